This design comes from an exercise in tuning for small area on the open sky130 flow, not from production work.
In this exercise RTL edits were held to simulation tests only and were not proved equivalent to the original.
The runs stand in the order in which they began. Some may have run side by side, so a run need not build on the results above it, and the first need not be the original design.
The series may have gaps, and a smaller design here may also do less where the tests do not look.
No driver is modelled on the clock port, so clocking that relies on it looks cheaper here than on a real chip.
Power figures rest on the tool's default switching activity, not on a simulated workload.

--- flow/config.mk ---
export PLATFORM = sky130hd
export DESIGN_NAME = uart_syn
export DESIGN_NICKNAME = uart_syn
export VERILOG_FILES = /design/flow/design.v
export SDC_FILE = /design/flow/constraint.sdc
export NUM_CORES = 4
export LEC_CHECK = 0
export CAP_MARGIN = 20
export CORE_MARGIN = 2
export CORE_UTILIZATION = 40
export SLEW_MARGIN = 20
--- flow/constraint.sdc ---
create_clock -name core_clock -period 20.0 [get_ports {sys_clk}]
set_input_delay 4.0000 -clock core_clock [delete_from_list [all_inputs] [get_ports {sys_clk}]]
set_output_delay 4.0000 -clock core_clock [all_outputs]
set_load 0.01 [all_outputs]
--- flow/design.v ---
module uart_receive (
	input				sys_clk,
	input				sys_rst,
	input          uart_r,   
	output    reg         uart_finish,   
	output    reg  [7:0]  uart_data
);
parameter CLK_FRE = 50000000;   
parameter UART_BPS = 9600;  
localparam BPS_CNT =CLK_FRE/UART_BPS;   
reg     [7:0]     data_r;  
reg               flag_r;  
reg     [3:0]     count_data_r;  
reg     [15:0]    count_clk;  
reg               uart_r_0;
reg               uart_r_1;  
wire              start_flag;  
assign  start_flag = uart_r_1 & (~uart_r_0); 
always @(posedge sys_clk or negedge sys_rst) begin
	if (!sys_rst)	begin
		uart_r_1 <= 1'b0;
		uart_r_0 <= 1'b0;
	end
	else begin
		uart_r_0 <= uart_r;
		uart_r_1 <= uart_r_0;  
	end
end
always @(posedge sys_clk or negedge sys_rst) begin
	if (!sys_rst) begin
		flag_r <= 1'b0;  
	end
	else begin
		if (start_flag == 1'b1) begin  
			flag_r <= 1'b1;  
		end
		else if ((count_data_r == 4'd9)&&(count_clk==BPS_CNT/2))  
			flag_r <= 1'b0;
		else
			flag_r <= flag_r;
	end
end
always @(posedge sys_clk or negedge sys_rst) begin
	if (!sys_rst) begin
		count_clk <= 16'd0;
		count_data_r <= 4'd0;  
	end
	else if (flag_r == 1'b1) begin
		if(count_clk < BPS_CNT-1) begin  
			count_clk <= count_clk + 1'b1;
			count_data_r <= count_data_r;   
		end
		else begin
			count_clk <= 16'd0;
			count_data_r <= count_data_r + 1; 
		end
	end
	else begin  
		count_clk <= 16'd0;
		count_data_r <= 4'd0;  
	end
end
always @(posedge sys_clk or negedge sys_rst) begin
	if (!sys_rst)
		data_r <= 8'b0;   
	else if (flag_r)  
		if (count_clk == BPS_CNT/2) begin  
			case (count_data_r)  
				4'd1  :   data_r [0] <= uart_r_1;  
				4'd2  :   data_r [1] <= uart_r_1;
				4'd3  :   data_r [2] <= uart_r_1;
				4'd4  :   data_r [3] <= uart_r_1;
				4'd5  :   data_r [4] <= uart_r_1;
				4'd6  :   data_r [5] <= uart_r_1;
				4'd7  :   data_r [6] <= uart_r_1;
				4'd8  :   data_r [7] <= uart_r_1;
				default:;
			endcase
		end
		else data_r <= data_r;
	else
		data_r <= 8'b0;  
end
always @(posedge sys_clk or negedge sys_rst) begin
	if (!sys_rst) begin
		uart_data <= 8'd0;
		uart_finish <= 1'd0; 
	end
	else if (count_data_r == 4'd9) begin  
		uart_data <= data_r;  
		uart_finish <= 1'd1;  
	end
	else begin
		uart_data <= 8'd0;
		uart_finish <= 1'd0;  
	end
end
endmodule
module uart_sender (
	input              sys_clk,
	input              sys_rst,
	input              uart_en,   
	input     [7:0]    uart_data, 
	output      reg    uart_send
);
parameter CLK_FREQ = 50000000;  
parameter UART_BPS = 9600;   
localparam BPS_CNT = CLK_FREQ/UART_BPS;  
reg            uart_en_0;
reg            uart_en_1;  
reg    [15:0]  count_clk;  
reg    [3:0]   count_data_s;  
reg            flag_s;  
reg    [7:0]   data_s;  
wire           start_flag; 
assign  start_flag = (~uart_en_1) & uart_en_0; 
always @(posedge sys_clk or negedge sys_rst) begin
	if (!sys_rst)	begin
		uart_en_1 <= 1'b0;
		uart_en_0 <= 1'b0;
	end
	else begin
		uart_en_0 <= uart_en;
		uart_en_1 <= uart_en_0;  
	end
end
always @(posedge sys_clk or negedge sys_rst) begin
	if (!sys_rst) begin
		flag_s <= 1'b0;  
		data_s <= 8'd0;
	end
	else begin
		if (start_flag == 1'b1)  begin 
			flag_s <= 1'b1;  
			data_s <= uart_data;  
		end
		else if ((count_data_s == 4'd9)&&(count_clk==BPS_CNT/2)) begin 
			flag_s <= 1'b0;
			data_s <= 8'd0;  
		end
		else begin
			flag_s <= flag_s;
			data_s <= data_s;
		end
	end
end
always @(posedge sys_clk or negedge sys_rst) begin
	if (!sys_rst) begin
		count_data_s <= 4'd0;
		count_clk <= 16'd0;   
	end
	else if (flag_s ==1'b1) begin  
		if (count_clk < BPS_CNT-1) begin 
			count_clk <= count_clk + 1'b1;
			count_data_s <= count_data_s;    
		end
		else begin
			count_clk <= 16'd0;  
			count_data_s <= count_data_s + 1'b1;  
		end
	end
	else begin
		count_data_s <= 4'd0;
		count_clk <= 16'd0;   
	end
end
always @(posedge sys_clk or negedge sys_rst) begin
	if (!sys_rst)
		uart_send <= 1'b0;
	else if (flag_s ==1'b1)	begin
		case (count_data_s)
			4'd0  :  uart_send <= 1'b0;  
			4'd1  :  uart_send <= data_s [0];
			4'd2  :  uart_send <= data_s [1];
			4'd3  :  uart_send <= data_s [2];
			4'd4  :  uart_send <= data_s [3];
			4'd5  :  uart_send <= data_s [4];
			4'd6  :  uart_send <= data_s [5];
			4'd7  :  uart_send <= data_s [6];
			4'd8  :  uart_send <= data_s [7];
			4'd9  :  uart_send <= 1'b1;  
			default:;
			endcase
	end
	else
		uart_send <= 1'b1;  
end
endmodule
module uart_beep (
	input               sys_clk,
	input               sys_rst,
	input               uart_en,
	output     reg      beep_en
);
parameter       MAX_COUNT = 27'd5000000;
reg    [26:0]   count;
reg             uart_en_0;
reg             uart_en_1;  
reg             beep_flag;  
wire            uart_en_ris;  
assign uart_en_ris = (~uart_en_0) & uart_en_1; 
always @ (posedge sys_clk or negedge sys_rst) begin
	if (!sys_rst) begin
		uart_en_1 <= 1'b0;
		uart_en_0 <= 1'b0;
	end
	else begin
		uart_en_0 <= uart_en;
		uart_en_1 <= uart_en_0;    
	end
end
always @ (posedge sys_clk or negedge sys_rst) begin
	if (!sys_rst) begin      
		beep_flag <= 1'b0;
		beep_en <= 1'b0;
	end
	else if (uart_en_ris) begin  
		beep_flag <= 1'b1;  
		beep_en <= 1'b1;
	end
	else if (count == MAX_COUNT) begin  
		beep_flag <= 1'b0; 
		beep_en <= 1'b0;  
	end
end
always @ (posedge sys_clk or negedge sys_rst) begin
	if (!sys_rst)
		count <= 27'd0;  
	else if (beep_flag == 1'b1) begin   
		if (count < MAX_COUNT) 
			count <= count + 1;
		else
			count <= 27'd0;  
	end
	else 
		count <= 27'd0;  
end
endmodule
module uart_scan_seg (
	input                  sys_clk,
	input                  sys_rst,
	input                  uart_en,   
	output  reg   [5:0]    sel,       
	output  reg   [7:0]    seg_led   
);
parameter	SEG0 = 6'b111111;  
parameter	SEG1 = 6'b011111;  
parameter	SEG2 = 6'b101111;  
parameter	SEG3 = 6'b110111;  
parameter	SEG4 = 6'b111011;
parameter	SEG5 = 6'b111101;
parameter	SEG6 = 6'b111110;
parameter	WORD0 = 2'd0;
parameter	WORD1 = 2'd1;
parameter	WORD2 = 2'd2;
parameter   MAX_COUNT = 28'd100000000;  
parameter   CNT_MAX2 =  23'd50000;  
parameter   CNT_MAX3 =  50000000;  
reg  [1:0]  word_sel;   
reg         word_sel2;  
reg         uart_en_0;
reg         uart_en_1;  
reg         start_flag;  
reg  [27:0] count_clk;  
reg  [22:0] count_clk2;  
reg  [26:0] count_clk3;  
reg         next_seg;  
reg         next_word;  
wire        uart_en_ris;   
assign    uart_en_ris = (~uart_en_0) && uart_en_1;
always @ (posedge sys_clk or negedge sys_rst) begin
	if (!sys_rst) begin
		uart_en_0 <= 1'b0;
		uart_en_1 <= 1'b0;  
	end
	else begin
		uart_en_1 <= uart_en;
		uart_en_0 <= uart_en_1;  
	end
end
always @(posedge sys_clk or negedge sys_rst) begin
	if (!sys_rst) begin
		word_sel <= WORD0;
		start_flag <= 1'b0;
	end
	else if (uart_en_ris) begin  
		word_sel <= WORD1;
		start_flag <= 1'b1;
	end
	else if (count_clk == MAX_COUNT) begin  
		word_sel <= WORD2;  
		start_flag <= 1'b0;   
	end
	else begin
		word_sel <= word_sel;
		start_flag <= start_flag;  
	end
end
always @(posedge sys_clk or negedge sys_rst) begin
	if (!sys_rst)
		count_clk <= 27'd0;  
	else if (start_flag) begin  
		if (count_clk < MAX_COUNT) 
			count_clk <= count_clk + 1;  
		else
			count_clk <= 27'd0;  
	end
	else 
		count_clk <= 27'd0;
end
always @ (posedge sys_clk or negedge sys_rst) begin
	if (!sys_rst) begin
		count_clk2 <= 22'd0;
		next_seg <= 1'b0;
	end
	else if (count_clk2 < CNT_MAX2) begin
		count_clk2 <= count_clk2 + 1;
		next_seg <= 1'b0;
	end
	else begin
		count_clk2 <= 27'd0;
		next_seg <= 1'b1;
	end	
end
always @ (posedge sys_clk or negedge sys_rst) begin
	if (!sys_rst) begin
		count_clk3 <= 27'd0;
		next_word <= 1'b0;
	end
	else if (count_clk3 < CNT_MAX3) begin
		count_clk3 <= count_clk3 + 1;
		next_word <= 1'b0;
	end
	else begin
		count_clk3 <= 27'd0;
		next_word <= 1'b1;
	end	
end
always @ (posedge sys_clk or negedge sys_rst) begin
	if (!sys_rst)
		sel <= SEG0;
	else if (next_seg == 1)  
		case (sel)    
		SEG0 :   sel <= SEG1;
		SEG1 :   sel <= SEG2;
		SEG2 :   sel <= SEG3;
		SEG3 :   sel <= SEG4;
		SEG4 :   sel <= SEG5;
		SEG5 :   sel <= SEG6;
		SEG6 :   sel <= SEG1;
		endcase
	else
		sel <= sel;  
end
always @ (posedge sys_clk or negedge sys_rst) begin
	if (!sys_rst)
		word_sel2 <= 1'd0;
	else if (next_word == 1'b1)  
		case (word_sel2)    
		1'd0 :   word_sel2 <= 1'd1;
		1'd1 :   word_sel2 <= 1'd0;
		endcase
	else
		word_sel2 <= word_sel2;  
end
always @(posedge sys_clk or negedge sys_rst) begin
	if (!sys_rst)
		seg_led <= 8'b11111111;
	else  if (word_sel == WORD1)
		case (sel)     
			SEG0 :  seg_led <= 8'b1111_1111;
			SEG1 :  seg_led <= 8'b1100_0111;   
			SEG2 :  seg_led <= 8'b1100_0000;   
			SEG3 :  seg_led <= 8'b1000_1000;   
			SEG4 :  seg_led <= 8'b1010_0001;   
			SEG5 :  seg_led <= 8'b1000_0110;   
			SEG6 :  seg_led <= 8'b1010_0001;   
		endcase
	else if (word_sel == WORD2) begin
		if (word_sel2 == 1'b0)
			case (sel)
				SEG1 :  seg_led <= 8'b1000_0110;   
				SEG2 :  seg_led <= 8'b1100_0111;   
				SEG3 :  seg_led <= 8'b1000_0110;   
				SEG4 :  seg_led <= 8'b1100_0110;   
				SEG5 :  seg_led <= 8'b1111_1111;
				SEG6 :  seg_led <= 8'b1111_1111;
			endcase
		else
			case (sel)
				SEG1 :  seg_led <= 8'b1001_0010;   
				SEG2 :  seg_led <= 8'b1001_0010;   
				SEG3 :  seg_led <= 8'b1001_0010;   
				SEG4 :  seg_led <= 8'b1010_0100;   
				SEG5 :  seg_led <= 8'b1111_1111;
				SEG6 :  seg_led <= 8'b1111_1111;
			endcase
		end
	else
		seg_led <= 8'b11111111;
end
endmodule
module uart_syn (
	input            sys_clk,
	input            sys_rst,
	input            uart_r,    
	output    		  uart_s,     
	output           beep_en,    
	output  [5:0]    sel,       
	output  [7:0]    seg_led   
);
wire  [7:0]  uart_data;
wire         uart_en;
uart_receive
u_uart_receive (
	.sys_clk          (sys_clk),
	.sys_rst          (sys_rst),
	.uart_r           (uart_r),
	.uart_data        (uart_data),
	.uart_finish      (uart_en)
);
uart_sender
u_uart_sender(
	.sys_clk          (sys_clk),
	.sys_rst          (sys_rst),
	.uart_en          (uart_en),
	.uart_data        (uart_data),
	.uart_send        (uart_s)
);
uart_beep #(
	.MAX_COUNT        (27'd500000)
)
u_uart_beep(
	.sys_clk          (sys_clk),
	.sys_rst          (sys_rst),
	.uart_en          (uart_en),
	.beep_en          (beep_en)
);
uart_scan_seg #(
	.MAX_COUNT        (28'd10000000),
	.CNT_MAX2         (23'd5000),
	.CNT_MAX3         (5000000)
)
u_uart_scan_seg (
	.sys_clk          (sys_clk),
	.sys_rst          (sys_rst),
	.uart_en          (uart_en),
	.sel              (sel),
	.seg_led          (seg_led)
);
endmodule
--- flow/run.sh ---
#!/bin/bash
# synth_recipe.tcl (not shown) runs the flow's synth.tcl, then flattens the netlist and writes it again
# the make line also repeats each setting of config.mk as NAME=value (left out here)
make -C /OpenROAD-flow-scripts/flow DESIGN_CONFIG=/design/flow/config.mk WORK_HOME=/design/flow/orfs CLKGATE_MAP_FILE= SYNTH_SCRIPT=/design/flow/synth_recipe.tcl finish
==> results.cfg, run 1 <==
[die]
ios = 19
start_util_pct = 40.8
die_h_um = 153
design.die.area_um2 = 23500
die_x_um = 153
row_count = 54
core-area_um2 = 21800

[clock_tree]
htreeDepth = 4
cts_sinks = 196
hold_buffers = 0
clkSlewWorstSetupHoldPaths_ns = 0.07
cts_setup_buffers = 0
cts_tree = built
clk_latency_ns = 0.43
cts_root_buf = clkbuf_16
numCtsBuffers = 17
clockBufferDepth = 2
cts_resized = 0

[setup_path]
path_depth = 1
cp-endpoint = sel[2]
crit_family = flip-flops
ff2ff_setup_slack_ns = 17.71
slowest_stage = dfstp_2
worstRegToRegCells = 5
cp-startpoint = u_uart_scan_seg.sel[2]$_DFFE_PN1P_
startpoint_type = flop
critPathKind = reg -> out
critPathMaxFanout = 13
crit_path_cell_trace = clkdlybuf4s50_1
cp_data_required_time_ns = 16.00
crit_arrival_ns = 1.66
cp-end-kind = primary output
slowest_delay_ns = 0.66
path_buf_inv = 1
r2r-end = u_uart_scan_seg.count_clk[20]$_DFF_PN0_
reg2reg_from = u_uart_scan_seg.count_clk[25]$_DFF_PN0_

[route]
via_count = 5915
drc_errors = 0
wirelength_mm = 15.1
wl_per_cell_um = 12.5
drt_pass1_iterations = 4
ant_nets = 0
drt-initial-drc-count = 297
vias_per_cell = 4.90

[synthesis]
seq_area_frac_synth_pct = 55.2
synth_area_per_cell_um2 = 10.3
syn_inst = 867
yosysWarningCount = 4
synth-seq-cells = 196
synth_cell_types = 63
async_reset_ff_share_pct = 100
synth_top_flop_cell = dfrtp_1
syn-cell-area_um2 = 8910
synth-edff-count = 0

[power_and_ir_drop]
p_total_mw = 0.899
leakage_nw = 4.27
power.density_nw_per_um2 = 89.3
max-vdd-ir-drop_v = 0.0000466

[outcome]
status = no timing/DRC/antenna violations

[job]
cap_violations = 0

[timing]
min_period_over_period_pct = 28.3
max_slew.worst_pin.slew_ns = 0.919
fin_skew_ns = 0.0125
max_slew_margin_pct = 38.1
setup_viol = 0
fmaxAchievable_mhz = 177
fin_crit_ns = 5.66
tns_ns = 0
finalHoldViolations = 0
rsz0062_at_grt = no
maxSlewViolCount = 0

[grt]
global_route.usage.met2_pct = 21.7
grt_use_met3_pct = 3.06
grt_antenna_before_repair = 0
grt_use_total_pct = 14.2
top_usage_layer = met2
grt_max_degree = 120
grt_pass1_vias = 5932
grt_util_met1_pct = 20.1
grt_pass1_wl_mm = 27.9
gr-total-overflow = 0

[layout]
final_cell_mix = dfrtp_1 (183), nor2_1 (144), nand2_1 (68)
multi_input_area_um2 = 3890
areaGrowthSynthToFinish_pct = 12.9
diodes = 0
ff_latch_area_um2 = 4920
final_common_cell = dfrtp_1
drive_gt1_share_pct = 6.80
nFillCells = 2043
nNetsFinal = 934

[placed_design]
dp_hpwl_mm = 10.1
io_buffers = 17
place.gp.congestion = 0.802

[hold_path]
holdCritPathClass = reg -> reg
==> synth_stat cells (all sizes together) (14+ instances only) <==
master  number  area [um2]
and3        19         120
clkbuf      14        52.6
dfrtp      183        4580
ha          18         225
inv         30         113
nand2       68         255
nand3       57         285
nand4       23         144
nor2       144         541
nor3        26         130
o21ai       22         110
xnor2       38         333
xor2        54         473
==> worst min-delay path by stage <==
stage	to	cells past startpoint	slack, ns	from
2_1_floorplan	u_uart_beep.uart_en_0$_DFF_PN0_	0	0.33	u_uart_receive.uart_finish$_DFF_PN0_
3_3_place_gp	u_uart_beep.uart_en_0$_DFF_PN0_	0	0.34	u_uart_receive.uart_finish$_DFF_PN0_
3_5_place_dp	u_uart_beep.uart_en_0$_DFF_PN0_	0	0.34	u_uart_receive.uart_finish$_DFF_PN0_
4_1_cts	u_uart_beep.uart_en_0$_DFF_PN0_	0	0.35	u_uart_receive.uart_finish$_DFF_PN0_
5_1_grt	u_uart_beep.uart_en_0$_DFF_PN0_	0	0.36	u_uart_receive.uart_finish$_DFF_PN0_
6_report	u_uart_beep.uart_en_0$_DFF_PN0_	0	0.35	u_uart_receive.uart_finish$_DFF_PN0_
==> flip-flops by register name (all words and copies together) (netlist names), 2 cells and up <==
| register | flops |
|---|---|
| u_uart_scan_seg.seg_led | 7 |
| u_uart_scan_seg.sel | 6 |
| u_uart_beep.count | 27 |
| u_uart_sender.data_s | 8 |
| u_uart_receive.data_r | 8 |
| u_uart_scan_seg.count_clk | 28 |
| u_uart_sender.count_clk | 16 |
| u_uart_scan_seg.count_clk2 | 23 |
| u_uart_receive.uart_data | 8 |
| u_uart_receive.count_clk | 16 |
| u_uart_sender.count_data_s | 4 |
| u_uart_scan_seg.word_sel | 2 |
| u_uart_scan_seg.count_clk3 | 27 |
| u_uart_receive.count_data_r | 4 |
==> cells by family (layout without fill, tap and decap cells) <==
logic type,Yosys count,in the layout,share of synthesized area [%]
AO/OA/AOI/OAI,86,86,6.78
XOR/XNOR,92,92,9.04
adder cells (fa/ha/maj),18,18,2.53
buffers and inverters,54,82,2.48
flip-flops,196,196,55.2
multiplexers,16,16,1.84
other,2,33,0.0843
AND/OR/NAND/NOR,403,403,22.0
==> through the flow <==
step           instance area, um2  std cells  hold WS (ns)  setup WS [ns]  util [%]
2_1_floorplan                9030        898         0.331          15.45         -
3_3_place_gp                 9470       1174         0.337          14.21      43.4
3_5_place_dp                 9470       1174         0.336          14.19      43.4
4_1_cts                     10100       1206         0.346          14.32      46.1
5_1_grt                     10100       1206         0.364          14.28      46.1
6_report                    10100       1206         0.346          14.34      46.1
==> metal layers <==
metal / routed length (um) / part of all wire (%) / up-vias
met5: 0 / 0 / -
met3: 348 / 2.3 / 15
met1: 7840 / 52 / 2816
met2: 6750 / 45 / 52
met4: 201 / 1.3 / 0
li1: - / - / 3032
==> layout make-up <==
| class | count | area share (%) |
|---|---|---|
| sequential | 196 | 48.9 |
| timing repair buffer | 20 | 1.95 |
| clock buffer | 18 | 4.26 |
| multi-input combinational | 648 | 38.6 |
| clock inverter | 14 | 1.67 |
| tap | 280 | 3.48 |
| inverter | 30 | 1.12 |
==> power breakdown <==
| part | switching, mW | internal (mW) | total (mW) | leakage, nW |
|---|---|---|---|---|
| clock network | 0.155 | 0.188 | 0.343 | 0.283 |
| logic | 0.0614 | 0.0469 | 0.108 | 1.42 |
| registers | 0.0230 | 0.425 | 0.448 | 2.57 |
==> run 2: changes to the inputs <==
==> flow/design.v (replaced) <==
module uart_receive (
	input            sys_clk,
	input            sys_rst,
	input            uart_r,
	output reg       uart_finish,    
	output reg [7:0] uart_data       
);
localparam [12:0] CNT_TAPS = 13'h1214;
localparam [12:0] CNT_LAST = 13'h0c5f;
localparam [12:0] CNT_ZERO = 13'h18bf;
localparam [12:0] CNT_MID  = 13'h1e4f;
reg        uart_r_0;
reg        uart_r_1;
reg        flag_r;
reg  [3:0] count_data_r;
reg [12:0] count_clk;
wire start_flag = uart_r_1 & ~uart_r_0;
wire bit_end    = (count_clk == CNT_LAST);
wire bit_mid    = (count_clk == CNT_MID);
always @(posedge sys_clk or negedge sys_rst) begin
	if (!sys_rst) begin
		uart_r_0     <= 1'b0;
		uart_r_1     <= 1'b0;
		flag_r       <= 1'b0;
		count_data_r <= 4'd0;
		uart_finish  <= 1'b0;
	end
	else begin
		uart_r_0 <= uart_r;
		uart_r_1 <= uart_r_0;
		if (start_flag)
			flag_r <= 1'b1;
		else if ((count_data_r == 4'd9) && bit_mid)
			flag_r <= 1'b0;
		if (flag_r)
			count_data_r <= count_data_r + {3'd0, bit_end};
		else
			count_data_r <= 4'd0;
		uart_finish <= (count_data_r == 4'd9);
	end
end
always @(posedge sys_clk) begin
	if (flag_r)
		count_clk <= {count_clk[11:0], (^(count_clk & CNT_TAPS)) ^ bit_end};
	else
		count_clk <= CNT_ZERO;
	if (bit_mid)
		uart_data <= {uart_r_1, uart_data[7:1]};
end
endmodule
module uart_sender (
	input            sys_clk,
	input            sys_rst,
	input            start,       
	input      [7:0] uart_data,
	output reg       uart_send
);
localparam [12:0] CNT_TAPS = 13'h1214;
localparam [12:0] CNT_LAST = 13'h0c5f;
localparam [12:0] CNT_ZERO = 13'h18bf;
localparam [12:0] CNT_MID  = 13'h1e4f;
reg        flag_s;
reg  [3:0] count_data_s;
reg [12:0] count_clk;
reg  [7:0] data_s;          
wire bit_end = (count_clk == CNT_LAST);
wire bit_mid = (count_clk == CNT_MID);
wire tx_bit = count_data_s[3] ? (count_data_s[0] | data_s[0])
                              : ((|count_data_s[2:0]) & data_s[count_data_s[2:0]]);
always @(posedge sys_clk or negedge sys_rst) begin
	if (!sys_rst) begin
		flag_s    <= 1'b0;
		uart_send <= 1'b0;
	end
	else begin
		if (start)
			flag_s <= 1'b1;
		else if ((count_data_s == 4'd9) && bit_mid)
			flag_s <= 1'b0;
		uart_send <= ~flag_s | tx_bit;
	end
end
always @(posedge sys_clk) begin
	if (flag_s) begin
		count_clk    <= {count_clk[11:0], (^(count_clk & CNT_TAPS)) ^ bit_end};
		count_data_s <= count_data_s + {3'd0, bit_end};
	end
	else begin
		count_clk    <= CNT_ZERO;
		count_data_s <= 4'd0;
	end
	if (start)
		data_s <= {uart_data[6:0], uart_data[7]};
end
endmodule
module uart_beep (
	input      sys_clk,
	input      sys_rst,
	input      start,        
	output reg beep_en
);
localparam [18:0] CNT_TAPS = 19'h40023;
localparam [18:0] CNT_LAST = 19'h42921;
localparam [18:0] CNT_ZERO = 19'h05242;
reg [18:0] count;
wire done = (count == CNT_LAST);
always @(posedge sys_clk or negedge sys_rst) begin
	if (!sys_rst)
		beep_en <= 1'b0;
	else if (start)
		beep_en <= 1'b1;
	else if (done)
		beep_en <= 1'b0;
end
always @(posedge sys_clk) begin
	if (beep_en)
		count <= {count[17:0], (^(count & CNT_TAPS)) ^ done};
	else
		count <= CNT_ZERO;
end
endmodule
module uart_scan_seg (
	input            sys_clk,
	input            sys_rst,
	input            start_l,    
	output reg [5:0] sel,
	output reg [7:0] seg_led
);
localparam [12:0] SEG_TAPS  = 13'h1046;
localparam [12:0] SEG_LAST  = 13'h0044;
localparam [12:0] SEG_RESET = 13'h1822;
localparam [22:0] WORD_TAPS  = 23'h400010;
localparam [22:0] WORD_LAST  = 23'h465779;
localparam [22:0] WORD_RESET = 23'h032bbc;
localparam [23:0] LOAD_TAPS = 24'h800043;
localparam [23:0] LOAD_LAST = 24'h140353;
localparam [23:0] LOAD_ZERO = 24'h2806a6;
localparam [2:0] D0 = 3'd0;    
localparam [2:0] D1 = 3'd1;
localparam [2:0] D2 = 3'd3;
localparam [2:0] D3 = 3'd7;
localparam [2:0] D4 = 3'd6;
localparam [2:0] D5 = 3'd4;
localparam [2:0] D6 = 3'd5;
reg [12:0] seg_cnt;
reg [22:0] word_cnt;
reg [23:0] load_cnt;
reg  [2:0] sel_l;
reg        word2_l;
reg        load_l;
reg        seen_l;
wire next_seg  = (seg_cnt == SEG_LAST);
wire next_word = (word_cnt == WORD_LAST);
wire load_done = (load_cnt == LOAD_LAST);
reg [2:0] sel_now;
always @(*) begin
	if (!next_seg)
		sel_now = sel_l;
	else case (sel_l)
		D0: sel_now = D1;
		D1: sel_now = D2;
		D2: sel_now = D3;
		D3: sel_now = D4;
		D4: sel_now = D5;
		D5: sel_now = D6;
		D6: sel_now = D1;
		default: sel_now = 3'bxxx;
	endcase
end
always @(*) begin
	case (sel_now)
		D0: sel = 6'b111111;
		D1: sel = 6'b011111;
		D2: sel = 6'b101111;
		D3: sel = 6'b110111;
		D4: sel = 6'b111011;
		D5: sel = 6'b111101;
		D6: sel = 6'b111110;
		default: sel = 6'bxxxxxx;
	endcase
end
always @(*) begin
	if (load_l)
		case (sel_l)
			D0: seg_led = 8'b1111_1111;
			D1: seg_led = 8'b1100_0111;   
			D2: seg_led = 8'b1100_0000;   
			D3: seg_led = 8'b1000_1000;   
			D4: seg_led = 8'b1010_0001;   
			D5: seg_led = 8'b1000_0110;   
			D6: seg_led = 8'b1010_0001;   
			default: seg_led = 8'bxxxx_xxxx;
		endcase
	else if (seen_l) begin
		if (!word2_l)
			case (sel_l)
				D1: seg_led = 8'b1000_0110;   
				D2: seg_led = 8'b1100_0111;   
				D3: seg_led = 8'b1000_0110;   
				D4: seg_led = 8'b1100_0110;   
				D5: seg_led = 8'b1111_1111;
				D6: seg_led = 8'b1111_1111;
				default: seg_led = 8'bxxxx_xxxx;   
			endcase
		else
			case (sel_l)
				D1: seg_led = 8'b1001_0010;   
				D2: seg_led = 8'b1001_0010;   
				D3: seg_led = 8'b1001_0010;   
				D4: seg_led = 8'b1010_0100;   
				D5: seg_led = 8'b1111_1111;
				D6: seg_led = 8'b1111_1111;
				default: seg_led = 8'bxxxx_xxxx;
			endcase
	end
	else
		seg_led = 8'b1111_1111;
end
always @(posedge sys_clk or negedge sys_rst) begin
	if (!sys_rst) begin
		seg_cnt  <= SEG_RESET;
		word_cnt <= WORD_RESET;
		sel_l    <= D0;
		word2_l  <= 1'b0;
		load_l   <= 1'b0;
		seen_l   <= 1'b0;
	end
	else begin
		seg_cnt  <= {seg_cnt[11:0], (^(seg_cnt & SEG_TAPS)) ^ next_seg};
		word_cnt <= {word_cnt[21:0], (^(word_cnt & WORD_TAPS)) ^ next_word};
		sel_l    <= sel_now;
		word2_l  <= word2_l ^ next_word;
		if (start_l)
			load_l <= 1'b1;
		else if (load_done)
			load_l <= 1'b0;
		seen_l <= seen_l | start_l;
	end
end
always @(posedge sys_clk) begin
	if (load_l)
		load_cnt <= {load_cnt[22:0], (^(load_cnt & LOAD_TAPS)) ^ load_done};
	else
		load_cnt <= LOAD_ZERO;
end
endmodule
module uart_syn (
	input            sys_clk,
	input            sys_rst,
	input            uart_r,
	output           uart_s,
	output           beep_en,
	output  [5:0]    sel,
	output  [7:0]    seg_led
);
wire [7:0] uart_data;
wire       uart_en;
reg en_1, en_2, en_3;
always @(posedge sys_clk or negedge sys_rst) begin
	if (!sys_rst) begin
		en_1 <= 1'b0;
		en_2 <= 1'b0;
		en_3 <= 1'b0;
	end
	else begin
		en_1 <= uart_en;
		en_2 <= en_1;
		en_3 <= en_2;
	end
end
wire en_rise   = en_1 & ~en_2;
wire en_fall   = ~en_1 & en_2;
wire en_rise_l = en_2 & ~en_3;
uart_receive u_uart_receive (
	.sys_clk     (sys_clk),
	.sys_rst     (sys_rst),
	.uart_r      (uart_r),
	.uart_finish (uart_en),
	.uart_data   (uart_data)
);
uart_sender u_uart_sender (
	.sys_clk   (sys_clk),
	.sys_rst   (sys_rst),
	.start     (en_rise),
	.uart_data (uart_data),
	.uart_send (uart_s)
);
uart_beep u_uart_beep (
	.sys_clk (sys_clk),
	.sys_rst (sys_rst),
	.start   (en_fall),
	.beep_en (beep_en)
);
uart_scan_seg u_uart_scan_seg (
	.sys_clk (sys_clk),
	.sys_rst (sys_rst),
	.start_l (en_rise_l),
	.sel     (sel),
	.seg_led (seg_led)
);
endmodule
==> results.cfg, run 2 <==
[grt]
grt_pass1_vias = 2711
gr-total-overflow = 0
grt_pass1_wl_mm = 12.9
grt_antenna_before_repair = 0
grt_max_degree = 57
grt_use_total_pct = 12.4

[clock_tree]
cts_resized = 0
cts_setup_buffers = 0
htreeDepth = 4
clkSlewWorstSetupHoldPaths_ns = 0.06
numCtsBuffers = 17
clockBufferDepth = 2
clk_latency_ns = 0.41
cts_root_buf = clkbuf_16
cts_tree = built
cts_sinks = 145
hold_buffers = 0

[hold_path]
holdCritPathClass = reg -> reg
hold_depth = 0

[die]
design.die.area_um2 = 13600
die_h_um = 117
core-area_um2 = 12500
row_count = 41
die_x_um = 117
start_util_pct = 40.5
ios = 19

[setup_path]
cp-end-kind = primary output
worstRegToRegCells = 3
crit_path_cell_trace = nand2_1 -> o22a_1 -> o221a_2 -> clkdlybuf4s50_1
critPathMaxFanout = 38
cp_data_required_time_ns = 16.00
critPathKind = reg -> out
slowest_delay_ns = 0.95
crit_arrival_ns = 2.55
startpoint_type = flop
slowest_stage = dfrtp_1

[power_and_ir_drop]
power_switching_mw = 0.132
power.density_nw_per_um2 = 109
p_sw_share_pct = 20.2
seqPwrFrac_pct = 49.2
combPwrFrac_pct = 3.1
p_total_mw = 0.650
leakage_nw = 2.42
p_int_mw = 0.519
max-vdd-ir-drop_v = 0.0000713
clkPwrFrac_pct = 47.7

[synthesis]
synth_top_flop_cell = dfxtp_1
netlist_top_cells_count = dfxtp_1 (73), and2_1 (42), dfrtp_1 (41), nand2b_1 (31), nand2_1 (18)
yosys.cell_count.top_type = dfxtp_1
synth_cell_types = 53
yosysTopAreaCell = dfxtp_1
synth_area_leaders = dfxtp_1 (29%), dfrtp_1 (20%), edfxtp_1 (9.5%)
seq_area_frac_synth_pct = 66.3
synth-edff-count = 16
syn-cell-area_um2 = 5070
synth-seq-cells = 145
yosysWarningCount = 5
yosys.area.top_type_share_pct = 28.8
syn_inst = 402
async_reset_ff_share_pct = 38.6
synth_area_per_cell_um2 = 12.6

[outcome]
status = no timing/DRC/antenna violations

[timing]
fin_skew_ns = 0.00429
fmaxAchievable_mhz = 153
max_slew_margin_pct = 38.6
finalHoldViolations = 0
max_slew.worst_pin.slew_ns = 0.921
fin_crit_ns = 6.55
setup_viol = 0
tns_ns = 0
rsz0062_at_grt = no
min_period_over_period_pct = 32.8
maxSlewViolCount = 0

[job]
cap_violations = 0

[layout]
nNetsFinal = 433
largest-register = u_uart_scan_seg.load_cnt
final_cell_mix = dfxtp_1 (73), and2_1 (42), dfrtp_1 (41)
drive_gt1_share_pct = 11.9
diodes = 0
largestRegisters = u_uart_scan_seg.load_cnt (24), u_uart_scan_seg.word_cnt (23), u_uart_beep.count (19)
largest_register_ffs = 24
areaGrowthSynthToFinish_pct = 17.9
final_common_cell = dfxtp_1

[route]
vias_per_cell = 4.65
wirelength_mm = 7.49
drt-initial-drc-count = 205
wl_per_cell_um = 12.3
drc_errors = 0
drt_pass1_iterations = 5
ant_nets = 0
via_count = 2833

[placed_design]
place.gp.congestion = 0.768
dp_hpwl_mm = 4.72
io_buffers = 17
-- run 2: stage by stage --
| stage | std cells | cell area, um2 | hold WS (ns) | setup WS [ns] | util (%) |
|---|---|---|---|---|---|
| after global routing | 609 | 5970 | 0.356 | 13.24 | 47.7 |
| after floorplan | 402 | 5070 | 0.331 | 14.54 | - |
| after detailed placement | 577 | 5380 | 0.335 | 13.87 | 43.0 |
| after global placement | 577 | 5380 | 0.332 | 13.95 | 43.0 |
| after CTS | 609 | 5970 | 0.348 | 13.40 | 47.7 |
| final | 609 | 5970 | 0.347 | 13.45 | 47.7 |
-- run 2: area by class of cell --
type,instances,area (um2)
Inverter,8,30.0
Sequential cell,145,3360
Fill cell,1151,6550
Timing Repair Buffer,18,173
Tap cell,172,215
Clock buffer,20,447
Clock inverter,12,141
Multi-Input combinational cell,234,1600
-- run 2: cells by family (layout without fill, tap and decap cells) --
group | Yosys count | count (layout) | share of synthesized area, %
fa+ha+maj | 6 | 6 | 1.48
compound gates | 34 | 34 | 4.15
xor+xnor | 17 | 17 | 3.21
other cells | 1 | 1 | 0.0740
buf+inv | 23 | 58 | 2.00
flops | 145 | 145 | 66.3
mux | 7 | 7 | 1.65
simple gates | 169 | 169 | 21.1
-- run 2: power groups by stage --
stage / Clock, mW / Combinational, mW / Sequential, mW
2_1_floorplan: 0 / 0.0161 / 0.322
3_3_place_gp: 0 / 0.0199 / 0.325
3_5_place_dp: 0 / 0.0209 / 0.325
4_1_cts: 0.318 / 0.0211 / 0.320
5_1_grt: 0.332 / 0.0243 / 0.322
6_report: 0.310 / 0.0205 / 0.320
-- run 2: worst max-delay path, delay by kind of cell, from the launching register on --
kind | cells | cell delay, ns
compound gates | 2 | 0.51
simple gates | 1 | 0.21
buf+inv | 1 | 0.48
flops | 1 | 0.95
-- run 2: path summary, 6_finish.rpt --
| check | start | endpoint | slack [ns] |
|---|---|---|---|
| max in group asynchronous | sys_rst | u_uart_scan_seg.word_cnt[6]$_DFF_PN0_ | 15.83 |
| setup reg to reg | u_uart_receive.count_clk[2]$_SDFF_PN1_ | u_uart_receive.uart_data[1]$_DFFE_PP_ | 18.19 |
| hold reg to reg | u_uart_receive.uart_finish$_DFF_PN0_ | en_1$_DFF_PN0_ | 0.35 |
| hold / removal | u_uart_receive.uart_finish$_DFF_PN0_ | en_1$_DFF_PN0_ | 0.35 |
| min in group asynchronous | sys_rst | u_uart_scan_seg.load_l$_DFFE_PN0P_ | 3.71 |
| setup / recovery | u_uart_scan_seg.load_l$_DFFE_PN0P_ | seg_led[0] | 13.45 |
-- run 2: per-layer routing --
| layer | routed length, um | track usage (%) |
|---|---|---|
| met1 | 3840 | 17.5 |
| met2 | 3260 | 16.8 |
| met3 | 254 | 5.14 |
| met4 | 135 | 5.25 |
| met5 | 0 | 0 |
==> run 3: changes to the inputs <==
==> flow/flow/run.sh (new file) <==
#!/bin/bash
# Standard layout, with a smaller clock tree (small clock buffers, no dummy
# loads) and the smallest buffer on each input and output port.
set -euo pipefail
export CTS_ARGS="-sink_clustering_enable -repair_clock_nets -dont_use_dummy_load -buf_list {sky130_fd_sc_hd__clkbuf_4 sky130_fd_sc_hd__clkbuf_8} -root_buf sky130_fd_sc_hd__clkbuf_8 -sink_clustering_size 30"
export BUFFER_PORTS_ARGS="-buffer_cell sky130_fd_sc_hd__buf_1"
bash standard.sh > standard.log 2>&1
==> flow/standard.sh (new file) <==
#!/bin/bash
# synth_recipe.tcl (not shown) runs the flow's synth.tcl, then flattens the netlist and writes it again
# the make line also repeats each setting of config.mk as NAME=value (left out here)
make -C /OpenROAD-flow-scripts/flow DESIGN_CONFIG=/design/flow/config.mk WORK_HOME=/design/flow/orfs CLKGATE_MAP_FILE= SYNTH_SCRIPT=/design/flow/synth_recipe.tcl "${@:-finish}"
--- a/flow/config.mk
+++ b/flow/config.mk
@@ -9,3 +9,3 @@
 export CORE_MARGIN = 2
-export CORE_UTILIZATION = 40
+export CORE_UTILIZATION = 60
 export SLEW_MARGIN = 20
removed: flow/run.sh
==> results.cfg, run 3 <==
[outcome]
status = no timing/DRC/antenna violations

[setup_path]
worstRegToRegCells = 3
cp_data_required_time_ns = 16.00
cp-end-kind = primary output
crit_arrival_ns = 2.16
r2r-end = u_uart_receive.uart_data[0]$_DFFE_PP_
slowest_stage = dfrtp_1
reg2reg_from = u_uart_receive.count_clk[2]$_SDFF_PN1_
path_buf_inv = 1
critPathKind = reg -> out
crit_family = flip-flops
startpoint_type = flop
slowest_delay_ns = 0.92
crit_path_cell_trace = nand2_1 -> o22a_1 -> o221a_2 -> buf_1
critPathMaxFanout = 38
ff2ff_setup_slack_ns = 18.18

[hold_path]
worstHoldStart = u_uart_scan_seg.word_cnt[2]$_DFF_PN1_
hold_depth = 0
holdCritPathClass = reg -> reg
min_to = u_uart_scan_seg.word_cnt[3]$_DFF_PN1_

[die]
row_count = 33
ios = 19
core-area_um2 = 8220
start_util_pct = 61.7
die_x_um = 95.9
die_h_um = 95.9
design.die.area_um2 = 9200

[synthesis]
syn-cell-area_um2 = 5070
synth_cell_types = 53
async_reset_ff_share_pct = 38.6
syn_inst = 402
synth_top_flop_cell = dfxtp_1
yosysWarningCount = 5
synth-edff-count = 16
netlist_top_cells_count = dfxtp_1 (73), and2_1 (42), dfrtp_1 (41), nand2b_1 (31), nand2_1 (18)
yosys.area.top_type_share_pct = 28.8
synth_area_per_cell_um2 = 12.6
seq_area_frac_synth_pct = 66.3
synth-seq-cells = 145
yosys.cell_count.top_type = dfxtp_1
yosysTopAreaCell = dfxtp_1
synth_area_leaders = dfxtp_1 (29%), dfrtp_1 (20%), edfxtp_1 (9.5%)

[grt]
grt_max_degree = 57
grt_use_total_pct = 17.2
gr-total-overflow = 0
grt_antenna_before_repair = 0
grt_pass1_wl_mm = 12.0
grt_pass1_vias = 2600

[route]
drt_pass1_iterations = 5
via_count = 2797
wirelength_mm = 7.13
ant_nets = 0
vias_per_cell = 5.31
drc_errors = 0
drt-initial-drc-count = 104
wl_per_cell_um = 13.5

[clock_tree]
cts_setup_buffers = 0
cts_sinks = 145
numCtsBuffers = 17
cts_resized = 0
cts_tree = built
clk_latency_ns = 0.41
clockBufferDepth = 2
hold_buffers = 0
htreeDepth = 4
cts_root_buf = clkbuf_8
clkSlewWorstSetupHoldPaths_ns = 0.07

[layout]
final_area_um2 = 5430
nFillCells = 665
diodes = 0
largest-register = u_uart_scan_seg.load_cnt
areaGrowthSynthToFinish_pct = 7.23
drive_gt1_share_pct = 9.72
stdcell_count = 527
final_cell_mix = dfxtp_1 (73), and2_1 (42), dfrtp_1 (41)
final_common_cell = dfxtp_1
largest_register_ffs = 24
largestRegisters = u_uart_scan_seg.load_cnt (24), u_uart_scan_seg.word_cnt (23), u_uart_beep.count (19)
nNetsFinal = 433

[placed_design]
place.gp.congestion = 0.785
post-place-cells = 510
dp_hpwl_mm = 4.60
dpl_cell_area_um2 = 5200
dp_slack_ns = 14.23
io_buffers = 17

[job]
cap_violations = 0

[timing]
fin_ws_ns = 13.84
fin_crit_ns = 6.16
min_period_over_period_pct = 30.8
maxSlewViolCount = 0
rsz0062_at_grt = no
tns_ns = 0
hold_slack_ns = 0.355
fin_skew_ns = 0.0210
max_slew_margin_pct = 40.8
fmaxAchievable_mhz = 162
setup_viol = 0
finalHoldViolations = 0
max_slew.worst_pin.slew_ns = 0.887

[power_and_ir_drop]
clkPwrFrac_pct = 31.8
max-vdd-ir-drop_v = 0.0000685
power.density_nw_per_um2 = 91.7
leakage_nw = 2.20
combPwrFrac_pct = 4.0
power_switching_mw = 0.103
seqPwrFrac_pct = 64.1
p_sw_share_pct = 20.6
p_int_mw = 0.396
## run 3: worst max-delay path by stage
stage	startpoint	cells after the start	to	slack [ns]
6_report	u_uart_scan_seg.load_l$_DFFE_PN0P_	4	seg_led[0]	13.84
4_1_cts	u_uart_scan_seg.load_l$_DFFE_PN0P_	4	seg_led[0]	13.80
2_1_floorplan	u_uart_scan_seg.seg_cnt[1]$_DFF_PN1_	5	sel[2]	14.54
3_5_place_dp	u_uart_scan_seg.load_l$_DFFE_PN0P_	4	seg_led[0]	14.23
3_3_place_gp	u_uart_scan_seg.load_l$_DFFE_PN0P_	4	seg_led[0]	14.30
5_1_grt	u_uart_scan_seg.load_l$_DFFE_PN0P_	4	seg_led[0]	13.60
## run 3: cells by family (layout without fill, tap and decap cells)
logic type / after synthesis / after routing / share of synthesized area [%]
adder cells (fa/ha/maj): 6 / 6 / 1.48
AND/OR/NAND/NOR: 169 / 169 / 21.1
XOR/XNOR: 17 / 17 / 3.21
multiplexers: 7 / 7 / 1.65
AO/OA/AOI/OAI: 34 / 34 / 4.15
flip-flops: 145 / 145 / 66.3
buffers and inverters: 23 / 43 / 2.00
other: 1 / 1 / 0.0740
## run 3: metal layers
layer	GRT usage (%)	wire, um	up-vias
li1	-	-	1407
met1	24.3	3670	1360
met2	25.0	3200	25
met3	6.34	186	5
met4	5.00	66	0
met5	0	0	-
## run 3: final cells by class
type,count,area (um2),share of cell area (%)
sequential,145,3360,61.9
multi-input combinational,234,1600,29.5
clock buffer,17,234,4.31
tap,105,131,2.42
timing repair buffer,18,72.6,1.34
inverter,8,30.0,0.553
## run 3: stage by stage
step	total power, mW	utilization, %
floorplan	0.339	-
global placement	0.345	63.3
detailed placement	0.346	63.3
CTS	0.507	66.1
global route	0.522	66.1
finish	0.499	66.1
## run 3: power by group through the flow
stage / Sequential [mW] / Combinational, mW / Clock (mW)
after global placement: 0.325 / 0.0196 / 0
final: 0.320 / 0.0201 / 0.159
after floorplan: 0.322 / 0.0161 / 0
after detailed placement: 0.325 / 0.0206 / 0
after global routing: 0.322 / 0.0230 / 0.177
after CTS: 0.320 / 0.0207 / 0.166
==> run 4: changes to the inputs <==
==> flow/flow/run.sh (replaced) <==
#!/bin/bash
# Standard layout, except:
#  - the clock tree is built by flow/cts_pre.tcl (one root and a few leaf
#    clkbuf_8 buffers) instead of TritonCTS's H-tree with dummy loads;
#  - each input and output port gets the smallest buffer (buf_1).
# make's output goes to standard.log; ORFS's per-step logs are in orfs/logs.
set -euo pipefail
export PRE_CTS_TCL="$PWD/flow/cts_pre.tcl"
export CTS_ARGS="-dont_use_dummy_load"
export BUFFER_PORTS_ARGS="-buffer_cell sky130_fd_sc_hd__buf_1"
bash standard.sh > standard.log 2>&1
==> flow/flow/cts_pre.tcl (new file) <==
# Runs before ORFS's CTS step: builds the clock tree by hand (the clock port
# drives one root buffer, which drives leaf buffers of at most 18 clock sinks
# each), then tells TritonCTS to leave those nets alone.
source [file join [file dirname [info script]] mtree.tcl]
manual_clock_tree sys_clk -18 sky130_fd_sc_hd__clkbuf_8 sky130_fd_sc_hd__clkbuf_8
set skip {}
foreach n [get_nets {sys_clk clknet_*}] { lappend skip [get_name $n] }
set_cts_config -skip_nets $skip
==> flow/flow/mtree.tcl (new file) <==
# Manual clock tree: the clock sinks are split into groups of equal size by
# position (capacity-limited k-means), each group driven by one leaf buffer
# placed at its centre.  With a root cell the clock port drives one root
# buffer that drives the leaf buffers; otherwise the port drives the leaf
# buffers itself.  A negative nleaf gives the largest group size instead.
proc manual_clock_tree {port nleaf cell {rootcell ""}} {
  set block [ord::get_db_block]
  set db [ord::get_db]
  set clknet [[$block findBTerm $port] getNet]
  set sinks {}
  foreach it [$clknet getITerms] {
    set inst [$it getInst]
    set bb [$inst getBBox]
    lappend sinks [list $it [expr {([$bb xMin]+[$bb xMax])/2.0}] [expr {([$bb yMin]+[$bb yMax])/2.0}]]
  }
  set n [llength $sinks]
  if {$nleaf <= 0} { set nleaf [expr {int(ceil($n / double(-$nleaf)))}] }
  # k-means, initial centres spread along the longer axis order
  set sorted [lsort -real -index 1 $sinks]
  set cx {}; set cy {}
  for {set k 0} {$k < $nleaf} {incr k} {
    set s [lindex $sorted [expr {int(($k+0.5)*$n/$nleaf)}]]
    lappend cx [lindex $s 1]; lappend cy [lindex $s 2]
  }
  for {set iter 0} {$iter < 50} {incr iter} {
    # capacity-limited assignment: sinks with the most to lose go first
    set cap [expr {int(ceil(double($n)/$nleaf))}]
    set order {}
    set i 0
    foreach s $sinks {
      set ds {}
      for {set k 0} {$k < $nleaf} {incr k} {
        lappend ds [list $k [expr {abs([lindex $s 1]-[lindex $cx $k]) + abs([lindex $s 2]-[lindex $cy $k])}]]
      }
      set ds [lsort -real -index 1 $ds]
      lappend order [list $i [expr {[lindex $ds 1 1]-[lindex $ds 0 1]}] $ds]
      incr i
    }
    set asg [lrepeat $n 0]
    set used [lrepeat $nleaf 0]
    foreach o [lsort -real -decreasing -index 1 $order] {
      foreach kd [lindex $o 2] {
        set k [lindex $kd 0]
        if {[lindex $used $k] < $cap} {
          lset asg [lindex $o 0] $k
          lset used $k [expr {[lindex $used $k]+1}]
          break
        }
      }
    }
    set sx [lrepeat $nleaf 0.0]; set sy [lrepeat $nleaf 0.0]; set sc [lrepeat $nleaf 0]
    foreach s $sinks a $asg {
      lset sx $a [expr {[lindex $sx $a]+[lindex $s 1]}]
      lset sy $a [expr {[lindex $sy $a]+[lindex $s 2]}]
      lset sc $a [expr {[lindex $sc $a]+1}]
    }
    for {set k 0} {$k < $nleaf} {incr k} {
      if {[lindex $sc $k] > 0} {
        lset cx $k [expr {[lindex $sx $k]/[lindex $sc $k]}]
        lset cy $k [expr {[lindex $sy $k]/[lindex $sc $k]}]
      }
    }
  }
  set master [$db findMaster $cell]
  for {set k 0} {$k < $nleaf} {incr k} {
    set buf [odb::dbInst_create $block $master "clkbuf_leaf_$k"]
    set net [odb::dbNet_create $block "clknet_leaf_$k"]
    $net setSigType CLOCK
    [$buf findITerm A] connect $clknet
    [$buf findITerm X] connect $net
    $buf setLocation [expr {int([lindex $cx $k])}] [expr {int([lindex $cy $k])}]
    $buf setPlacementStatus PLACED
    lappend nets $net
  }
  foreach s $sinks a $asg {
    set it [lindex $s 0]
    $it disconnect
    $it connect [lindex $nets $a]
  }
  if {$rootcell != ""} {
    # a root buffer between the port and the leaf buffers, at their centre
    set root [odb::dbInst_create $block [$db findMaster $rootcell] "clkbuf_root"]
    set rnet [odb::dbNet_create $block "clknet_root"]
    $rnet setSigType CLOCK
    set mx 0.0; set my 0.0
    for {set k 0} {$k < $nleaf} {incr k} {
      set mx [expr {$mx + [lindex $cx $k]/$nleaf}]; set my [expr {$my + [lindex $cy $k]/$nleaf}]
    }
    foreach it [$clknet getITerms] { $it disconnect; $it connect $rnet }
    [$root findITerm A] connect $clknet
    [$root findITerm X] connect $rnet
    $root setLocation [expr {int($mx)}] [expr {int($my)}]
    $root setPlacementStatus PLACED
  }
  puts "manual clock tree: $n sinks, $nleaf x $cell, group sizes $sc"
}
--- a/flow/config.mk
+++ b/flow/config.mk
@@ -9,3 +9,3 @@
 export CORE_MARGIN = 2
-export CORE_UTILIZATION = 60
+export CORE_UTILIZATION = 70
 export SLEW_MARGIN = 20
==> results.cfg, run 4 <==
[hold_path]
min_to = en_1$_DFF_PN0_
hold_depth = 0
holdCritPathClass = reg -> reg
worstHoldStart = u_uart_receive.uart_finish$_DFF_PN0_

[synthesis]
synth_area_leaders = dfxtp_1 (29%), dfrtp_1 (20%), edfxtp_1 (9.5%)
syn_inst = 402
synth_area_per_cell_um2 = 12.6
seq_area_frac_synth_pct = 66.3
yosysWarningCount = 5
synth-edff-count = 16
syn-cell-area_um2 = 5070
synth_top_flop_cell = dfxtp_1
yosys.area.top_type_share_pct = 28.8
synth-seq-cells = 145
synth_cell_types = 53
yosysTopAreaCell = dfxtp_1
yosys.cell_count.top_type = dfxtp_1
netlist_top_cells_count = dfxtp_1 (73), and2_1 (42), dfrtp_1 (41), nand2b_1 (31), nand2_1 (18)
async_reset_ff_share_pct = 38.6

[timing]
max_slew.worst_pin.slew_ns = 0.953
tns_ns = 0
min_period_over_period_pct = 31.1
fin_skew_ns = 0.0105
setup_viol = 0
max_slew_margin_pct = 36.5
finalHoldViolations = 0
rsz0062_at_grt = no
fmaxAchievable_mhz = 161
fin_ws_ns = 13.77
fin_crit_ns = 6.23
maxSlewViolCount = 0

[placed_design]
io_buffers = 17
dp_slack_ns = 14.21
dpl_cell_area_um2 = 5190
place.gp.congestion = 0.736
dp_hpwl_mm = 4.70

[setup_path]
cp-startpoint = u_uart_scan_seg.load_l$_DFFE_PN0P_
crit_path_cell_trace = nand2_1 -> o22a_1 -> o221a_2 -> buf_1
ff2ff_setup_slack_ns = 18.19
slowest_stage = dfrtp_1
reg2reg_from = u_uart_sender.count_clk[2]$_SDFF_PN1_
startpoint_type = flop
r2r-end = u_uart_sender.count_data_s[2]$_SDFF_PN0_
worstRegToRegCells = 7
crit_arrival_ns = 2.23
cp-end-kind = primary output
slowest_delay_ns = 0.98
cp_data_required_time_ns = 16.00
critPathKind = reg -> out
critPathMaxFanout = 38

[outcome]
status = no timing/DRC/antenna violations

[die]
ios = 19
start_util_pct = 71.0
die_x_um = 89.1
design.die.area_um2 = 7940
core-area_um2 = 7140
row_count = 31
die_h_um = 89.1

[power_and_ir_drop]
max-vdd-ir-drop_v = 0.0000868
power.density_nw_per_um2 = 86.7
leakage_nw = 2.15

[layout]
nFillCells = 503
final_core_utilization_pct = 74.7
areaGrowthSynthToFinish_pct = 5.19
final_cell_mix = dfxtp_1 (73), and2_1 (42), dfrtp_1 (41)
diodes = 0
largest-register = u_uart_scan_seg.load_cnt
largest_register_ffs = 24
final_common_cell = dfxtp_1
drive_gt1_share_pct = 8.19
final_area_um2 = 5330
largestRegisters = u_uart_scan_seg.load_cnt (24), u_uart_scan_seg.word_cnt (23), u_uart_beep.count (19)
nNetsFinal = 426

[clock_tree]
cts_resized = 0
cts_setup_buffers = 0
clkSlewWorstSetupHoldPaths_ns = 0.09
hold_buffers = 0
clk_latency_ns = 0.38

[route]
drt-initial-drc-count = 177
drc_errors = 0
ant_nets = 0
wirelength_mm = 7.13
drt_pass1_iterations = 4
via_count = 2819
vias_per_cell = 5.48
wl_per_cell_um = 13.9

[grt]
grt_antenna_before_repair = 0
grt_pass1_vias = 2600
grt_use_total_pct = 18.2
grt_pass1_wl_mm = 11.8
gr-total-overflow = 0
grt_max_degree = 57

[job]
cap_violations = 0
run 4: cell types whose count changed in the layout (fill, tap and decap cells not counted):
cell and change:
clkbuf_8 -7
run 4: stage by stage:
step | hold WS [ns] | std cells | power, mW
after global routing | 0.360 | 514 | 0.482
after global placement | 0.334 | 504 | 0.344
after floorplan | 0.331 | 402 | 0.339
final | 0.355 | 514 | 0.462
after CTS | 0.340 | 514 | 0.443
after detailed placement | 0.340 | 504 | 0.346
run 4: worst max-delay path: cells and delay by family (launching register included):
family / cells / cell delay [ns]
buffers and inverters: 1 / 0.13
AOI/OAI and AO/OA: 2 / 0.51
and+or+nand+nor: 1 / 0.22
DFF: 1 / 0.98
run 4: worst max path at each step:
stage                            end  slack, ns  cells after the start
after floorplan               sel[2]      14.54                      5
after global placement    seg_led[0]      14.32                      4
after detailed placement  seg_led[0]      14.21                      4
after CTS                 seg_led[0]      14.21                      4
after global routing      seg_led[0]      13.63                      4
final                     seg_led[0]      13.77                      4
run 4: metal layers:
metal	track usage (%)	up-vias	part of all wire [%]
met5	0	-	0
met4	2.58	0	1.5
met3	2.12	9	2.6
met2	30.6	26	47
met1	26.6	1383	48
li1	-	1401	-
run 4: final cells by class:
type | instances | area [um2] | area share, %
flip-flops and latches | 145 | 3360 | 63.1
repair buffers | 18 | 72.6 | 1.36
well taps | 99 | 124 | 2.32
plain buffers | 10 | 138 | 2.58
multi-input cells | 234 | 1600 | 30.1
inverters | 8 | 30.0 | 0.563
run 4: where the power goes:
part / leakage [nW] / internal (mW) / switching (mW)
sequential: 1.45 / 0.309 / 0.0103
clock: 0.0719 / 0.0451 / 0.0765
combinational: 0.633 / 0.0114 / 0.00965
run 4: cell families after synthesis:
kind of cell | share of synthesized area [%]
and+or+nand+nor | 21.1
adders and majority gates | 1.48
AOI/OAI and AO/OA | 4.15
other | 0.0740
buffers and inverters | 2.00
muxes | 1.65
DFF | 66.3
xor gates and xnor gates | 3.21
==> run 5: changes to the inputs <==
--- a/flow/design.v
+++ b/flow/design.v
@@ -11,2 +11,3 @@
 localparam [12:0] CNT_MID  = 13'h1e4f;
+localparam [12:0] CNT_POL  = 13'h0aaa;
 reg        uart_r_0;
@@ -15,3 +16,4 @@
 reg  [3:0] count_data_r;
-reg [12:0] count_clk;
+reg [12:0] count_q;             
+wire [12:0] count_clk = count_q ^ CNT_POL;
 wire start_flag = uart_r_1 & ~uart_r_0;
@@ -43,5 +45,5 @@
 	if (flag_r)
-		count_clk <= {count_clk[11:0], (^(count_clk & CNT_TAPS)) ^ bit_end};
+		count_q <= {count_clk[11:0], (^(count_clk & CNT_TAPS)) ^ bit_end} ^ CNT_POL;
 	else
-		count_clk <= CNT_ZERO;
+		count_q <= CNT_ZERO ^ CNT_POL;
 	if (bit_mid)
@@ -61,5 +63,7 @@
 localparam [12:0] CNT_MID  = 13'h1e4f;
+localparam [12:0] CNT_POL  = 13'h0aaa;
 reg        flag_s;
 reg  [3:0] count_data_s;
-reg [12:0] count_clk;
+reg [12:0] count_q;             
+wire [12:0] count_clk = count_q ^ CNT_POL;
 reg  [7:0] data_s;          
@@ -84,3 +88,3 @@
 	if (flag_s) begin
-		count_clk    <= {count_clk[11:0], (^(count_clk & CNT_TAPS)) ^ bit_end};
+		count_q      <= {count_clk[11:0], (^(count_clk & CNT_TAPS)) ^ bit_end} ^ CNT_POL;
 		count_data_s <= count_data_s + {3'd0, bit_end};
@@ -88,3 +92,3 @@
 	else begin
-		count_clk    <= CNT_ZERO;
+		count_q      <= CNT_ZERO ^ CNT_POL;
 		count_data_s <= 4'd0;
@@ -101,7 +105,8 @@
 );
-localparam [18:0] CNT_TAPS = 19'h40023;
-localparam [18:0] CNT_LAST = 19'h42921;
-localparam [18:0] CNT_ZERO = 19'h05242;
+localparam [18:0] CNT_TAPS = 19'h52004;
+localparam [18:0] CNT_SKIP = 19'h44242;
+localparam [18:0] CNT_LAST = 19'h40000;
 reg [18:0] count;
 wire done = (count == CNT_LAST);
+wire fb   = (^(count & CNT_TAPS)) ^ (count == CNT_SKIP);
 always @(posedge sys_clk or negedge sys_rst) begin
@@ -114,8 +119,4 @@
 end
-always @(posedge sys_clk) begin
-	if (beep_en)
-		count <= {count[17:0], (^(count & CNT_TAPS)) ^ done};
-	else
-		count <= CNT_ZERO;
-end
+always @(posedge sys_clk)
+	count <= {count[17:0], (beep_en & ~done) ? fb : start};
 endmodule
@@ -134,5 +135,5 @@
 localparam [22:0] WORD_RESET = 23'h032bbc;
-localparam [23:0] LOAD_TAPS = 24'h800043;
-localparam [23:0] LOAD_LAST = 24'h140353;
-localparam [23:0] LOAD_ZERO = 24'h2806a6;
+localparam [23:0] LOAD_TAPS = 24'h820012;
+localparam [23:0] LOAD_SKIP = 24'hc95130;
+localparam [23:0] LOAD_LAST = 24'h800000;
 localparam [2:0] D0 = 3'd0;    
@@ -154,2 +155,3 @@
 wire load_done = (load_cnt == LOAD_LAST);
+wire load_fb   = (^(load_cnt & LOAD_TAPS)) ^ (load_cnt == LOAD_SKIP);
 reg [2:0] sel_now;
@@ -239,8 +241,4 @@
 end
-always @(posedge sys_clk) begin
-	if (load_l)
-		load_cnt <= {load_cnt[22:0], (^(load_cnt & LOAD_TAPS)) ^ load_done};
-	else
-		load_cnt <= LOAD_ZERO;
-end
+always @(posedge sys_clk)
+	load_cnt <= {load_cnt[22:0], (load_l & ~load_done) ? load_fb : start_l};
 endmodule
==> results.cfg, run 5 <==
[outcome]
status = no timing/DRC/antenna violations

[synthesis]
yosys.area.top_type_share_pct = 31.0
seq_area_frac_synth_pct = 71.3
synth_area_per_cell_um2 = 13.1
syn_inst = 359
synthMuxAreaShare_pct = 1.14
yosysTopAreaCell = dfxtp_1
synth_cell_types = 52
synth_compound_area_share_pct = 5.20
synth-edff-count = 16
synthSimpleGateAreaFrac_pct = 15.8
synth_area_leaders = dfxtp_1 (31%), dfrtp_1 (22%), edfxtp_1 (10%)
synth_top_flop_cell = dfxtp_1
netlist_top_cells_count = dfxtp_1 (73), dfrtp_1 (41), nand2_1 (26), nor2_1 (21), nor2b_1 (17)
async_reset_ff_share_pct = 38.6
synth_top_family_by_area = simple AND/OR/NAND/NOR gates
synthXorXnorAreaFrac_pct = 4.08
yosys.cell_count.top_type = dfxtp_1
yosysWarningCount = 5
synth-seq-cells = 145
synthAdderAreaFrac_pct = 1.06
syn-cell-area_um2 = 4720

[layout]
largestRegisters = u_uart_scan_seg.load_cnt (24), u_uart_scan_seg.word_cnt (23), u_uart_beep.count (19)
final_cell_mix = dfxtp_1 (73), dfrtp_1 (41), nand2_1 (26)
drive_gt1_share_pct = 9.26
nNetsFinal = 387
largest_register_ffs = 24
final_core_utilization_pct = 77.6
areaGrowthSynthToFinish_pct = 5.62
final_common_cell = dfxtp_1
diodes = 0
largest-register = u_uart_scan_seg.load_cnt
stdcell_count = 455

[route]
wirelength_mm = 7.11
drt-initial-drc-count = 117
ant_nets = 0
wl_per_cell_um = 15.6
drt_pass1_iterations = 4
via_count = 2603
vias_per_cell = 5.72
drc_errors = 0

[setup_path]
cp_data_required_time_ns = 16.00
startpoint_type = flop
critPathKind = reg -> out
cp-startpoint = u_uart_scan_seg.seg_cnt[0]$_DFF_PN0_
crit_arrival_ns = 2.27
reg2reg_from = u_uart_sender.count_q[2]$_SDFF_PN1_
critPathMaxFanout = 7
cp-end-kind = primary output

[power_and_ir_drop]
power.density_nw_per_um2 = 93.3
seqPwrFrac_pct = 68.8
p_sw_share_pct = 21.4
max-vdd-ir-drop_v = 0.0000754
power_switching_mw = 0.0994
combPwrFrac_pct = 4.9
leakage_nw = 2.04
clkPwrFrac_pct = 26.3
p_int_mw = 0.366

[timing]
fin_crit_ns = 6.27
tns_ns = 0
finalHoldViolations = 0
max_slew_margin_pct = 52.5
maxSlewViolCount = 0
fin_skew_ns = 0.0108
fmaxAchievable_mhz = 159
max_slew.worst_pin.slew_ns = 0.712
rsz0062_at_grt = no
min_period_over_period_pct = 31.4
setup_viol = 0

[clock_tree]
clkSlewWorstSetupHoldPaths_ns = 0.09
clk_latency_ns = 0.39
cts_setup_buffers = 0
hold_buffers = 0
cts_resized = 0

[die]
die_h_um = 86.1
ios = 19
design.die.area_um2 = 7410
die_x_um = 86.1
row_count = 29
core-area_um2 = 6420
start_util_pct = 73.5

[grt]
global_route.usage.met2_pct = 33.3
top_usage_layer = met2
grt_pass1_vias = 2609
grt_use_total_pct = 20.3
grt_antenna_before_repair = 0
grt_max_degree = 57
grt_pass1_wl_mm = 12.3
grt_use_met3_pct = 2.21
grt_util_met1_pct = 30.3
gr-total-overflow = 0

[placed_design]
dp_hpwl_mm = 4.83
place.gp.congestion = 0.775
io_buffers = 17
post-place-cells = 445

[job]
cap_violations = 0

[hold_path]
holdCritPathClass = reg -> reg
worstHoldStart = u_uart_beep.count[4]$_DFF_P_
-- run 5: per-layer routing --
metal	share of wire (%)	routed length, um	vias to the layer above
met5	0	0	-
met4	2.0	143	0
met3	3.1	219	15
met2	46	3310	28
met1	48	3450	1270
li1	-	-	1290
-- run 5: critical path: stages (launching register included) --
cell	delay (ns)
dfrtp_1	0.38
nor4_1	0.50
and4b_1	0.48
xnor2_1	0.16
or2_1	0.23
buf_1	0.13
-- run 5: area by class of cell --
type / instances / area (um2)
Inverter: 6 / 22.5
Multi-Input combinational cell: 199 / 1290
Timing Repair Buffer: 18 / 72.6
Sequential cell: 145 / 3360
Tap cell: 77 / 96.3
Buffer: 10 / 138
Fill cell: 413 / 1440
-- run 5: through the flow --
| stage | power (mW) | hold WS, ns | worst slack, ns | instance area [um2] |
|---|---|---|---|---|
| final | 0.465 | 0.356 | 13.73 | 4980 |
| after global routing | 0.485 | 0.362 | 13.49 | 4980 |
| after CTS | 0.445 | 0.338 | 14.16 | 4980 |
| after detailed placement | 0.349 | 0.337 | 14.16 | 4850 |
| after global placement | 0.347 | 0.332 | 14.27 | 4850 |
| after floorplan | 0.340 | 0.331 | 14.54 | 4720 |
-- run 5: path summary, 6_finish.rpt --
kind                                                             to  slack (ns)  depth (start not counted)
min reg2reg                            u_uart_beep.count[5]$_DFF_P_        0.36                          0
min                                    u_uart_beep.count[5]$_DFF_P_        0.36                          0
min in group asynchronous        u_uart_scan_seg.sel_l[0]$_DFF_PN0_        3.73                          2
max reg2reg                u_uart_sender.count_data_s[3]$_SDFF_PN0_       18.05                          7
max                                                          sel[2]       13.73                          5
max in group asynchronous    u_uart_scan_seg.word_cnt[10]$_DFF_PN0_       15.83                          2
-- run 5: power by group through the flow --
stage	combinational [mW]	clock, mW	sequential [mW]
after global placement	0.0213	0	0.326
after detailed placement	0.0231	0	0.326
final	0.0228	0.122	0.320
after CTS	0.0231	0.0955	0.326
after global routing	0.0262	0.136	0.322
after floorplan	0.0170	0	0.323
-- run 5: logic make-up (layout without fill, tap and decap cells) --
family,count (synthesis),in the layout
and+or+nand+nor,130,130
xor gates and xnor gates,22,22
DFF,145,145
buffers and inverters,15,34
adders and majority gates,4,4
muxes,4,4
AOI/OAI and AO/OA,38,38
other,1,1
==> run 6: changes to the inputs <==
--- a/flow/design.v
+++ b/flow/design.v
@@ -7,6 +7,6 @@
 );
-localparam [12:0] CNT_TAPS = 13'h1214;
-localparam [12:0] CNT_LAST = 13'h0c5f;
-localparam [12:0] CNT_ZERO = 13'h18bf;
-localparam [12:0] CNT_MID  = 13'h1e4f;
+localparam [12:0] CNT_TAPS = 13'h1040;
+localparam [12:0] CNT_LAST = 13'h1b5a;
+localparam [12:0] CNT_ZERO = 13'h16b5;
+localparam [12:0] CNT_MID  = 13'h13d2;
 localparam [12:0] CNT_POL  = 13'h0aaa;
@@ -43,2 +43,3 @@
 end
+integer i;
 always @(posedge sys_clk) begin
@@ -48,4 +49,5 @@
 		count_q <= CNT_ZERO ^ CNT_POL;
-	if (bit_mid)
-		uart_data <= {uart_r_1, uart_data[7:1]};
+	for (i = 0; i < 8; i = i + 1)
+		if (bit_mid && (count_data_r == ((i == 0) ? 4'd8 : i)))
+			uart_data[i] <= uart_r_1;
 end
@@ -59,6 +61,6 @@
 );
-localparam [12:0] CNT_TAPS = 13'h1214;
-localparam [12:0] CNT_LAST = 13'h0c5f;
-localparam [12:0] CNT_ZERO = 13'h18bf;
-localparam [12:0] CNT_MID  = 13'h1e4f;
+localparam [12:0] CNT_TAPS = 13'h1040;
+localparam [12:0] CNT_LAST = 13'h1b5a;
+localparam [12:0] CNT_ZERO = 13'h16b5;
+localparam [12:0] CNT_MID  = 13'h13d2;
 localparam [12:0] CNT_POL  = 13'h0aaa;
@@ -68,7 +70,7 @@
 wire [12:0] count_clk = count_q ^ CNT_POL;
-reg  [7:0] data_s;          
+reg        load_bit;        
 wire bit_end = (count_clk == CNT_LAST);
 wire bit_mid = (count_clk == CNT_MID);
-wire tx_bit = count_data_s[3] ? (count_data_s[0] | data_s[0])
-                              : ((|count_data_s[2:0]) & data_s[count_data_s[2:0]]);
+wire tx_bit = (count_data_s[3] & count_data_s[0]) |
+              ((|count_data_s) & uart_data[count_data_s[2:0]]);
 always @(posedge sys_clk or negedge sys_rst) begin
@@ -83,3 +85,3 @@
 			flag_s <= 1'b0;
-		uart_send <= ~flag_s | tx_bit;
+		uart_send <= ~flag_s | (load_bit ? tx_bit : uart_send);
 	end
@@ -95,4 +97,3 @@
 	end
-	if (start)
-		data_s <= {uart_data[6:0], uart_data[7]};
+	load_bit <= start | (flag_s & bit_end);
 end
@@ -105,4 +106,4 @@
 );
-localparam [18:0] CNT_TAPS = 19'h52004;
-localparam [18:0] CNT_SKIP = 19'h44242;
+localparam [18:0] CNT_TAPS = 19'h40800;
+localparam [18:0] CNT_SKIP = 19'h0282a;
 localparam [18:0] CNT_LAST = 19'h40000;
@@ -129,5 +130,5 @@
 );
-localparam [12:0] SEG_TAPS  = 13'h1046;
-localparam [12:0] SEG_LAST  = 13'h0044;
-localparam [12:0] SEG_RESET = 13'h1822;
+localparam [12:0] SEG_TAPS  = 13'h1004;
+localparam [12:0] SEG_LAST  = 13'h1c40;
+localparam [12:0] SEG_RESET = 13'h0620;
 localparam [22:0] WORD_TAPS  = 23'h400010;
==> results.cfg, run 6 <==
[outcome]
status = no timing/DRC/antenna violations

[route]
wl_per_cell_um = 14.5
ant_nets = 0
wirelength_mm = 6.57
via_count = 2569
drc_errors = 0
drt_pass1_iterations = 4
drt-initial-drc-count = 140
vias_per_cell = 5.68

[clock_tree]
cts_setup_buffers = 0
cts_resized = 0
clkSlewWorstSetupHoldPaths_ns = 0.10
hold_buffers = 0
clk_latency_ns = 0.37

[power_and_ir_drop]
p_sw_share_pct = 21.2
max-vdd-ir-drop_v = 0.0000808
power.density_nw_per_um2 = 90.5
leakage_nw = 2.00
combPwrFrac_pct = 3.8
p_int_mw = 0.343
seqPwrFrac_pct = 69.9
power_switching_mw = 0.0921
clkPwrFrac_pct = 26.3

[layout]
largestRegisters = u_uart_scan_seg.load_cnt (24), u_uart_scan_seg.word_cnt (23), u_uart_beep.count (19)
nNetsFinal = 384
largest_register_ffs = 24
stdcell_count = 452
diodes = 0
ff_latch_area_um2 = 3140
nFillCells = 443
multi_input_area_um2 = 1360
areaGrowthSynthToFinish_pct = 5.03
final_cell_mix = dfxtp_1 (74), dfrtp_1 (42), nand2_1 (35)
drive_gt1_share_pct = 9.87
largest-register = u_uart_scan_seg.load_cnt
final_common_cell = dfxtp_1

[timing]
maxSlewViolCount = 0
fin_ws_ns = 13.81
rsz0062_at_grt = no
min_period_over_period_pct = 31.0
hold_slack_ns = 0.356
fin_crit_ns = 6.19
fmaxAchievable_mhz = 162
fin_skew_ns = 0.0106
tns_ns = 0
finalHoldViolations = 0
max_slew_margin_pct = 56.0
setup_viol = 0
max_slew.worst_pin.slew_ns = 0.660

[placed_design]
io_buffers = 17
dp_slack_ns = 14.20
dp_hpwl_mm = 4.53
place.gp.congestion = 0.846
post-place-cells = 443

[grt]
grt_pass1_wl_mm = 11.6
grt_pass1_vias = 2592
grt_antenna_before_repair = 0
grt_use_total_pct = 19.0
gr-total-overflow = 0
grt_max_degree = 57

[die]
die_x_um = 84.9
start_util_pct = 72.1
design.die.area_um2 = 7200
core-area_um2 = 6350
ios = 19
die_h_um = 84.9
row_count = 29

[synthesis]
yosys.area.top_type_share_pct = 32.4
seq_area_frac_synth_pct = 68.6
synth_area_leaders = dfxtp_1 (32%), dfrtp_1 (23%), dfstp_2 (8.0%)
yosys.cell_count.top_type = dfxtp_1
async_reset_ff_share_pct = 40.6
synth_top_flop_cell = dfxtp_1
syn_inst = 360
synth-edff-count = 8
yosysWarningCount = 5
synth-seq-cells = 138
yosysTopAreaCell = dfxtp_1
syn-cell-area_um2 = 4580
synth_area_per_cell_um2 = 12.7
synth_cell_types = 57
netlist_top_cells_count = dfxtp_1 (74), dfrtp_1 (42), nand2_1 (35), nor2b_1 (15)

[setup_path]
cp-end-kind = primary output
cp_data_required_time_ns = 16.00
critPathKind = reg -> out
ff2ff_setup_slack_ns = 18.11
startpoint_type = flop
crit_arrival_ns = 2.19
critPathMaxFanout = 11

[job]
cap_violations = 0

[hold_path]
holdCritPathClass = reg -> reg
-- run 6: cell count changes after synthesis, moves of 7 or more --
cell      delta
nor2_1       -7
nand2_1      +9
o21ai_1      -9
edfxtp_1     -8
-- run 6: area by class of cell --
| class | instances | share of cell area (%) |
|---|---|---|
| sequential | 138 | 65.3 |
| multi-input combinational | 205 | 28.2 |
| buffer | 9 | 2.58 |
| tap | 77 | 2.00 |
| timing repair buffer | 18 | 1.51 |
| inverter | 5 | 0.390 |
-- run 6: power groups by stage --
stage	registers, mW	clock network (mW)	logic [mW]
after global routing	0.306	0.128	0.0193
after detailed placement	0.310	0	0.0171
after global placement	0.310	0	0.0162
after CTS	0.310	0.0883	0.0171
final	0.304	0.114	0.0165
after floorplan	0.307	0	0.0125
-- run 6: kinds of logic after synthesis --
family	synth area share, %
other	0.0819
multiplexers	1.39
AND/OR/NAND/NOR	19.1
AO/OA/AOI/OAI	5.28
flip-flops	68.6
XOR/XNOR	2.68
buffers and inverters	1.78
adder cells (fa/ha/maj)	1.09
-- run 6: stage by stage --
step	utilization [%]	area [um2]	power (mW)
3_3_place_gp	73.8	4680	0.326
2_1_floorplan	-	4580	0.320
4_1_cts	75.7	4810	0.416
3_5_place_dp	73.8	4680	0.327
6_report	75.7	4810	0.435
5_1_grt	75.7	4810	0.453
-- run 6: worst paths after layout --
check / to / cells after the start / start
max in group asynchronous: en_1$_DFF_PN0_ / 2 / sys_rst
max: sel[2] / 5 / u_uart_scan_seg.seg_cnt[4]$_DFF_PN0_
min reg2reg: u_uart_scan_seg.load_cnt[7]$_DFF_P_ / 0 / u_uart_scan_seg.load_cnt[6]$_DFF_P_
max reg2reg: u_uart_scan_seg.sel_l[2]$_DFF_PN0_ / 4 / u_uart_scan_seg.seg_cnt[4]$_DFF_PN0_
min in group asynchronous: u_uart_scan_seg.word_cnt[12]$_DFF_PN0_ / 2 / sys_rst
min: u_uart_scan_seg.load_cnt[7]$_DFF_P_ / 0 / u_uart_scan_seg.load_cnt[6]$_DFF_P_
-- run 6: routing by layer --
metal | track usage [%] | up-vias | part of all wire [%]
li1 | - | 1278 | -
met1 | 28.9 | 1234 | 49
met4 | 3.03 | 0 | 1.0
met3 | 1.75 | 6 | 3.5
met2 | 31.1 | 51 | 46
met5 | 0 | - | 0
-- run 6: worst max-delay path: stages (launching register included) --
cell,delay [ns]
dfrtp_1,0.40
nor4b_2,0.31
nand4_1,0.44
xnor2_1,0.27
or2_2,0.28
buf_1,0.13

-- static timing again, ports no longer ideal --
The flow's constraints put no driver on any port. The routed layouts listed below were extracted and timed again, unchanged, in two steps.
Step 1 assumes that a clkbuf_16 drives the clock port and a buf_2 every other input.
Step 2 times the ports against the registers' clock, not the clock port: input delays grow and output delays shrink by t, the midpoint of the rising clock arrivals with the driver on.
Slacks: no drivers / after step 1 / after step 2; pairs: no drivers / after step 1.
| run | t (ns) | setup WS [ns] | hold slack, ns | latest minus earliest clock arrival (ns) |
|---|---|---|---|---|
| run 1 | 0.470 | 14.343 / 14.298 / 14.323 | 0.346 / 0.346 / 0.346 | 0.013 / 0.013 |
| run 2 | 0.444 | 13.446 / 13.410 / 13.854 | 0.347 / 0.347 / 0.347 | 0.005 / 0.005 |
| run 3 | 0.430 | 13.843 / 13.811 / 14.242 | 0.355 / 0.355 / 0.355 | 0.025 / 0.025 |
| run 4 | 0.406 | 13.775 / 13.746 / 14.153 | 0.355 / 0.355 / 0.355 | 0.011 / 0.011 |
| run 5 | 0.416 | 13.728 / 13.700 / 14.116 | 0.356 / 0.356 / 0.356 | 0.012 / 0.012 |
| run 6 | 0.389 | 13.809 / 13.781 / 14.170 | 0.356 / 0.356 / 0.356 | 0.012 / 0.011 |
After both steps every run listed still meets setup and hold. The setup slack of run 1, which loses most, moves by -0.045 ns with the drivers and by -0.020 ns with both steps. The worst setup slack also covers recovery checks on asynchronous resets.
